What follows belongs to an exercise in optimizing a design on an open flow for small area; a production flow would make more cautious choices. At most, simulation tests tie the RTL to the original design; equivalence was not proved. Runs are listed by start time; runs that overlapped did not see each other's results, and the first one shown may already differ from the original design. The series may have gaps, and a smaller design here may also do less where the tests do not look. For runs 3 and 4, only the layout was checked, not whether the RTL still works. The clock cells of runs 5 to 10 come from the design's own scripts or RTL, not from TritonCTS. The clock input has no modelled driver; a real chip could not lean on it and would need a root buffer or a full tree.

--- flow/config.mk ---
export PLATFORM = sky130hd
export DESIGN_NAME = UART_Loopback_Top
export DESIGN_NICKNAME = UART_Loopback_Top
export VERILOG_FILES = /design/flow/design.v
export SDC_FILE = /design/flow/constraint.sdc
export NUM_CORES = 4
export LEC_CHECK = 0
export CAP_MARGIN = 20
export CORE_MARGIN = 2
export CORE_UTILIZATION = 40
export SLEW_MARGIN = 20
--- flow/constraint.sdc ---
create_clock -name core_clock -period 10.0 [get_ports {i_Clk}]
set_input_delay 2.0000 -clock core_clock [delete_from_list [all_inputs] [get_ports {i_Clk}]]
set_output_delay 2.0000 -clock core_clock [all_outputs]
set_load 0.01 [all_outputs]
--- flow/design.v ---
module uart_rx #(
    parameter BAUD_RATE = 115200,
    parameter CLK_HZ = 25000000
) (
    input i_serial,
    input i_Clk,
    input i_reset,
    output [7:0] o_rx_data,
    output o_rx_done
);
    parameter CLK_PER_BIT = CLK_HZ/BAUD_RATE;
    parameter CLK_MID = ((CLK_PER_BIT-1)/2);
    parameter IDLE = 2'b00;
    parameter START = 2'b01;
    parameter DATA = 2'b10;
    parameter STOP = 2'b11;
    reg [7:0] r_rx_data;
    reg r_rx_done;
    reg [1:0] state;
    reg [2:0] data_bit_counter;
    reg [31:0] clk_bit_counter;
    reg bit_data;
    wire is_fe;
    wire r_serial;
    falling_edge_det falling_edge_det_0(i_serial, i_Clk, i_reset, is_fe, r_serial);
    wire bit_end;
    assign bit_end = (clk_bit_counter == CLK_PER_BIT - 1);  
    always @(posedge i_Clk or posedge i_reset) begin
        if (i_reset) begin
            r_rx_done <= 0;
            r_rx_data <= 8'b00000000;
            data_bit_counter <= 3'b000;
            clk_bit_counter <= 0;
            bit_data <= 0;
            state <= IDLE;
        end
        else begin
            case (state)
                IDLE: begin
                    r_rx_done <= 0;
                    data_bit_counter <= 3'b000;
                    clk_bit_counter <= 0;
                    bit_data <= 0;
                    if (is_fe)
                        state <= START;
                end
                START: begin
                    clk_bit_counter <= clk_bit_counter + 1;
                    if (clk_bit_counter == CLK_MID) begin
                        bit_data <= r_serial;
                    end
                    else if (clk_bit_counter == CLK_PER_BIT - 1) begin
                        clk_bit_counter <= 0;
                        if (bit_data == 0) begin
                            state <= DATA;
                        end
                        else 
                            state <= IDLE;
                    end 
                end
                DATA: begin
                    clk_bit_counter <= clk_bit_counter + 1;
                    if (clk_bit_counter == CLK_MID) begin
                        bit_data <= r_serial;
                    end
                    else if (clk_bit_counter == CLK_PER_BIT - 1) begin
                        clk_bit_counter <= 0;
                        r_rx_data[data_bit_counter] <= bit_data;
                        data_bit_counter <= data_bit_counter + 1;
                        if (data_bit_counter == 7) begin
                            state <= STOP;
                            data_bit_counter <= 0;
                        end
                    end
                end
                STOP: begin
                    clk_bit_counter <= clk_bit_counter + 1;
                    if (clk_bit_counter == CLK_PER_BIT - 1) begin
                        clk_bit_counter <= 0;
                        state <= IDLE;
                        r_rx_done <= 1;
                    end
                end
                default: 
                    state <= IDLE;
            endcase
        end
    end
    assign o_rx_data = r_rx_data;
    assign o_rx_done = r_rx_done;
endmodule
module falling_edge_det (
    input i_sig,
    input i_Clk,
    input i_reset,
    output reg o_is_fe,
    output reg o_sig
);
    reg [1:0] r_in;
    always @(posedge i_Clk or posedge i_reset) begin
        if (i_reset) begin
            r_in <= 2'b0;
            o_is_fe <= 0;
            o_sig   <= 1'b0;
        end
        else begin
            o_sig <= r_in[1];
            r_in[1] <= r_in[0];
            r_in[0] <= i_sig;
            if (r_in[1] & ~r_in[0]) 
                o_is_fe <= 1;
            else
                o_is_fe <= 0;
        end
    end
endmodule
module uart_tx #(
    parameter BAUD_RATE = 115200,
    parameter CLK_HZ = 25000000
) (
    input [7:0] i_data,
    input i_Clk,
    input i_reset,
    input i_start,
    output o_tx_serial,
    output o_tx_done,
    output o_busy
);
    parameter CLK_PER_BIT = CLK_HZ/BAUD_RATE;
    parameter IDLE = 2'b00;
    parameter START = 2'b01;
    parameter DATA = 2'b10;
    parameter STOP = 2'b11;
    reg [1:0] state;
    reg r_tx_serial;
    reg r_tx_done;
    reg r_busy;
    reg [2:0] data_bit_counter;
    reg [31:0] clk_bit_counter;
    reg [7:0] r_data;
    wire bit_end;
    assign bit_end = (clk_bit_counter == CLK_PER_BIT - 1);  
    always @(posedge i_Clk or posedge i_reset) begin
        if (i_reset) begin
            state <= IDLE;
            r_tx_serial <= 1;
            r_tx_done <= 0;
            data_bit_counter <= 0;
            clk_bit_counter <= 0;
            r_data <= 0;
        end
        else begin
            case (state)
                IDLE: begin
                    r_tx_serial <= 1;
                    r_tx_done <= 0;
                    data_bit_counter <= 0;
                    clk_bit_counter <= 0;
                    if (i_start && ~o_busy) begin
                        r_data <= i_data;
                        state <= START;
                    end
                end 
                START: begin
                    r_tx_serial <= 0;
                    clk_bit_counter <= clk_bit_counter + 1;
                    if (clk_bit_counter == CLK_PER_BIT - 1) begin
                        clk_bit_counter <= 0;
                        state <= DATA;
                    end
                end
                DATA: begin
                    r_tx_serial <= r_data[data_bit_counter];
                    clk_bit_counter <= clk_bit_counter + 1;
                    if (clk_bit_counter == CLK_PER_BIT - 1) begin
                        clk_bit_counter <= 0;
                        data_bit_counter <= data_bit_counter + 1;
                        if (data_bit_counter == 7) begin
                            state <= STOP;
                            data_bit_counter <= 0;
                        end
                    end
                end
                STOP: begin
                    r_tx_serial <= 1;
                    clk_bit_counter <= clk_bit_counter + 1;
                    if (clk_bit_counter == CLK_PER_BIT - 1) begin
                        clk_bit_counter <= 0;
                        r_tx_done <= 1;
                        state <= IDLE;
                    end
                end
                default: 
                    state <= IDLE;
            endcase
        end
    end
    assign o_tx_serial = r_tx_serial;
    assign o_tx_done = r_tx_done;
    assign o_busy = (state != IDLE);
endmodule
module LED_Display_two_hex (
    input [7:0] i_data,
    output a1,
    output b1,
    output c1,
    output d1,
    output e1,
    output f1,
    output g1,
    output a2,
    output b2,
    output c2,
    output d2,
    output e2,
    output f2,
    output g2
);
    wire [3:0] r_data_upper;
    wire [3:0] r_data_lower;
    assign r_data_upper = i_data[7:4];
    assign r_data_lower = i_data[3:0];
    wire [6:0] led_digit_data_upper;
    wire [6:0] led_digit_data_lower;
    num_2_led num_2_led_0(r_data_upper, led_digit_data_upper);
    num_2_led num_2_led_1(r_data_lower, led_digit_data_lower);
    assign a1 = led_digit_data_upper[0];
    assign b1 = led_digit_data_upper[1];
    assign c1 = led_digit_data_upper[2];
    assign d1 = led_digit_data_upper[3];
    assign e1 = led_digit_data_upper[4];
    assign f1 = led_digit_data_upper[5];
    assign g1 = led_digit_data_upper[6];
    assign a2 = led_digit_data_lower[0];
    assign b2 = led_digit_data_lower[1];
    assign c2 = led_digit_data_lower[2];
    assign d2 = led_digit_data_lower[3];
    assign e2 = led_digit_data_lower[4];
    assign f2 = led_digit_data_lower[5];
    assign g2 = led_digit_data_lower[6];
endmodule
module num_2_led (
    input [3:0] i_num,
    output reg [6:0] led_digit
);
always @(*) begin
    case (i_num)
        4'h0: led_digit = 7'b1000000;
        4'h1: led_digit = 7'b1111001;
        4'h2: led_digit = 7'b0100100;
        4'h3: led_digit = 7'b0110000;
        4'h4: led_digit = 7'b0011001;
        4'h5: led_digit = 7'b0010010;
        4'h6: led_digit = 7'b0000010;
        4'h7: led_digit = 7'b1111000;
        4'h8: led_digit = 7'b0000000;
        4'h9: led_digit = 7'b0010000;
        4'hA: led_digit = 7'b0001000;
        4'hB: led_digit = 7'b0000011;
        4'hC: led_digit = 7'b1000110;
        4'hD: led_digit = 7'b0100001;
        4'hE: led_digit = 7'b0000110;
        4'hF: led_digit = 7'b0001110;
        default: led_digit = 7'b1111111;
    endcase
end
endmodule
module UART_Loopback_Top (
    input i_UART_RX,
    input i_Clk,
    input i_Switch_1,  
    output o_UART_TX,
    output o_Segment1_A,
    output o_Segment1_B,
    output o_Segment1_C,
    output o_Segment1_D,
    output o_Segment1_E,
    output o_Segment1_F,
    output o_Segment1_G,
    output o_Segment2_A,
    output o_Segment2_B,
    output o_Segment2_C,
    output o_Segment2_D,
    output o_Segment2_E,
    output o_Segment2_F,
    output o_Segment2_G
);
    reg [7:0] r_rx_data;
    wire rx_done;
    uart_rx #(
        .BAUD_RATE(115200), 
        .CLK_HZ(25000000)
    ) uart_rx_0 (
        .i_serial(i_UART_RX),
        .i_Clk(i_Clk),
        .i_reset(i_Switch_1),
        .o_rx_data(r_rx_data),
        .o_rx_done(rx_done)
    );
    reg [7:0] data;
    reg start;
    wire busy;
    wire o_tx_serial;
    assign o_UART_TX = busy ? o_tx_serial : 1;
    uart_tx #(
        .BAUD_RATE(115200), 
        .CLK_HZ(25000000)
    ) uart_tx_0 (
        .i_data(data),
        .i_Clk(i_Clk),
        .i_reset(i_Switch_1),
        .i_start(start),
        .o_tx_serial(o_tx_serial),
        .o_tx_done(),
        .o_busy(busy)
    );
    LED_Display_two_hex LED_Display_two_hex_0(
        .i_data(data), 
        .a1(o_Segment1_A),
        .b1(o_Segment1_B),
        .c1(o_Segment1_C),
        .d1(o_Segment1_D),
        .e1(o_Segment1_E),
        .f1(o_Segment1_F),
        .g1(o_Segment1_G),
        .a2(o_Segment2_A),
        .b2(o_Segment2_B),
        .c2(o_Segment2_C),
        .d2(o_Segment2_D),
        .e2(o_Segment2_E),
        .f2(o_Segment2_F),
        .g2(o_Segment2_G)
    );
    always @(posedge i_Clk or posedge i_Switch_1) begin
        if (i_Switch_1) begin
            data <= 0;
            start <= 0;
        end
        else begin
            if (rx_done) begin
                data <= r_rx_data;
                start <= 1;
            end
            else begin
                data <= data;
                start <= 0;
            end
        end        
    end
endmodule 
--- flow/run.sh ---
#!/bin/bash
# synth_recipe.tcl (not shown) runs the flow's synth.tcl, then flattens the netlist and writes it again
# the make line also repeats each setting of config.mk as NAME=value (left out here)
make -C /OpenROAD-flow-scripts/flow DESIGN_CONFIG=/design/flow/config.mk WORK_HOME=/design/flow/orfs CLKGATE_MAP_FILE= SYNTH_SCRIPT=/design/flow/synth_recipe.tcl finish
==> results.txt, run 1 <==
- Dividing the detail-routed wire length by the instance count gives 14.4 microns.
- The placed instances occupy a cell area of 6330 sq um.
- Data arrives at the worst endpoint at 2.37 ns.
- Post-CTS repair changed the size of 0 cells.
- 0 antenna diodes ended up in the layout.
- The CTS tree is built.
- The ratio of final minimum period to clock period is 43.7%.
- The path class of the tightest hold or removal check is flop to flop.
- In the final layout, flip-flops and latches occupy 2650 sq um.
- CTS placed an instance of sky130_fd_sc_hd__clkbuf_16 at the clock tree root.
- The most common cell after layout, fill and taps aside is sky130_fd_sc_hd__dfrtp_1.
- The initial antenna violation count was 0.
- The fraction of final layout cells with drive strength greater than 1 is 9.94%.
- The global placement routability congestion is ~0.8.
- The full die area is 16000 sq um.
- After synthesis, the share of flip-flops with an asynchronous set or reset is 100%.
- The count of fill cells added during filler insertion is about 1300.
- The total area inside the core boundary comes to 14600 sq um.
- Dividing the detail-routed via count by the number of cells gives 5.39.
- Once routing completed, OpenROAD measured the worst setup slack at 5.63 ns.
- The die is about 130 microns wide.
- The number of I/O pins is 18.
- The count of input and output buffers is 17.
- After the last flow step, the layout net total stands at 655.
- The detailed router finished its first iteration with 221 violations.
- The number of vias after detailed routing is 4356.
- The largest net degree at the start of global routing is 67.
- Among all stages on the critical path, the largest delay is contributed by sky130_fd_sc_hd__clkdlybuf4s50_1.
- The largest single stage delay on the critical path is 0.55 ns.
- The detailed-route wire length is 11700 microns.
- The number of buffers inserted for hold repair after clock tree synthesis is 0.
- In this run the vertical extent of the chip is 127 microns.
- The startpoint identified for the worst register-to-register timing path is uart_rx_0.clk_bit_counter[0]$_DFF_PP0_.
- STA puts the critical path data required time at around 8.0 ns.
- The worst-case register-to-register setup slack is 7.44 ns.
- The family of cells with the greatest summed delay on the critical path is buffers and inverters.
- The worst hold path startpoint is uart_rx_0.falling_edge_det_0.r_in[1]$_DFF_PP0_.
- The maximum fanout encountered on the critical timing path is 6.
- The total congestion overflow is 0.
- The via count of the first global-routing pass is 4331.
- The setup skew after layout is 0.00721 ns.
- The count of cell types in the netlist is 64.
- The worst setup path is captured at an output pin.
- The number of remaining DRC errors is 0.
- The sequential area share after synthesis is 44.2%.
- Counting along the longest clock path gives a buffer depth of 2.
- The flow ran to the end and the layout has no timing, DRC or antenna violations.
- The number of setup buffers added after CTS is 0.
- The worst hold path was traced through 0 stages.
- The final hold violation count is 0.
- The post-synthesis cell count is 609.
- Once the floorplan was initialized, standard cells occupied between 40% and 50% of the core.
- The final count of pins violating max slew was 0.
- Counting I/O delays and the setup requirement, the final critical path takes between 4 and 5 ns.
- In the layout the commonest cells are 105 x sky130_fd_sc_hd__dfrtp_1, 87 x sky130_fd_sc_hd__nor2_1, 43 x sky130_fd_sc_hd__nand2_1.
- The primary flip-flop cell chosen by synthesis mapping is sky130_fd_sc_hd__dfrtp_1.
- The hold path endpoint is uart_rx_0.falling_edge_det_0.o_sig$_DFF_PP0_.
- Across the run, the number of max-cap violations was 0.
- The net count after synthesis is 645.
- Counting cells, the worst reg-to-reg path comes to 7.
- In this run, synthesis inferred 0 flip-flops with an integrated enable.
- Setup violations remaining at the end of the flow were counted as 0.
- The TritonCTS buffer count is 9.
- The area added between synthesis and finish is 10.4%.
- The first global-routing pass estimated 20500 microns of wire.
- After clock tree synthesis, the clock-pin slew on the worst setup and hold paths is ~0.060 ns.
- In this run, synthesis produced a sequential element count of 106.
- For this run, the number of Yosys warnings is 5.
- The half-perimeter wire length of the detailed placement result is 8160 microns.
- The worst setup path is launched from a flop.
- In the global route stage, overall resource usage came out at 15.6%.
- In this run the critical register-to-register path is captured at uart_rx_0.clk_bit_counter[27]$_DFF_PP0_.
- Traced cell by cell, the critical path runs through inv_1 > ha_1 > nor2b_1 > or3b_2 > o21ai_0 > clkdlybuf4s50_1.
- The level count of the clock H-tree is 3.
- The total area of multi-input combinational cells is 3160 sq um.
- The count of clock tree sinks is 106.
- The setup path with the least slack is of type flop to output pin.
- The total negative slack is 0 ns.
- The number of buffer and inverter instances along the worst setup path is 2.
- At the pin with the least slew margin, the transition time is 0.846 ns.
- After synthesis, the mean cell area works out to 9.87 sq um.
- Prior to clock tree synthesis, the placed netlist has a worst setup slack of 6.00 ns.
- After routing the design area is about 6600 sq um.
- The first-pass detailed-route iteration total is 6.
- The site row count is 44.
- The highest achievable clock rate is 0.229 GHz.
- The number of routed nets with antenna violations is 0.
- The clock reaches the later pin of the worst-skew pair after 0.35 ns.
- Setup repair after global routing left no endpoint under its margin.
- The relative slew slack is 43.2%.
- The netlist area before placement is 6010 sq um.
==> synth_stat cells (6+ instances only) <==
master	count	share of area (%)
sky130_fd_sc_hd__xnor2_1	20	2.9
sky130_fd_sc_hd__dfrtp_1	105	44
sky130_fd_sc_hd__a22o_1	6	0.87
sky130_fd_sc_hd__nand3_1	26	2.2
sky130_fd_sc_hd__o21ai_0	23	1.9
sky130_fd_sc_hd__a21oi_1	15	1.2
sky130_fd_sc_hd__inv_1	28	1.7
sky130_fd_sc_hd__nand2_1	43	2.7
sky130_fd_sc_hd__or3_1	6	0.62
sky130_fd_sc_hd__mux2_2	10	1.9
sky130_fd_sc_hd__ha_1	33	6.9
sky130_fd_sc_hd__mux2i_1	10	1.7
sky130_fd_sc_hd__clkbuf_1	10	0.62
sky130_fd_sc_hd__nor4_1	11	1.1
sky130_fd_sc_hd__nor3_1	10	0.83
sky130_fd_sc_hd__xor2_1	33	4.8
sky130_fd_sc_hd__nor2_1	87	5.4
sky130_fd_sc_hd__nand4_1	29	3.0
sky130_fd_sc_hd__nor2b_1	6	0.62
sky130_fd_sc_hd__and3_1	7	0.73
sky130_fd_sc_hd__and2_1	6	0.62
==> kinds of logic after synthesis <==
group,Yosys count,synth area share (%)
adder cells (fa/ha/maj),33,6.87
flip-flops,106,44.2
buffers and inverters,48,3.41
AND/OR/NAND/NOR,273,24.5
XOR/XNOR,53,7.72
AO/OA/AOI/OAI,68,7.47
multiplexers,28,5.85
==> worst reg2reg max path, cell delays in order (launching register included) <==
cell and delay, ns:
sky130_fd_sc_hd__dfrtp_1 0.42, sky130_fd_sc_hd__inv_1 0.08, sky130_fd_sc_hd__ha_1 0.13, sky130_fd_sc_hd__nor4b_2 0.23
sky130_fd_sc_hd__nand4_2 0.21, sky130_fd_sc_hd__nor3_2 0.59, sky130_fd_sc_hd__nand2b_2 0.64, sky130_fd_sc_hd__nor2_1 0.12
==> worst max path at each step <==
stage                   startpoint            to  slack [ns]  cells past startpoint
2_1_floorplan           i_Switch_1     async pin        5.21                      1
3_3_place_gp   data[5]$_DFFE_PP0P_  o_Segment1_A        6.05                      6
3_5_place_dp   data[5]$_DFFE_PP0P_  o_Segment1_A        6.00                      6
4_1_cts        data[5]$_DFFE_PP0P_  o_Segment1_A        5.61                      6
5_1_grt        data[5]$_DFFE_PP0P_  o_Segment1_A        5.52                      6
6_report       data[5]$_DFFE_PP0P_  o_Segment1_A        5.63                      6
==> flip-flops by register name, indices dropped and copies added, names as in the netlist, 2 cells and up, named ones only <==
name and count:
uart_rx_0.clk_bit_counter 32, uart_tx_0.clk_bit_counter 32, data 8, uart_rx_0.r_rx_data 8, uart_tx_0.data_bit_counter 3, uart_rx_0.falling_edge_det_0.r_in 2
uart_rx_0.data_bit_counter 3, uart_tx_0.state 2, uart_tx_0.r_data 8
==> metrics by stage <==
stage / hold WS, ns / instances / utilization, %
2_1_floorplan: 0.347 / 609 / -
3_3_place_gp: 0.358 / 792 / 43.4
3_5_place_dp: 0.362 / 792 / 43.4
4_1_cts: 0.379 / 808 / 45.4
5_1_grt: 0.390 / 808 / 45.5
6_report: 0.377 / 808 / 45.5
==> metal layers <==
metal  part of all wire, %  up-vias  global-route usage [%]
met5                     0        -                       0
met4                   1.1        0                    5.49
met3                   3.2        9                    2.78
met2                    45       73                    24.6
met1                    50     2102                    21.6
li1                      -     2172                       -
==> layout make-up <==
| cell class | instances | share of cell area (%) |
|---|---|---|
| Multi-Input combinational cell | 455 | 47.6 |
| Sequential cell | 106 | 40.0 |
| Clock inverter | 1 | 0.0754 |
| Inverter | 29 | 1.68 |
| Timing Repair Buffer | 18 | 2.68 |
| Tap cell | 184 | 3.47 |
| Clock buffer | 15 | 4.49 |
Power of run 1 is not shown: the default activity estimate is doubtful for this run.
==> run 2, diff against run 1 <==
==> flow/design.v (replaced) <==
module uart_rx (
    input        i_serial,
    input        i_Clk,
    input        i_reset,
    output [7:0] o_rx_data,
    output       o_rx_done
);
    localparam [3:0] IDLE = 4'd0, DONE = 4'd1, START = 4'd2, BAD = 4'd3,
                     STOP = 4'd4;
    reg [2:0] r_in;
    reg [3:0] state;
    reg [7:0] cnt;
    reg [7:0] sr;
    wire is_fe = r_in[2] & ~r_in[1];
    wire r_serial = r_in[2];
    wire mid, last;
    bit_timer t0 (.cnt(cnt), .mid(mid), .last(last));
    wire idle = (state == IDLE) | (state == DONE);
    always @(posedge i_Clk or posedge i_reset)
        if (i_reset)
            r_in <= 3'b000;
        else
            r_in <= {r_in[1:0], i_serial};
    always @(posedge i_Clk)
        cnt <= (idle | last) ? 8'd0 : bit_timer_next(cnt);
    always @(posedge i_Clk)
        if (state[3] & mid)
            sr <= {r_serial, sr[7:1]};
    always @(posedge i_Clk or posedge i_reset) begin
        if (i_reset)
            state <= IDLE;
        else if (idle)
            state <= is_fe ? START : IDLE;
        else if (state == START) begin
            if (mid & r_serial) state <= BAD;
            else if (last)      state <= 4'd8;
        end
        else if (last) begin
            if (state == BAD)       state <= IDLE;
            else if (state == STOP) state <= DONE;
            else if (state == 4'd15) state <= STOP;
            else                    state <= state + 4'd1;
        end
    end
    assign o_rx_data = sr;
    assign o_rx_done = (state == DONE);
    function [7:0] bit_timer_next(input [7:0] c);
        bit_timer_next = c + 8'd1;
    endfunction
endmodule
module bit_timer (
    input  [7:0] cnt,
    output       mid,
    output       last
);
    assign mid  = (cnt == 8'd108);
    assign last = (cnt == 8'd216);
endmodule
module uart_tx (
    input  [7:0] i_data,
    input        i_Clk,
    input        i_reset,
    input        i_start,
    output       o_tx_serial
);
    reg [3:0] state;
    reg [7:0] cnt;
    wire mid, last;
    bit_timer t0 (.cnt(cnt), .mid(mid), .last(last));
    wire run = state[3] | (state == 4'd7);
    always @(posedge i_Clk)
        cnt <= (~run | last) ? 8'd0 : cnt + 8'd1;
    always @(posedge i_Clk or posedge i_reset) begin
        if (i_reset)
            state <= 4'd0;
        else if (state == 4'd0)
            state <= i_start ? 4'd5 : 4'd0;
        else if (~run | last)
            state <= state + 4'd1;
    end
    assign o_tx_serial = state[3] ? i_data[state[2:0]] : (state != 4'd7);
endmodule
module LED_Display_two_hex (
    input [7:0] i_data,
    output a1,
    output b1,
    output c1,
    output d1,
    output e1,
    output f1,
    output g1,
    output a2,
    output b2,
    output c2,
    output d2,
    output e2,
    output f2,
    output g2
);
    wire [3:0] r_data_upper;
    wire [3:0] r_data_lower;
    assign r_data_upper = i_data[7:4];
    assign r_data_lower = i_data[3:0];
    wire [6:0] led_digit_data_upper;
    wire [6:0] led_digit_data_lower;
    num_2_led num_2_led_0(r_data_upper, led_digit_data_upper);
    num_2_led num_2_led_1(r_data_lower, led_digit_data_lower);
    assign a1 = led_digit_data_upper[0];
    assign b1 = led_digit_data_upper[1];
    assign c1 = led_digit_data_upper[2];
    assign d1 = led_digit_data_upper[3];
    assign e1 = led_digit_data_upper[4];
    assign f1 = led_digit_data_upper[5];
    assign g1 = led_digit_data_upper[6];
    assign a2 = led_digit_data_lower[0];
    assign b2 = led_digit_data_lower[1];
    assign c2 = led_digit_data_lower[2];
    assign d2 = led_digit_data_lower[3];
    assign e2 = led_digit_data_lower[4];
    assign f2 = led_digit_data_lower[5];
    assign g2 = led_digit_data_lower[6];
endmodule
module num_2_led (
    input [3:0] i_num,
    output reg [6:0] led_digit
);
always @(*) begin
    case (i_num)
        4'h0: led_digit = 7'b1000000;
        4'h1: led_digit = 7'b1111001;
        4'h2: led_digit = 7'b0100100;
        4'h3: led_digit = 7'b0110000;
        4'h4: led_digit = 7'b0011001;
        4'h5: led_digit = 7'b0010010;
        4'h6: led_digit = 7'b0000010;
        4'h7: led_digit = 7'b1111000;
        4'h8: led_digit = 7'b0000000;
        4'h9: led_digit = 7'b0010000;
        4'hA: led_digit = 7'b0001000;
        4'hB: led_digit = 7'b0000011;
        4'hC: led_digit = 7'b1000110;
        4'hD: led_digit = 7'b0100001;
        4'hE: led_digit = 7'b0000110;
        4'hF: led_digit = 7'b0001110;
        default: led_digit = 7'b1111111;
    endcase
end
endmodule
module UART_Loopback_Top (
    input i_UART_RX,
    input i_Clk,
    input i_Switch_1,  
    output o_UART_TX,
    output o_Segment1_A,
    output o_Segment1_B,
    output o_Segment1_C,
    output o_Segment1_D,
    output o_Segment1_E,
    output o_Segment1_F,
    output o_Segment1_G,
    output o_Segment2_A,
    output o_Segment2_B,
    output o_Segment2_C,
    output o_Segment2_D,
    output o_Segment2_E,
    output o_Segment2_F,
    output o_Segment2_G
);
    wire [7:0] rx_byte;
    wire rx_done;
    reg [7:0] data;
    uart_rx uart_rx_0 (
        .i_serial(i_UART_RX),
        .i_Clk(i_Clk),
        .i_reset(i_Switch_1),
        .o_rx_data(rx_byte),
        .o_rx_done(rx_done)
    );
    uart_tx uart_tx_0 (
        .i_data(data),
        .i_Clk(i_Clk),
        .i_reset(i_Switch_1),
        .i_start(rx_done),
        .o_tx_serial(o_UART_TX)
    );
    LED_Display_two_hex LED_Display_two_hex_0(
        .i_data(data),
        .a1(o_Segment1_A),
        .b1(o_Segment1_B),
        .c1(o_Segment1_C),
        .d1(o_Segment1_D),
        .e1(o_Segment1_E),
        .f1(o_Segment1_F),
        .g1(o_Segment1_G),
        .a2(o_Segment2_A),
        .b2(o_Segment2_B),
        .c2(o_Segment2_C),
        .d2(o_Segment2_D),
        .e2(o_Segment2_E),
        .f2(o_Segment2_F),
        .g2(o_Segment2_G)
    );
    always @(posedge i_Clk or posedge i_Switch_1) begin
        if (i_Switch_1)
            data <= 8'd0;
        else if (rx_done)
            data <= rx_byte;
    end
endmodule
==> run 2 against run 1 <==
- clock-buffer cell count fell by 7
- via count shrank 60%
- routed wire length shrank 64%
- synthesized area shrank 60%
- sequential share of layout area is 2.3 points lower
- utilization rose by 1.5 points
==> results.txt, run 2 <==
- The number of instances on the worst hold path was 0 (unchanged).
- The worst register-to-register path begins at uart_rx_0.state[1]$_DFFE_PP0P_.
- The count of input and output buffers is 17 (unchanged).
- The die height was 81.6 microns (-36%).
- The ratio of final minimum period to clock period is 41.5% (-2.3 points).
- The area added between synthesis and finish is 14.1%.
- The horizontal die dimension is 81.6 microns (-36%).
- TritonCTS built the clock tree.
- The top-area cell type share of the netlist area is 19.8% (-24 points).
- The total congestion overflow came to 0 (unchanged).
- The count of antenna diodes in the layout is 0 (unchanged).
- The synthesis warning total is 4 (-1).
- The setup skew after layout is 0.00766 ns (+0.000454 ns).
- The cell with the most instances after synthesis is sky130_fd_sc_hd__nor2_1.
- The final hold violation count is 0 (unchanged).
- The clock slew at the register clock pins of the worst setup and hold paths is 0.08 ns (+0.02 ns).
- The global placement routability congestion is 0.783 (-1.9%).
- The most common cell after layout, fill and taps aside is sky130_fd_sc_hd__nor2_1.
- The clock tree buffer depth is 2 (unchanged).
- The highest achievable clock rate is 0.241 GHz (+5.5%).
- The fraction of final layout cells with drive strength greater than 1 was 6.34% (-3.6 points).
- The site row count came to 28 (-36%).
- The mean area per synthesized cell is 9.63 sq um (-2.4%).
- The vias per cell was 5.09 (-5.5%).
- The number of routed nets with antenna violations is 0 (unchanged).
- The detailed-route wire length is 4190 microns (-64%).
- The maximum fanout encountered on the critical timing path is 7 (+1).
- The number of vias after detailed routing was 1747 (-60%).
- The first-pass detailed-route iteration total was 4 (-2).
- The TritonCTS buffer count came to 5 (-4).
- Among all flip-flop cells after synthesis, the most frequent one is sky130_fd_sc_hd__dfrtp_1.
- The critical path is of the flop to output pin type.
- By area the synthesized netlist is led by sky130_fd_sc_hd__dfrtp_1 20%, sky130_fd_sc_hd__dfxtp_1 13%, sky130_fd_sc_hd__ha_1 11%, sky130_fd_sc_hd__edfxtp_1 10%, sky130_fd_sc_hd__o21ai_0 4.6%.
- Setup repair after global routing left no endpoint under its margin.
- The count of max-cap constraint violations is 0 (unchanged).
- The initial antenna violation count is 0 (unchanged).
- The violation count after the first detailed-routing iteration is 43 (-81%).
- The count of clock tree sinks is 43 (-59%).
- The fraction of synthesis flops using an asynchronous set or reset pin is 44.2% (-56 points).
- The netlist area before placement is 2410 sq um (-60%).
- The full die area is 6650 sq um (-58%).
- The number of buffers inserted for hold repair after clock tree synthesis is 0 (unchanged).
- The min-delay analysis places its worst path in the category flop to flop.
- The count of cell types in the netlist is 46 (-28%).
- The largest net degree at the start of global routing was 20 (-70%).
- The type of origin of the critical path is a flop.
- The count of flip-flops with a built-in enable after synthesis is 8 (+8).
- The wire length per cell after detailed routing is 12.2 microns (-15%).
- The final count of pins violating max slew came to 0 (unchanged).
- The slew at the pin closest to its max-slew limit is 0.877 ns (+0.0311 ns).
- The setup violation total in the final timing report is 0 (unchanged).
- The critical path endpoint category is an output pin.
- The data required time of the worst path is 8.00 ns (about the same).
- The via count of the first global-routing pass came to 1566 (-64%).
- The post-synthesis cell count is 250 (-59%).
- The area of the core is 5850 sq um (-60%).
- The endpoint arrival time on the critical path came to 2.15 ns (-0.22 ns).
- The sequential area share after synthesis is 43.0% (-1.1 points).
- The final net count came to 292 (-55%).
- The worst hold path startpoint is uart_rx_0.r_in[0]$_DFF_PP0_.
- The clock latency at the later pin of the worst-skew pair is 0.30 ns (-0.05 ns).
- The worst hold-check slack was 0.356 ns (-0.0202 ns).
- The critical register-to-register path endpoint is data[6]$_DFFE_PP0P_.
- The cell chosen for the clock root is sky130_fd_sc_hd__clkbuf_8.
- The post-cts sizing count is 0 (unchanged).
- The run finished with no timing, DRC or antenna violations.
- The net count after synthesis was 275 (-57%).
- In the layout the commonest cells are 25 x sky130_fd_sc_hd__nor2_1, 22 x sky130_fd_sc_hd__nand2_1, 22 x sky130_fd_sc_hd__o21ai_0, 22 x sky130_fd_sc_hd__ha_1, 19 x sky130_fd_sc_hd__dfrtp_1.
- The number of remaining DRC errors is 0 (unchanged).
- The relative slew slack is 41.3% (-1.9 points).
- The total routing usage reported by global routing came to 14.2% (-1.4 points).
- The worst-case register-to-register setup slack is 8.03 ns (+0.59 ns).
- The path depth of the worst reg2reg path came to 4 (-3).
- The half-perimeter wire length of the detailed placement result is 2950 microns (-64%).
- The initial cell density of the core is 41.1% (-0.054 points).
- The clock period minus final worst setup slack is 4.15 ns (-0.228 ns).
- The number of I/O pins is 18 (unchanged).
- The post-CTS setup buffer count is 0 (unchanged).
- The wire length of the first global-routing pass is 7260 microns (-65%).
- For hold timing, the worst endpoint is uart_rx_0.r_in[1]$_DFF_PP0_.
- The commonest cells after synthesis are 25 x sky130_fd_sc_hd__nor2_1, 22 x sky130_fd_sc_hd__ha_1, 22 x sky130_fd_sc_hd__nand2_1, 22 x sky130_fd_sc_hd__o21ai_0, 19 x sky130_fd_sc_hd__dfrtp_1.
- The level count of the clock H-tree was 2 (-1).
- Of all cell types, the one taking the most synthesized area is sky130_fd_sc_hd__dfrtp_1.
- The post-synthesis register bit count came to 43 (-59%).
- The total negative slack was 0 ns (unchanged).
==> run 2: cell type report <==
class                   count  area (sq um)
fillers                   587          3100
inverters                  18          67.6
flip-flops and latches     43          1040
repair buffers             18           178
well taps                  75          93.8
multi-input cells         181          1270
clock buffers               8           101
==> run 2: stage by stage <==
stage | util, % | cell area, sq um | std cells | setup WS [ns]
6_report | 47.0 | 2750 | 343 | 5.85
5_1_grt | 47.0 | 2750 | 343 | 5.73
4_1_cts | 47.0 | 2750 | 343 | 5.85
3_5_place_dp | 45.2 | 2650 | 335 | 6.17
3_3_place_gp | 45.2 | 2650 | 335 | 6.20
2_1_floorplan | - | 2410 | 250 | 6.70
==> run 2: worst max-delay path by stage <==
stage / cells past startpoint / slack [ns] / startpoint / to
global placement: 4 / 6.20 / data[3]$_DFFE_PP0P_ / o_UART_TX
floorplan: 4 / 6.70 / data[0]$_DFFE_PP0P_ / o_Segment2_D
CTS: 5 / 5.85 / data[0]$_DFFE_PP0P_ / o_Segment2_D
finish: 5 / 5.85 / data[0]$_DFFE_PP0P_ / o_Segment2_D
detailed placement: 5 / 6.17 / data[0]$_DFFE_PP0P_ / o_Segment2_D
global route: 5 / 5.73 / data[0]$_DFFE_PP0P_ / o_Segment2_D
==> run 2: layer usage <==
metal	track usage [%]	routed length [microns]	part of all wire (%)
met3	4.62	148	3.5
met4	4.50	54	1.3
met5	0	0	0
met1	19.0	2210	53
met2	21.8	1780	43
==> run 2: cell families (layout without fill, tap and decap cells) <==
kind of cell             after synthesis  after routing  share of synthesized area [%]
AND/OR/NAND/NOR                       89             89                           19.0
AO/OA/AOI/OAI                         47             47                           11.7
flip-flops                            43             43                           43.0
buffers and inverters                 26             44                           4.16
adder cells (fa/ha/maj)               22             22                           11.4
XOR/XNOR                              13             13                           4.73
multiplexers                          10             10                           5.92
==> run 2: critical path: stages, from the launching register on <==
cell and delay [ns]:
sky130_fd_sc_hd__dfrtp_1 0.42, sky130_fd_sc_hd__inv_1 0.15, sky130_fd_sc_hd__ha_1 0.33, sky130_fd_sc_hd__inv_1 0.04
sky130_fd_sc_hd__mux4_2 0.43, sky130_fd_sc_hd__clkdlybuf4s50_1 0.48
Power of run 2 is not shown: the default activity estimate is doubtful for this run.
==> run 3, diff against run 2 <==
--- a/flow/design.v
+++ b/flow/design.v
@@ -22,6 +22,9 @@
         else
             r_in <= {r_in[1:0], i_serial};
-    always @(posedge i_Clk)
-        cnt <= (idle | last) ? 8'd0 : bit_timer_next(cnt);
+    always @(posedge i_Clk or posedge i_reset)
+        if (i_reset)
+            cnt <= 8'd0;
+        else
+            cnt <= {cnt[6:0], ~idle & ~(cnt[7] ^ cnt[2])};
     always @(posedge i_Clk)
         if (state[3] & mid)
@@ -45,7 +48,4 @@
     assign o_rx_data = sr;
     assign o_rx_done = (state == DONE);
-    function [7:0] bit_timer_next(input [7:0] c);
-        bit_timer_next = c + 8'd1;
-    endfunction
 endmodule
 module bit_timer (
@@ -54,6 +54,6 @@
     output       last
 );
-    assign mid  = (cnt == 8'd108);
-    assign last = (cnt == 8'd216);
+    assign mid  = ~cnt[7] & ~cnt[5] & cnt[4] & cnt[3] & cnt[2] & cnt[1] & ~cnt[0];
+    assign last = cnt[7] & ~cnt[6] & ~cnt[5] & ~cnt[4] & ~cnt[3] & ~cnt[2] & ~cnt[0];
 endmodule
 module uart_tx (
@@ -70,5 +70,5 @@
     wire run = state[3] | (state == 4'd7);
     always @(posedge i_Clk)
-        cnt <= (~run | last) ? 8'd0 : cnt + 8'd1;
+        cnt <= {cnt[6:0], run & ~(cnt[7] ^ cnt[2])};
     always @(posedge i_Clk or posedge i_reset) begin
         if (i_reset)
--- a/flow/config.mk
+++ b/flow/config.mk
@@ -6,6 +6,9 @@
 export NUM_CORES = 4
 export LEC_CHECK = 0
+export ABC_AREA = 1
 export CAP_MARGIN = 20
 export CORE_MARGIN = 2
 export CORE_UTILIZATION = 40
+export CTS_BUF_LIST = sky130_fd_sc_hd__clkbuf_2 sky130_fd_sc_hd__clkbuf_4
+export CTS_CLUSTER_SIZE = 30
 export SLEW_MARGIN = 20
==> run 3 against run 2 <==
- maximum frequency down 0.83%
- die area down 7.4%
- sequential share of layout area up 4.9 points
- clock skew up 0.0016 ns
- flip-flop and latch count unchanged
- routed wire length down 9.7%
- still clean on timing, DRC and antenna
- critical path depth down 1
- hold slack worse by 0.018 ns
- non-clock buffer count down 1
- synthesized area down 7.8%
- worst setup slack worse by 0.035 ns
- register-to-register slack better by 0.20 ns
==> results.txt, run 3 <==
- The worst setup path is launched from a flop.
- The ratio of final minimum period to clock period is 41.8% (+0.35 points).
- The data required time of the worst path is 8.00 ns (about the same).
- The horizontal die dimension came to 78.5 microns (-3.8%).
- The site row count came to 27 (-3.6%).
- The first-pass detailed-route iteration total is 4 (unchanged).
- The post-synthesis cell count is 253 (+1.2%).
- The relative slew slack was 33.5% (-7.8 points).
- The sequential area share after synthesis came to 48.5% (+5.4 points).
- The total negative slack came to 0 ns (unchanged).
- The number of remaining DRC errors is 0 (unchanged).
- The delay contributed by the slowest stage of the critical path is 0.60 ns (+0.12 ns).
- The cell sitting at the root of the clock tree is a sky130_fd_sc_hd__clkbuf_4.
- The setup violation total in the final timing report is 0 (unchanged).
- The CTS tree is built.
- The level count of the clock H-tree is 2 (unchanged).
- From synthesis to final layout, the design area changed by 13.9%.
- The fraction of synthesis flops using an asynchronous set or reset pin is 62.8% (+19 points).
- The top-area cell type share of the netlist area is 30.4% (+11 points).
- The critical path endpoint category is an output pin.
- The post-route standard cell area excluding fillers is 2530 sq um (-8.0%).
- The violation count after the first detailed-routing iteration is 83 (+93%).
- The wire length per cell after detailed routing is 11.0 microns (-10%).
- The initial cell density of the core is 40.8% (-0.34 points).
- The count of input and output buffers is 17 (unchanged).
- The setup skew after layout is 0.00927 ns (+0.00161 ns).
- The maximum fanout encountered on the critical timing path is 6 (-1).
- The wire length of the first global-routing pass is 6640 microns (-8.5%).
- The number of vias after detailed routing came to 1699 (-2.7%).
- The cell accounting for the most synthesized area is sky130_fd_sc_hd__dfrtp_1.
- The total routing usage reported by global routing was 13.3% (-0.90 points).
- The detailed-route wire length is 3780 microns (-9.7%).
- By count the netlist is led by 53 x sky130_fd_sc_hd__nand2_1, 30 x sky130_fd_sc_hd__inv_1, 27 x sky130_fd_sc_hd__dfrtp_1, 27 x sky130_fd_sc_hd__o21ai_0, 24 x sky130_fd_sc_hd__nand3_1.
- The number of I/O pins is 18 (unchanged).
- The area of the core is 5440 sq um (-7.0%).
- The number of buffers inserted for hold repair after clock tree synthesis came to 0 (unchanged).
- Setup repair after global routing left no endpoint under its margin.
- The cell area reported after detailed placement came to 2450 sq um (-7.4%).
- The initial antenna violation count is 0 (unchanged).
- The endpoint arrival time on the critical path is 2.18 ns (+0.03 ns).
- The most common cell after layout, fill and taps aside is sky130_fd_sc_hd__nand2_1.
- The synthesis warning total is 4 (unchanged).
- The clock slew at the register clock pins of the worst setup and hold paths is 0.12 ns (+0.04 ns).
- The count of antenna diodes in the layout is 0 (unchanged).
- The via count of the first global-routing pass is 1496 (-4.5%).
- The final hold violation count came to 0 (unchanged).
- The post-cts sizing count is 0 (unchanged).
- Leaving out fill and tap cells, the most frequent cells in the layout are 53 x sky130_fd_sc_hd__nand2_1, 29 x sky130_fd_sc_hd__inv_1, 27 x sky130_fd_sc_hd__o21ai_0, 27 x sky130_fd_sc_hd__dfrtp_1, 24 x sky130_fd_sc_hd__nand3_1.
- The net count after synthesis is 274 (-0.36%).
- The startpoint of the lowest-slack register-to-register path is uart_rx_0.state[3]$_DFFE_PP0P_.
- The number of buffer and inverter instances along the worst setup path is 2 (-1).
- The slew at the pin closest to its max-slew limit is 0.990 ns (+0.114 ns).
- The post-CTS setup buffer count is 0 (unchanged).
- The worst hold path class is flop to flop.
- The fraction of final layout cells with drive strength greater than 1 came to 6.96% (+0.62 points).
- The cell with the most instances after synthesis is sky130_fd_sc_hd__nand2_1.
- The final net count is 293 (+0.34%).
- The most critical setup path has its startpoint at data[1]$_DFFE_PP0P_.
- The count of flip-flops with a built-in enable after synthesis is 8 (unchanged).
- The mean area per synthesized cell was 8.77 sq um (-8.9%).
- The signal on the critical path passes through inv_1 > ha_1 > o311ai_0 > clkdlybuf4s50_1.
- The worst setup path is of the flop to output pin kind.
- The die height came to 78.5 microns (-3.8%).
- The full die area came to 6160 sq um (-7.4%).
- The largest net degree at the start of global routing is 28 (+40%).
- The post-synthesis register bit count was 43 (unchanged).
- The most used flip-flop cell after synthesis is sky130_fd_sc_hd__dfrtp_1.
- The total congestion overflow is 0 (unchanged).
- The netlist area before placement was 2220 sq um (-7.8%).
- The worst hold path startpoint is uart_tx_0.cnt[1]$_DFF_P_.
- The clock period minus final worst setup slack is 4.18 ns (+0.0347 ns).
- The count of clock tree sinks is 43 (unchanged).
- The run finished with no timing, DRC or antenna violations.
- The final count of pins violating max slew is 0 (unchanged).
- The TritonCTS buffer count is 5 (unchanged).
- By area the synthesized netlist is led by sky130_fd_sc_hd__dfrtp_1 30%, sky130_fd_sc_hd__edfxtp_1 11%, sky130_fd_sc_hd__ha_1 10%, sky130_fd_sc_hd__nand2_1 9.0%, sky130_fd_sc_hd__dfxtp_1 7.2%.
- The global placement routability congestion is 0.786 (+0.42%).
- The slowest stage of the critical path belongs to the cell sky130_fd_sc_hd__clkdlybuf4s50_1.
- The number of routed nets with antenna violations is 0 (unchanged).
- The count of cell types in the netlist is 33 (-28%).
- The vias per cell is 4.92 (-3.3%).
- The highest achievable clock rate was 0.239 GHz (-0.83%).
- The count of max-cap constraint violations is 0 (unchanged).
- The clock latency at the later pin of the worst-skew pair is 0.34 ns (+0.04 ns).
- The family of cells with the greatest summed delay on the critical path is buffers and inverters.
- The clock tree buffer depth was 2 (unchanged).
- The half-perimeter wire length of the detailed placement result is 2790 microns (-5.6%).
run 3: cell count changes in the layout (fill, tap and decap cells not counted), sizes merged, moves of 6 or more:
cell,before,now
o21ai,23,31
nor2,25,14
nand3,9,24
dfrtp,19,27
inv,18,32
nand2,23,55
dfxtp,16,8
nand2b,6,0
xor2,9,2
run 3: kinds of logic (layout without fill, tap and decap cells):
group / count (synthesis) / in the layout / share of synthesized area [%]
compound gates: 48 / 48 / 11.8
xor+xnor: 2 / 2 / 0.789
fa+ha+maj: 18 / 18 / 10.1
buf+inv: 37 / 57 / 6.71
flops: 43 / 43 / 48.5
simple gates: 105 / 105 / 22.0
run 3: final timing paths:
path                                             endpoint  slack (ns)  cells past startpoint
max                                          o_Segment2_D        5.82                      4
min                              uart_tx_0.cnt[2]$_DFF_P_        0.34                      0
max reg2reg                     uart_rx_0.sr[2]$_DFFE_PP_        8.23                      2
min reg2reg                      uart_tx_0.cnt[2]$_DFF_P_        0.34                      0
max in group asynchronous      uart_rx_0.cnt[6]$_DFF_PP0_        7.60                      2
min in group asynchronous  uart_tx_0.state[3]$_DFFE_PP0P_        2.02                      2
run 3: per-layer routing:
layer  vias to the layer above  global-route usage [%]  part of all wire [%]
li1                        885                       -                     -
met2                        32                    22.4                    46
met4                         0                    3.68                   1.3
met1                       776                    17.1                    49
met5                         -                       0                     0
met3                         6                    3.10                   3.6
run 3: area by class of cell:
class / instances / area, sq um
Clock buffer: 5 / 37.5
Inverter: 32 / 120
Timing Repair Buffer: 17 / 170
Fill cell: 533 / 2910
Sequential cell: 43 / 1080
Multi-Input combinational cell: 173 / 995
Tap cell: 72 / 90.1
Clock inverter: 3 / 38.8
run 3: metrics by stage:
| stage | instances | setup WS (ns) | utilization, % | hold slack [ns] |
|---|---|---|---|---|
| 3_3_place_gp | 337 | 6.26 | 45.1 | 0.314 |
| 5_1_grt | 345 | 5.67 | 46.5 | 0.359 |
| 3_5_place_dp | 337 | 6.21 | 45.1 | 0.315 |
| 6_report | 345 | 5.82 | 46.5 | 0.338 |
| 2_1_floorplan | 253 | 6.66 | - | 0.310 |
| 4_1_cts | 345 | 5.81 | 46.5 | 0.343 |
Power of run 3 is not shown: the default activity estimate is doubtful for this run.
==> run 4, diff against run 3 <==
--- a/flow/design.v
+++ b/flow/design.v
@@ -4,22 +4,21 @@
     input        i_reset,
     output [7:0] o_rx_data,
-    output       o_rx_done
-);
-    localparam [3:0] IDLE = 4'd0, DONE = 4'd1, START = 4'd2, BAD = 4'd3,
-                     STOP = 4'd4;
-    reg [2:0] r_in;
+    output       o_rx_end       
+);
+    localparam [3:0] IDLE = 4'd0, START = 4'd2, BAD = 4'd3, STOP = 4'd4;
+    reg [1:0] r_in;
     reg [3:0] state;
     reg [7:0] cnt;
     reg [7:0] sr;
-    wire is_fe = r_in[2] & ~r_in[1];
-    wire r_serial = r_in[2];
+    wire is_fe = r_in[1] & ~r_in[0];
+    wire r_serial = r_in[1];
     wire mid, last;
     bit_timer t0 (.cnt(cnt), .mid(mid), .last(last));
-    wire idle = (state == IDLE) | (state == DONE);
+    wire idle = (state == IDLE);
     always @(posedge i_Clk or posedge i_reset)
         if (i_reset)
-            r_in <= 3'b000;
+            r_in <= 2'b00;
         else
-            r_in <= {r_in[1:0], i_serial};
+            r_in <= {r_in[0], i_serial};
     always @(posedge i_Clk or posedge i_reset)
         if (i_reset)
@@ -40,12 +39,12 @@
         end
         else if (last) begin
-            if (state == BAD)       state <= IDLE;
-            else if (state == STOP) state <= DONE;
+            if (state == BAD)        state <= IDLE;
+            else if (state == STOP)  state <= IDLE;
             else if (state == 4'd15) state <= STOP;
-            else                    state <= state + 4'd1;
+            else                     state <= state + 4'd1;
         end
     end
     assign o_rx_data = sr;
-    assign o_rx_done = (state == DONE);
+    assign o_rx_end = (state == STOP) & last;
 endmodule
 module bit_timer (
@@ -62,4 +61,5 @@
     input        i_reset,
     input        i_start,
+    output       o_load,
     output       o_tx_serial
 );
@@ -75,8 +75,9 @@
             state <= 4'd0;
         else if (state == 4'd0)
-            state <= i_start ? 4'd5 : 4'd0;
+            state <= i_start ? 4'd3 : 4'd0;
         else if (~run | last)
             state <= state + 4'd1;
     end
+    assign o_load = (state == 4'd4);
     assign o_tx_serial = state[3] ? i_data[state[2:0]] : (state != 4'd7);
 endmodule
@@ -168,5 +169,6 @@
 );
     wire [7:0] rx_byte;
-    wire rx_done;
+    wire rx_end;
+    wire load;
     reg [7:0] data;
     uart_rx uart_rx_0 (
@@ -175,5 +177,5 @@
         .i_reset(i_Switch_1),
         .o_rx_data(rx_byte),
-        .o_rx_done(rx_done)
+        .o_rx_end(rx_end)
     );
     uart_tx uart_tx_0 (
@@ -181,5 +183,6 @@
         .i_Clk(i_Clk),
         .i_reset(i_Switch_1),
-        .i_start(rx_done),
+        .i_start(rx_end),
+        .o_load(load),
         .o_tx_serial(o_UART_TX)
     );
@@ -204,5 +207,5 @@
         if (i_Switch_1)
             data <= 8'd0;
-        else if (rx_done)
+        else if (load)
             data <= rx_byte;
     end
==> flow/flow/run.sh (new file) <==
#!/bin/bash
# The standard layout (standard.sh), with these changes:
#  - synthesis maps the logic with an area-oriented ABC script (area.abc);
#    everything else in the synthesis script is the standard flow's own;
#  - no adder cells (ADDER_MAP_FILE empty), so Yosys's adder extraction
#    leaves that logic to ABC;
#  - the port buffers are sky130_fd_sc_hd__buf_1;
#  - clock tree synthesis uses the arguments in cts_args (no dummy loads).
# Each tool's output goes to flow.log in this folder (and ORFS's own logs
# under orfs/logs).
set -euo pipefail
here=$(pwd)
sed "s#^source \$::env(SCRIPTS_DIR)/synth_preamble.tcl#&\nset abc_args [lreplace \$abc_args 1 1 $here/flow/area.abc]#" \
    "$FLOW_HOME/scripts/synth.tcl" > my_synth_core.tcl
sed "s#source \$::env(SCRIPTS_DIR)/synth.tcl#source $here/my_synth_core.tcl#" synth_recipe.tcl > my_synth.tcl
sed -e "s#SYNTH_SCRIPT=[^ ]*#SYNTH_SCRIPT=$here/my_synth.tcl ADDER_MAP_FILE=#" standard.sh > my_standard.sh
export BUFFER_PORTS_ARGS="-buffer_cell sky130_fd_sc_hd__buf_1"
export CTS_ARGS="$(cat flow/cts_args)"
bash my_standard.sh > flow.log 2>&1
==> flow/flow/area.abc (new file) <==
strash
dch
amap
topo
==> flow/flow/cts_args (new file) <==
-sink_clustering_enable -repair_clock_nets -dont_use_dummy_load -buf_list sky130_fd_sc_hd__clkbuf_4 sky130_fd_sc_hd__clkbuf_8
==> flow/standard.sh (new file) <==
#!/bin/bash
# synth_recipe.tcl (not shown) runs the flow's synth.tcl, then flattens the netlist and writes it again
# the make line also repeats each setting of config.mk as NAME=value (left out here)
make -C /OpenROAD-flow-scripts/flow DESIGN_CONFIG=/design/flow/config.mk WORK_HOME=/design/flow/orfs CLKGATE_MAP_FILE= SYNTH_SCRIPT=/design/flow/synth_recipe.tcl "${@:-finish}"
--- a/flow/config.mk
+++ b/flow/config.mk
@@ -6,9 +6,6 @@
 export NUM_CORES = 4
 export LEC_CHECK = 0
-export ABC_AREA = 1
 export CAP_MARGIN = 20
 export CORE_MARGIN = 2
 export CORE_UTILIZATION = 40
-export CTS_BUF_LIST = sky130_fd_sc_hd__clkbuf_2 sky130_fd_sc_hd__clkbuf_4
-export CTS_CLUSTER_SIZE = 30
 export SLEW_MARGIN = 20
removed: flow/run.sh
==> run 4 against run 3 <==
- the run now fails in clock tree synthesis (4_1_cts)
- synthesized cell count decreased by 29%
- synthesized area decreased by 20%
==> results.txt, run 4 <==
- In the synthesized netlist the dominant register cell turns out to be sky130_fd_sc_hd__dfrtp_1.
- The count of cell types in the netlist was 34 (+3.0%).
- The fraction of synthesis flops using an asynchronous set or reset pin is 61.9% (-0.89 points).
- The last stage reached is clock tree synthesis (4_1_cts).
- The number of I/O pins came to 18 (unchanged).
- The global placement routability congestion was 0.904 (+15%).
- The half-perimeter wire length of the detailed placement result is 2520 microns (-9.7%).
- The count of input and output buffers is 17 (unchanged).
- The die height is 70.6 microns (-10%).
- In the post-synthesis netlist, the biggest area contributors are sky130_fd_sc_hd__dfrtp_1 37%, sky130_fd_sc_hd__edfxtp_1 14%, sky130_fd_sc_hd__dfxtp_1 9.0%, sky130_fd_sc_hd__nor2_1 7.6%, sky130_fd_sc_hd__clkinv_1 5.1%.
- The site row count came to 24 (-11%).
- The run stopped with a tool error.
- The post-synthesis cell count is 180 (-29%).
- The sequential area share after synthesis came to 59.3% (+11 points).
- The cell accounting for the most synthesized area is sky130_fd_sc_hd__dfrtp_1.
- The cell with the most instances after synthesis is sky130_fd_sc_hd__nor2_1.
- The netlist area before placement is 1770 sq um (-20%).
- The net count after synthesis is 183 (-33%).
- The synthesis warning total is 4 (unchanged).
- The post-synthesis register bit count came to 42 (-2.3%).
- The first error in the log reads "[ERROR STA-0564] clock_tree_synthesis positional arguments not supported".
- The horizontal die dimension is 70.6 microns (-10%).
- The mean area per synthesized cell is 9.85 sq um (+12%).
- The initial cell density of the core was 41.0% (+0.19 points).
- Ranked by instance count, the synthesized netlist is headed by 36 x sky130_fd_sc_hd__nor2_1, 26 x sky130_fd_sc_hd__dfrtp_1, 24 x sky130_fd_sc_hd__clkinv_1.
- The top-area cell type share of the netlist area was 36.7% (+6.3 points).
- The count of flip-flops with a built-in enable after synthesis is 8 (unchanged).
run 4: cells by family after synthesis:
family                 after synthesis  synth area share (%)
and+or+nand+nor                     64                  15.9
AOI/OAI and AO/OA                   50                  19.7
DFF                                 42                  59.3
buffers and inverters               24                  5.08
run 4: worst min path at each step:
stage                     slack (ns)                        to  cells past startpoint
after global placement          0.31  uart_tx_0.cnt[2]$_DFF_P_                      0
after detailed placement        0.31  uart_tx_0.cnt[2]$_DFF_P_                      0
after floorplan                 0.31  uart_tx_0.cnt[2]$_DFF_P_                      0
run 4: stage by stage:
step | area, sq um | util, % | std cells | setup WS, ns | hold slack [ns]
2_1_floorplan | 1770 | - | 180 | 6.69 | 0.310
3_3_place_gp | 1900 | 44.0 | 249 | 6.54 | 0.314
3_5_place_dp | 1900 | 44.0 | 249 | 6.47 | 0.312
==> run 5, diff against run 4 <==
--- a/flow/design.v
+++ b/flow/design.v
@@ -7,10 +7,10 @@
 );
     localparam [3:0] IDLE = 4'd0, START = 4'd2, BAD = 4'd3, STOP = 4'd4;
-    reg [1:0] r_in;
+    reg r_in;
     reg [3:0] state;
     reg [7:0] cnt;
     reg [7:0] sr;
-    wire is_fe = r_in[1] & ~r_in[0];
-    wire r_serial = r_in[1];
+    wire is_fe = r_in & ~i_serial;
+    wire r_serial = r_in;
     wire mid, last;
     bit_timer t0 (.cnt(cnt), .mid(mid), .last(last));
@@ -18,7 +18,7 @@
     always @(posedge i_Clk or posedge i_reset)
         if (i_reset)
-            r_in <= 2'b00;
+            r_in <= 1'b0;
         else
-            r_in <= {r_in[0], i_serial};
+            r_in <= i_serial;
     always @(posedge i_Clk or posedge i_reset)
         if (i_reset)
@@ -75,5 +75,5 @@
             state <= 4'd0;
         else if (state == 4'd0)
-            state <= i_start ? 4'd3 : 4'd0;
+            state <= i_start ? 4'd2 : 4'd0;
         else if (~run | last)
             state <= state + 4'd1;
--- a/flow/flow/run.sh
+++ b/flow/flow/run.sh
@@ -6,5 +6,6 @@
 #    leaves that logic to ABC;
 #  - the port buffers are sky130_fd_sc_hd__buf_1;
-#  - clock tree synthesis uses the arguments in cts_args (no dummy loads).
+#  - the clock tree is one level of buffers, each driving a group of
+#    registers (cts.tcl).
 # Each tool's output goes to flow.log in this folder (and ORFS's own logs
 # under orfs/logs).
@@ -16,4 +17,7 @@
 sed -e "s#SYNTH_SCRIPT=[^ ]*#SYNTH_SCRIPT=$here/my_synth.tcl ADDER_MAP_FILE=#" standard.sh > my_standard.sh
 export BUFFER_PORTS_ARGS="-buffer_cell sky130_fd_sc_hd__buf_1"
-export CTS_ARGS="$(cat flow/cts_args)"
+export PRE_CTS_TCL=$here/flow/cts.tcl
+export CTS_CLOCK_PORT=i_Clk
+export CTS_LEAF_CELL=sky130_fd_sc_hd__clkbuf_4
+export CTS_LEAVES=4
 bash my_standard.sh > flow.log 2>&1
==> flow/flow/area.abc (replaced) <==
strash
&get -n
&deepsyn -T 60
&put
dch -f
amap
topo
==> flow/flow/cts.tcl (new file) <==
# Sourced by ORFS's cts.tcl before it builds the clock tree (PRE_CTS_TCL).
# The design has few registers, so the clock tree is one level: the
# registers are split by placement into CTS_LEAVES groups (1, 2 or 4:
# halves by x, then by y), and the clock port drives one CTS_LEAF_CELL per
# group, placed at the group's centre, which drives that group's clock pins.
rename clock_tree_synthesis orfs_clock_tree_synthesis

proc cts_split { items axis } {
  set sorted [lsort -real -index $axis $items]
  set half [expr {[llength $sorted] / 2}]
  return [list [lrange $sorted 0 [expr {$half - 1}]] [lrange $sorted $half end]]
}

proc clock_tree_synthesis { args } {
  set db [ord::get_db]
  set block [ord::get_db_block]
  set clk_net [$block findNet $::env(CTS_CLOCK_PORT)]
  set master [$db findMaster $::env(CTS_LEAF_CELL)]
  set sinks {}
  foreach it [$clk_net getITerms] {
    lassign [[$it getInst] getLocation] x y
    lappend sinks [list $x $y $it]
  }
  set groups [list $sinks]
  if { $::env(CTS_LEAVES) >= 2 } { set groups [cts_split $sinks 0] }
  if { $::env(CTS_LEAVES) >= 4 } {
    set groups [concat [cts_split [lindex $groups 0] 1] [cts_split [lindex $groups 1] 1]]
  }
  set i 0
  foreach g $groups {
    set buf [odb::dbInst_create $block $master clkbuf_leaf_$i]
    set net [odb::dbNet_create $block clknet_leaf_$i]
    $net setSigType CLOCK
    set sx 0
    set sy 0
    foreach s $g {
      lassign $s x y it
      set sx [expr {$sx + $x}]
      set sy [expr {$sy + $y}]
      $it disconnect
      $it connect $net
    }
    [$buf findITerm A] connect $clk_net
    [$buf findITerm X] connect $net
    $buf setLocation [expr {$sx / [llength $g]}] [expr {$sy / [llength $g]}]
    $buf setPlacementStatus PLACED
    puts "clock tree: $::env(CTS_LEAF_CELL) clkbuf_leaf_$i drives [llength $g] clock pins"
    incr i
  }
  set_propagated_clock [all_clocks]
}
--- a/flow/config.mk
+++ b/flow/config.mk
@@ -7,5 +7,5 @@
 export LEC_CHECK = 0
 export CAP_MARGIN = 20
-export CORE_MARGIN = 2
-export CORE_UTILIZATION = 40
+export CORE_AREA = 2 2 64 64
+export DIE_AREA = 0 0 66 66
 export SLEW_MARGIN = 20
removed: flow/flow/cts_args
==> run 5 against run 4 <==
- the run now finishes clean
- synthesized area is 3.7% lower
- synthesized cell count stayed put
==> results.txt, run 5 <==
- The fraction of synthesis flops using an asynchronous set or reset pin is 61.0% (-0.93 points).
- Entering global routing, the biggest net connects 26 pins.
- In the global route stage, overall resource usage came out at 16.3%.
- The horizontal die dimension is 66 microns (-6.5%).
- The area added between synthesis and finish is 9.01%.
- The routed design has 3270 microns of wire.
- The total congestion overflow is 0.
- The number of routed nets with antenna violations is 0.
- The run finished with no timing, DRC or antenna violations.
- The count of max-cap constraint violations is 0.
- The clock reaches the later pin of the worst-skew pair after about 0.18 ns.
- The number of antenna diodes in the final layout is 0.
- The area share of xor/xnor cells in the synthesized design was 0% (unchanged).
- The die covers roughly 4400 sq um.
- The commonest cells after synthesis are 40 x sky130_fd_sc_hd__nor2_1, 25 x sky130_fd_sc_hd__dfrtp_1, 22 x sky130_fd_sc_hd__clkinv_1.
- In the final design database the tool counted 206 nets.
- The worst hold path class is flop to flop.
- The critical path endpoint category is an output pin.
- The initial antenna violation count came to 0.
- The count of cell types in the netlist came to 29 (-15%).
- The number of vias after detailed routing is 1321.
- After routing, the total negative slack on setup checks comes to 0 ns.
- After synthesis, the cell types taking the most area are sky130_fd_sc_hd__dfrtp_1 37%, sky130_fd_sc_hd__edfxtp_1 14%, sky130_fd_sc_hd__dfxtp_1 9.4%, sky130_fd_sc_hd__nor2_1 8.8%, sky130_fd_sc_hd__clkinv_1 4.8%.
- The clock period minus final worst setup slack is about 3.8 ns.
- The total instance count after detailed placement is 245 (-1.6%).
- The fraction of the mapped netlist area in simple logic gates was 17.9% (+1.9 points).
- The count of flip-flops with a built-in enable after synthesis came to 8 (unchanged).
- Clock-pin slew was measured on the worst setup and hold paths at 0.12 ns.
- The data required time of the worst path is about 8.0 ns.
- The sequential area share after synthesis is 60.1% (+0.79 points).
- The post-cts sizing count is 0.
- The via count of the first global-routing pass came to 1295.
- The highest achievable clock rate is approximately 0.26 GHz.
- The share of the synthesized area in compound gates (AO/OA/AOI/OAI) came to 17.2% (-2.5 points).
- The netlist area before placement is 1710 sq um (-3.7%).
- The synthesis warning total is 4 (unchanged).
- The adder-cell share of the synthesized area is 0% (unchanged).
- The wire length of the first global-routing pass is 5790 microns.
- The number of I/O pins is 18 (unchanged).
- The signal on the critical path passes through clkinv_1 > nor2_1 > clkinv_1 > nor2_1 > nor2_1 > or3_1 > buf_1.
- The count of fill cells added during filler insertion is 354.
- The cell with the most instances after synthesis is sky130_fd_sc_hd__nor2_1.
- The most common cell after layout, fill and taps aside is sky130_fd_sc_hd__nor2_1.
- The setup skew after layout is between 0.02 and 0.025 ns.
- The final count of pins violating max slew came to 0.
- The type of origin of the critical path is a flop.
- In the synthesized netlist the dominant register cell turns out to be sky130_fd_sc_hd__dfrtp_1.
- The count of input and output buffers came to 17 (unchanged).
- The post-synthesis mux area share is 0% (unchanged).
- The mean area per synthesized cell is 9.49 sq um (-3.7%).
- For the worst setup path, the data arrival time is approximately 1.8 ns.
- Leaving out fill and tap cells, the most frequent cells in the layout are 40 x sky130_fd_sc_hd__nor2_1, 25 x sky130_fd_sc_hd__dfrtp_1, 22 x sky130_fd_sc_hd__clkinv_1.
- Setup repair after global routing left no endpoint under its margin.
- The half-perimeter wire length of the detailed placement result came to 2450 microns (-3.0%).
- The violation count after the first detailed-routing iteration is 76.
- The final non-filler cell total is 249.
- The site row count is 22 (-8.3%).
- For this run, the slowest stage of the critical path takes between 0.4 and 0.5 ns.
- After layout, the worst path uses 38.4% of the clock period.
- The relative slew slack is between 40 and 50%.
- The type of the worst setup path is flop to output pin.
- The top-area cell type share of the netlist area is 36.6% (-0.067 points).
- The cell area reported after detailed placement is 1830 sq um (-3.7%).
- By area, the combinational part of the netlist is dominated by simple AND/OR/NAND/NOR gates.
- The core region is 3690 sq um.
- Of the cells placed in the final design, the portion with a size suffix greater than 1 is 1.99%.
- The global placement routability congestion is 0.952 (+5.4%).
- The initial cell density of the core is 46.3% (+5.3 points).
- The final hold violation count is 0.
- The first detailed-routing pass ran for 4 iterations.
- The post-synthesis register bit count is 41 (-2.4%).
- Summed over all instances, the cell type with the most area after synthesis is sky130_fd_sc_hd__dfrtp_1.
- The net count after synthesis was 183 (unchanged).
- In the routed design, unresolved DRC markers number 0.
- The slowest library cell on the worst path is sky130_fd_sc_hd__dfrtp_1.
- The die height is 66 microns (-6.5%).
- The post-CTS setup buffer count is 0.
- Dividing the detail-routed wire length by the instance count gives approximately 13 microns.
- In the routed layout, each cell is associated on average with a via count of 5.31.
- Setup violations remaining at the end of the flow were counted as 0.
- The critical path's most frequent cell is sky130_fd_sc_hd__nor2_1.
- The post-synthesis cell count is 180 (unchanged).
- In this run the worst path has a maximum fanout of 7.
- For the pin with the worst max-slew slack, the measured transition is around 0.86 ns.
- The finished cells cover 1860 sq um.
- Hold repair after CTS inserted 0 buffers.
-- run 5: cell type report --
class	count	area, sq um	share of cell area, %
Timing Repair Buffer	17	63.8	3.43
Buffer	4	30.0	1.61
Multi-Input combinational cell	117	599	32.2
Tap cell	48	60.1	3.23
Inverter	22	82.6	4.44
Sequential cell	41	1030	55.1
-- run 5: final timing paths --
path / startpoint / endpoint / depth (start not counted) / slack (ns)
worst max-delay path: uart_tx_0.state[1]$_DFFE_PP0P_ / o_UART_TX / 7 / 6.16
worst min-delay path: uart_tx_0.cnt[5]$_DFF_P_ / uart_tx_0.cnt[6]$_DFF_P_ / 0 / 0.34
worst max register to register: uart_rx_0.cnt[2]$_DFF_PP0_ / uart_tx_0.state[1]$_DFFE_PP0P_ / 7 / 7.94
worst min register to register: uart_tx_0.cnt[5]$_DFF_P_ / uart_tx_0.cnt[6]$_DFF_P_ / 0 / 0.34
max in group asynchronous: i_Switch_1 / uart_rx_0.cnt[3]$_DFF_PP0_ / 2 / 7.73
min in group asynchronous: i_Switch_1 / uart_tx_0.state[1]$_DFFE_PP0P_ / 2 / 1.85
-- run 5: kinds of logic after synthesis --
group	Yosys count
flip-flops	41
AO/OA/AOI/OAI	47
AND/OR/NAND/NOR	70
buffers and inverters	22
-- run 5: stage by stage --
stage | utilization (%) | setup WS [ns] | hold WS (ns)
2_1_floorplan | - | 6.63 | 0.310
5_1_grt | 50.5 | 5.99 | 0.351
3_5_place_dp | 49.7 | 6.40 | 0.312
3_3_place_gp | 49.7 | 6.47 | 0.313
4_1_cts | 50.5 | 6.17 | 0.332
6_report | 50.5 | 6.16 | 0.335
-- run 5: routing by layer --
metal	GRT usage (%)	vias to the layer above	routed length (microns)
li1	-	667	-
met1	22.8	625	1550
met2	28.2	22	1520
met3	1.87	7	154
met4	1.79	0	51
met5	0	-	0
-- run 5: critical path: cells and delay by family (launching register included) --
kind / cells / cell delay [ns]
simple gates: 4 / 0.80
buf+inv: 3 / 0.44
flops: 1 / 0.43
Power of run 5 is not shown: the default activity estimate is doubtful for this run.
==> run 6, diff against run 5 <==
--- a/flow/config.mk
+++ b/flow/config.mk
@@ -9,3 +9,4 @@
 export CORE_AREA = 2 2 64 64
 export DIE_AREA = 0 0 66 66
+export PLACE_DENSITY = 0.9
 export SLEW_MARGIN = 20
==> run 6 against run 5 <==
- synthesized cell count stayed put
- cell count stayed put
- synthesized area stayed put
- via count is 0.68% lower
- largest cell class unchanged
- register-to-register slack better by 0.09 ns
- sequential share of layout area stayed put
==> results.txt, run 6 <==
- The flow ran to the end and the layout has no timing, DRC or antenna violations.
- The count of input and output buffers was 17 (unchanged).
- The sequential area share after synthesis is 60.1% (unchanged).
- The initial cell density of the core is 46.3% (unchanged).
- The primary flip-flop cell chosen by synthesis mapping is sky130_fd_sc_hd__dfrtp_1.
- The post-cts sizing count came to 0 (unchanged).
- The total negative slack is 0 ns (unchanged).
- The global placement routability congestion is 0.862 (-9.5%).
- The post-synthesis cell count came to 180 (unchanged).
- The wire length of the first global-routing pass is 5030 microns (-13%).
- The slew at the pin closest to its max-slew limit is 0.894 ns (+0.0360 ns).
- The final hold violation count is 0 (unchanged).
- The number of remaining DRC errors is 0 (unchanged).
- The endpoint arrival time on the critical path is 1.83 ns (about the same).
- The initial antenna violation count is 0 (unchanged).
- The total congestion overflow was 0 (unchanged).
- The most common cell after layout, fill and taps aside is sky130_fd_sc_hd__nor2_1.
- The horizontal die dimension is 66 microns (unchanged).
- The fraction of synthesis flops using an asynchronous set or reset pin is 61.0% (unchanged).
- The full die area is 4360 sq um (unchanged).
- The data required time of the worst path came to 8.00 ns (about the same).
- The wire length on met1 is 1380 microns (-11%).
- The mean area per synthesized cell is 9.49 sq um (unchanged).
- The clock latency at the later pin of the worst-skew pair is 0.17 ns (about the same).
- The synthesis warning total was 4 (unchanged).
- The area added between synthesis and finish is 9.01% (unchanged).
- The post-synthesis register bit count was 41 (unchanged).
- By count the netlist is led by 40 x sky130_fd_sc_hd__nor2_1, 25 x sky130_fd_sc_hd__dfrtp_1, 22 x sky130_fd_sc_hd__clkinv_1.
- The cell with the most instances after synthesis is sky130_fd_sc_hd__nor2_1.
- The first-pass detailed-route iteration total is 4 (unchanged).
- The number of vias after detailed routing is 1312 (-0.68%).
- The path depth of the worst reg2reg path is 7 (unchanged).
- The number of routed nets with antenna violations is 0 (unchanged).
- The highest achievable clock rate was 0.261 GHz (+0.27%).
- Ranked by total cell area, the synthesized netlist is headed by sky130_fd_sc_hd__dfrtp_1 37%, sky130_fd_sc_hd__edfxtp_1 14%, sky130_fd_sc_hd__dfxtp_1 9.4%, sky130_fd_sc_hd__nor2_1 8.8%, sky130_fd_sc_hd__clkinv_1 4.8%.
- The worst-case register-to-register setup slack is 8.03 ns (+0.09 ns).
- Summed over all instances, the cell type with the most area after synthesis is sky130_fd_sc_hd__dfrtp_1.
- The fraction of final layout cells with drive strength greater than 1 is 1.99% (unchanged).
- The via count of the first global-routing pass is 1206 (-6.9%).
- Leaving out fill and tap cells, the most frequent cells in the layout are 40 x sky130_fd_sc_hd__nor2_1, 25 x sky130_fd_sc_hd__dfrtp_1, 22 x sky130_fd_sc_hd__clkinv_1.
- The critical path endpoint category is an output pin.
- The die height was 66 microns (unchanged).
- The count of antenna diodes in the layout is 0 (unchanged).
- The highest metal layer carrying signal wires in the routed design is met4.
- The netlist area before placement is 1710 sq um (unchanged).
- The final count of pins violating max slew is 0 (unchanged).
- STA classifies the critical path startpoint as a flop.
- The relative slew slack is 40.0% (-2.4 points).
- The critical register-to-register path endpoint is uart_tx_0.state[1]$_DFFE_PP0P_.
- The largest net degree at the start of global routing is 26 (unchanged).
- The ratio of final minimum period to clock period is 38.3% (-0.10 points).
- In this run the worst setup path terminates at o_UART_TX.
- The wire length per cell after detailed routing is 11.7 microns (-11%).
- The worst setup path is of the flop to output pin kind.
- The violation count after the first detailed-routing iteration is 71 (-6.6%).
- The vias per cell is 5.27 (-0.68%).
- The met2 routed wirelength came to 1400 microns (-7.5%).
- The setup skew after layout is 0.0196 ns (-0.00148 ns).
- The worst hold path belongs to the class flop to flop.
- The length of routed met3 wiring was 108 microns (-30%).
- The setup violation total in the final timing report is 0 (unchanged).
- The number of I/O pins is 18 (unchanged).
- The number of buffers inserted for hold repair after clock tree synthesis is 0 (unchanged).
- The total routing usage reported by global routing is 13.9% (-2.3 points).
- The count of cell types in the netlist came to 29 (unchanged).
- The count of flip-flops with a built-in enable after synthesis is 8 (unchanged).
- Setup repair after global routing left no endpoint under its margin.
- Tracing the worst setup path back leads to its startpoint at uart_tx_0.state[1]$_DFFE_PP0P_.
- The maximum fanout encountered on the critical timing path is 7 (unchanged).
- The detailed-route wire length is 2920 microns (-11%).
- The post-CTS setup buffer count is 0 (unchanged).
- The area of the core was 3690 sq um (unchanged).
- The net count after synthesis is 183 (unchanged).
- The site row count is 22 (unchanged).
- The startpoint of the lowest-slack register-to-register path is uart_rx_0.cnt[2]$_DFF_PP0_.
- The clock slew at the register clock pins of the worst setup and hold paths is 0.11 ns (about the same).
- The half-perimeter wire length of the detailed placement result is 2240 microns (-8.4%).
- The final net count is 206 (unchanged).
- The clock period minus final worst setup slack came to 3.83 ns (-0.0102 ns).
- The top-area cell type share of the netlist area is 36.6% (unchanged).
- The count of max-cap constraint violations is 0 (unchanged).
run 6: cell counts in the layout (fill, tap and decap cells not counted):
No cell type changed its count.
run 6: how the worst min path moves through the flow:
stage / from / endpoint / slack, ns / cells after the start
after floorplan: uart_tx_0.cnt[1]$_DFF_P_ / uart_tx_0.cnt[2]$_DFF_P_ / 0.31 / 0
after global routing: uart_tx_0.cnt[1]$_DFF_P_ / uart_tx_0.cnt[2]$_DFF_P_ / 0.35 / 0
after detailed placement: uart_tx_0.cnt[1]$_DFF_P_ / uart_tx_0.cnt[2]$_DFF_P_ / 0.31 / 0
final: uart_tx_0.cnt[5]$_DFF_P_ / uart_tx_0.cnt[6]$_DFF_P_ / 0.34 / 0
after global placement: uart_tx_0.cnt[1]$_DFF_P_ / uart_tx_0.cnt[2]$_DFF_P_ / 0.31 / 0
after CTS: uart_tx_0.cnt[1]$_DFF_P_ / uart_tx_0.cnt[2]$_DFF_P_ / 0.35 / 0
run 6: per-stage QoR:
step	cell area [sq um]	setup WS (ns)	utilization, %	hold WS [ns]	cells
2_1_floorplan	1710	6.63	-	0.310	180
3_3_place_gp	1830	6.45	49.7	0.312	245
3_5_place_dp	1830	6.38	49.7	0.314	245
4_1_cts	1860	6.17	50.5	0.348	249
5_1_grt	1860	5.99	50.5	0.350	249
6_report	1860	6.17	50.5	0.338	249
run 6: metal layers:
layer	GRT usage (%)	up-vias
met5	0	-
met4	1.28	0
met3	1.70	3
met2	25.4	25
met1	18.5	607
li1	-	677
run 6: cell type report:
type                    count  area, sq um
flip-flops and latches     41         1030
well taps                  48         60.1
repair buffers             17         63.8
multi-input cells         117          599
fillers                   355         1830
inverters                  22         82.6
plain buffers               4         30.0
run 6: cell families (layout without fill, tap and decap cells):
kind of cell / Yosys count / after routing / share of synthesized area [%]
and+or+nand+nor: 70 / 70 / 17.9
AOI/OAI and AO/OA: 47 / 47 / 17.2
DFF: 41 / 41 / 60.1
buffers and inverters: 22 / 43 / 4.84
run 6: worst max-delay path, cell delays in order, from the launching register on:
cell                       delay [ns]
sky130_fd_sc_hd__dfrtp_1         0.42
sky130_fd_sc_hd__clkinv_1        0.21
sky130_fd_sc_hd__nor2_1          0.21
sky130_fd_sc_hd__clkinv_1        0.10
sky130_fd_sc_hd__nor2_1          0.12
sky130_fd_sc_hd__nor2_1          0.08
sky130_fd_sc_hd__or3_1           0.38
sky130_fd_sc_hd__buf_1           0.13
Power of run 6 is not shown: the default activity estimate is doubtful for this run.
==> run 7, diff against run 6 <==
--- a/flow/flow/run.sh
+++ b/flow/flow/run.sh
@@ -19,5 +19,5 @@
 export PRE_CTS_TCL=$here/flow/cts.tcl
 export CTS_CLOCK_PORT=i_Clk
-export CTS_LEAF_CELL=sky130_fd_sc_hd__clkbuf_4
+export CTS_LEAF_CELL=sky130_fd_sc_hd__clkbuf_8
 export CTS_LEAVES=4
 bash my_standard.sh > flow.log 2>&1
--- a/flow/config.mk
+++ b/flow/config.mk
@@ -9,4 +9,3 @@
 export CORE_AREA = 2 2 64 64
 export DIE_AREA = 0 0 66 66
-export PLACE_DENSITY = 0.9
 export SLEW_MARGIN = 20
==> run 7 against run 6 <==
- still clean on timing, DRC and antenna
- worst setup slack better by 0.056 ns
- via count is 0.30% higher
- critical path depth did not move
- critical endpoint unchanged
==> results.txt, run 7 <==
- The flow ran to the end and the layout has no timing, DRC or antenna violations.
- The number of instances on the worst hold path is 0 (unchanged).
- The mean area per synthesized cell is 9.49 sq um (unchanged).
- The die height came to 66 microns (unchanged).
- STA classifies the critical path startpoint as a flop.
- The number of buffer and inverter instances along the worst setup path is 3 (unchanged).
- The final count of pins violating max slew came to 0 (unchanged).
- The fraction of final layout cells with drive strength greater than 1 is 1.99% (unchanged).
- The post-synthesis cell count came to 180 (unchanged).
- The count of max-cap constraint violations is 0 (unchanged).
- The setup violation total in the final timing report is 0 (unchanged).
- The slew at the pin closest to its max-slew limit was 0.856 ns (-0.0373 ns).
- The violation count after the first detailed-routing iteration was 83 (+17%).
- The synthesis warning total came to 4 (unchanged).
- The first-pass detailed-route iteration total is 4 (unchanged).
- Compared with the post-synthesis result, the final layout area differs by 10.5%.
- The full die area came to 4360 sq um (unchanged).
- The post-CTS setup buffer count is 0 (unchanged).
- The final hold violation count is 0 (unchanged).
- The number of remaining DRC errors is 0 (unchanged).
- The highest achievable clock rate is 0.265 GHz (+1.5%).
- The worst-case register-to-register setup slack is 7.93 ns (-0.10 ns).
- The top-area cell type share of the netlist area came to 36.6% (unchanged).
- In this run the most critical hold path is launched from uart_tx_0.cnt[1]$_DFF_P_.
- The vias per cell is 5.29 (+0.30%).
- The clock slew at the register clock pins of the worst setup and hold paths is 0.08 ns (-0.03 ns).
- The total congestion overflow was 0 (unchanged).
- The initial antenna violation count is 0 (unchanged).
- The cell with the most instances after synthesis is sky130_fd_sc_hd__nor2_1.
- The data required time of the worst path is 8.00 ns (about the same).
- The path depth of the worst reg2reg path is 7 (unchanged).
- For this design, the slowest cell found on the critical path is sky130_fd_sc_hd__dfrtp_1.
- The relative slew slack came to 42.5% (+2.5 points).
- The count of fill cells added during filler insertion came to 350 (-1.4%).
- The post-synthesis register bit count was 41 (unchanged).
- Summed over all instances, the cell type with the most area after synthesis is sky130_fd_sc_hd__dfrtp_1.
- The setup skew after layout is 0.0144 ns (-0.00520 ns).
- The post-cts sizing count is 0 (unchanged).
- The sequential area share after synthesis is 60.1% (unchanged).
- The initial cell density of the core came to 46.3% (unchanged).
- The wire length per cell after detailed routing was 13.1 microns (+12%).
- The cell family contributing the most delay on the critical path is simple AND/OR/NAND/NOR gates.
- The endpoint arrival time on the critical path is 1.78 ns (-0.05 ns).
- Setup repair after global routing left no endpoint under its margin.
- The clock latency at the later pin of the worst-skew pair is 0.14 ns (-0.03 ns).
- The number of I/O pins is 18 (unchanged).
- The clock period minus final worst setup slack was 3.78 ns (-0.0556 ns).
- The largest net degree at the start of global routing was 26 (unchanged).
- The count of antenna diodes in the layout is 0 (unchanged).
- The maximum fanout encountered on the critical timing path is 7 (unchanged).
- In the synthesized netlist the dominant register cell turns out to be sky130_fd_sc_hd__dfrtp_1.
- The fraction of synthesis flops using an asynchronous set or reset pin was 61.0% (unchanged).
- The path with the worst hold slack has its endpoint at uart_tx_0.cnt[2]$_DFF_P_.
- Leaving out fill and tap cells, the most frequent cells in the layout are 40 x sky130_fd_sc_hd__nor2_1, 25 x sky130_fd_sc_hd__dfrtp_1, 22 x sky130_fd_sc_hd__clkinv_1.
- By startpoint and endpoint, the worst setup path is classified as flop to output pin.
- The wire length of the first global-routing pass is 5790 microns (+15%).
- The netlist area before placement was 1710 sq um (unchanged).
- The ratio of final minimum period to clock period is 37.8% (-0.56 points).
- The horizontal die dimension is 66 microns (unchanged).
- The net count after synthesis is 183 (unchanged).
- The count of flip-flops with a built-in enable after synthesis is 8 (unchanged).
- The critical register-to-register path endpoint is uart_tx_0.state[1]$_DFFE_PP0P_.
- The site row count is 22 (unchanged).
- The half-perimeter wire length of the detailed placement result is 2450 microns (+9.2%).
- The library cell used most frequently in the layout, excluding fill and tap cells, is sky130_fd_sc_hd__nor2_1.
- STA classifies the critical path endpoint as an output pin.
- The startpoint of the lowest-slack register-to-register path is uart_rx_0.cnt[2]$_DFF_PP0_.
- By count the netlist is led by 40 x sky130_fd_sc_hd__nor2_1, 25 x sky130_fd_sc_hd__dfrtp_1, 22 x sky130_fd_sc_hd__clkinv_1.
- The area of the core was 3690 sq um (unchanged).
- Among the stages of the critical path, the cell type that occurs most often is sky130_fd_sc_hd__nor2_1.
- The number of buffers inserted for hold repair after clock tree synthesis is 0 (unchanged).
- The global placement routability congestion is 0.952 (+11%).
- The via count of the first global-routing pass came to 1295 (+7.4%).
- By area the synthesized netlist is led by sky130_fd_sc_hd__dfrtp_1 37%, sky130_fd_sc_hd__edfxtp_1 14%, sky130_fd_sc_hd__dfxtp_1 9.4%, sky130_fd_sc_hd__nor2_1 8.8%, sky130_fd_sc_hd__clkinv_1 4.8%.
- The total negative slack was 0 ns (unchanged).
- The total routing usage reported by global routing is 16.3% (+2.3 points).
- The number of routed nets with antenna violations was 0 (unchanged).
- The number of vias after detailed routing is 1316 (+0.30%).
- The count of input and output buffers is 17 (unchanged).
- The detailed-route wire length is 3270 microns (+12%).
- The worst hold path class is flop to flop.
- The critical path goes through clkinv_1 > nor2_1 > clkinv_1 > nor2_1 > nor2_1 > or3_1 > buf_1.
- The final net count is 206 (unchanged).
- The count of cell types in the netlist came to 29 (unchanged).
- The delay contributed by the slowest stage of the critical path is 0.42 ns (about the same).
## run 7: cell counts after synthesis
Identical to the previous run, type by type.
## run 7: worst max path at each step
stage / startpoint / to / cells after the start
floorplan: uart_tx_0.state[1]$_DFFE_PP0P_ / o_UART_TX / 6
global placement: uart_tx_0.state[1]$_DFFE_PP0P_ / o_UART_TX / 7
detailed placement: uart_tx_0.state[1]$_DFFE_PP0P_ / o_UART_TX / 7
CTS: uart_tx_0.state[1]$_DFFE_PP0P_ / o_UART_TX / 7
global route: data[6]$_DFFE_PP0N_ / o_Segment1_B / 7
finish: uart_tx_0.state[1]$_DFFE_PP0P_ / o_UART_TX / 7
## run 7: per-layer routing
layer	share of wire (%)	track usage, %	vias to the layer above
li1	-	-	668
met1	47	22.6	620
met4	2.2	2.81	0
met3	3.9	1.19	6
met2	47	28.4	22
met5	0	0	-
## run 7: final cells by class
| class | count | area, sq um | share of cell area [%] |
|---|---|---|---|
| repair buffers | 17 | 63.8 | 3.38 |
| plain buffers | 4 | 55.1 | 2.92 |
| flip-flops and latches | 41 | 1030 | 54.4 |
| inverters | 22 | 82.6 | 4.38 |
| multi-input cells | 117 | 599 | 31.8 |
| well taps | 48 | 60.1 | 3.18 |
## run 7: stage by stage
| stage | setup slack [ns] | hold slack, ns | cell area (sq um) | cells | utilization (%) |
|---|---|---|---|---|---|
| after CTS | 6.23 | 0.327 | 1890 | 249 | 51.2 |
| after floorplan | 6.63 | 0.310 | 1710 | 180 | - |
| after global placement | 6.47 | 0.313 | 1830 | 245 | 49.7 |
| final | 6.22 | 0.328 | 1890 | 249 | 51.2 |
| after global routing | 6.04 | 0.349 | 1890 | 249 | 51.2 |
| after detailed placement | 6.40 | 0.312 | 1830 | 245 | 49.7 |
## run 7: worst reg2reg max path: stages, from the launching register on
cell	delay, ns
sky130_fd_sc_hd__dfrtp_1	0.38
sky130_fd_sc_hd__clkinv_1	0.06
sky130_fd_sc_hd__nand2_1	0.06
sky130_fd_sc_hd__or3_1	0.31
sky130_fd_sc_hd__nor3_1	0.44
sky130_fd_sc_hd__nand2_1	0.16
sky130_fd_sc_hd__or4_1	0.42
sky130_fd_sc_hd__a31oi_1	0.18
## run 7: logic make-up (layout without fill, tap and decap cells)
| logic type | after synthesis | after routing | share of synthesized area [%] |
|---|---|---|---|
| simple gates | 70 | 70 | 17.9 |
| compound gates | 47 | 47 | 17.2 |
| flops | 41 | 41 | 60.1 |
| buf+inv | 22 | 43 | 4.84 |
Power of run 7 is not shown: the default activity estimate is doubtful for this run.
==> run 8, diff against run 7 <==
--- a/flow/design.v
+++ b/flow/design.v
@@ -6,5 +6,5 @@
     output       o_rx_end       
 );
-    localparam [3:0] IDLE = 4'd0, START = 4'd2, BAD = 4'd3, STOP = 4'd4;
+    localparam [3:0] IDLE = 4'd1, START = 4'd7, BAD = 4'd6, STOP = 4'd0;
     reg r_in;
     reg [3:0] state;
@@ -32,16 +32,11 @@
         if (i_reset)
             state <= IDLE;
-        else if (idle)
-            state <= is_fe ? START : IDLE;
-        else if (state == START) begin
-            if (mid & r_serial) state <= BAD;
-            else if (last)      state <= 4'd8;
+        else if (idle) begin
+            if (is_fe) state <= START;
         end
-        else if (last) begin
-            if (state == BAD)        state <= IDLE;
-            else if (state == STOP)  state <= IDLE;
-            else if (state == 4'd15) state <= STOP;
-            else                     state <= state + 4'd1;
-        end
+        else if (state == START && mid && r_serial)
+            state <= BAD;
+        else if (last)
+            state <= (state == BAD) ? IDLE : state + 4'd1;
     end
     assign o_rx_data = sr;
@@ -74,7 +69,5 @@
         if (i_reset)
             state <= 4'd0;
-        else if (state == 4'd0)
-            state <= i_start ? 4'd2 : 4'd0;
-        else if (~run | last)
+        else if (run ? last : (state != 4'd1) | i_start)
             state <= state + 4'd1;
     end
--- a/flow/flow/run.sh
+++ b/flow/flow/run.sh
@@ -19,5 +19,5 @@
 export PRE_CTS_TCL=$here/flow/cts.tcl
 export CTS_CLOCK_PORT=i_Clk
-export CTS_LEAF_CELL=sky130_fd_sc_hd__clkbuf_8
+export CTS_LEAF_CELL=sky130_fd_sc_hd__clkbuf_4
 export CTS_LEAVES=4
 bash my_standard.sh > flow.log 2>&1
--- a/flow/flow/cts.tcl
+++ b/flow/flow/cts.tcl
@@ -1,11 +1,10 @@
-# Sourced by ORFS's cts.tcl before it builds the clock tree (PRE_CTS_TCL).
-# The design has few registers, so the clock tree is one level: the
-# registers are split by placement into CTS_LEAVES groups (1, 2 or 4:
-# halves by x, then by y), and the clock port drives one CTS_LEAF_CELL per
-# group, placed at the group's centre, which drives that group's clock pins.
 rename clock_tree_synthesis orfs_clock_tree_synthesis
 
-proc cts_split { items axis } {
-  set sorted [lsort -real -index $axis $items]
+proc cts_split { items } {
+  set xs [lmap s $items { lindex $s 0 }]
+  set ys [lmap s $items { lindex $s 1 }]
+  set dx [expr {[tcl::mathfunc::max {*}$xs] - [tcl::mathfunc::min {*}$xs]}]
+  set dy [expr {[tcl::mathfunc::max {*}$ys] - [tcl::mathfunc::min {*}$ys]}]
+  set sorted [lsort -integer -index [expr {$dx >= $dy ? 0 : 1}] $items]
   set half [expr {[llength $sorted] / 2}]
   return [list [lrange $sorted 0 [expr {$half - 1}]] [lrange $sorted $half end]]
@@ -23,7 +22,7 @@
   }
   set groups [list $sinks]
-  if { $::env(CTS_LEAVES) >= 2 } { set groups [cts_split $sinks 0] }
-  if { $::env(CTS_LEAVES) >= 4 } {
-    set groups [concat [cts_split [lindex $groups 0] 1] [cts_split [lindex $groups 1] 1]]
+  while { [llength $groups] < $::env(CTS_LEAVES) } {
+    set sorted [lsort -decreasing -command { apply {{a b} { expr {[llength $a] - [llength $b]}} } } $groups]
+    set groups [concat [lrange $sorted 1 end] [cts_split [lindex $sorted 0]]]
   }
   set i 0
--- a/flow/config.mk
+++ b/flow/config.mk
@@ -9,3 +9,4 @@
 export CORE_AREA = 2 2 64 64
 export DIE_AREA = 0 0 66 66
+export PLACE_DENSITY = 0.9
 export SLEW_MARGIN = 20
==> run 8 against run 7 <==
- critical path type unchanged
- design area shrank 2.2%
- critical endpoint is now o_Segment1_F
- hold slack gained 0.0082 ns
- utilization down 1.1 points
- worst setup slack improved by 0.0073 ns
- still clean on timing, DRC and antenna
- first-iteration DRC count shrank 17%
- clock skew shrank 0.0019 ns
- routed wire length shrank 5.2%
- sequential share of layout area grew 1.3 points
- synthesized cell count is 1.1% higher
==> results.txt, run 8 <==
- The final count of pins violating max slew is 0 (unchanged).
- The critical path's most frequent cell is sky130_fd_sc_hd__o21ai_0.
- The highest achievable clock rate came to 0.265 GHz (+0.19%).
- The fraction of the mapped netlist area in simple logic gates is 18.0% (+0.17 points).
- The worst hold path startpoint is uart_tx_0.cnt[1]$_DFF_P_.
- The routing usage on met1 is 19.0% (-3.6 points).
- The ratio of final minimum period to clock period is 37.7% (-0.073 points).
- The maximum fanout encountered on the critical timing path came to 4 (-3).
- The fraction of final layout cells with drive strength greater than 1 is 2.46% (+0.47 points).
- The count of fill cells added during filler insertion is 361 (+3.1%).
- The count of input and output buffers was 17 (unchanged).
- The total routing usage reported by global routing is 14.8% (-1.5 points).
- The wire length of the first global-routing pass is 5240 microns (-9.5%).
- The area share of xor/xnor cells in the synthesized design is 0% (unchanged).
- The initial cell density of the core is 45.9% (-0.44 points).
- The count of antenna diodes in the layout is 0 (unchanged).
- The met3 usage was 1.87% (+0.68 points).
- The count of max-cap constraint violations is 0 (unchanged).
- The initial antenna violation count is 0 (unchanged).
- The utilization after layout was 50.0% (-1.1 points).
- The met2 usage is 26.3% (-2.1 points).
- The largest individual stage delay along the critical path comes from the cell sky130_fd_sc_hd__dfrtp_1.
- The delay contributed by the slowest stage of the critical path is 0.40 ns (-0.02 ns).
- The number of vias after detailed routing came to 1330 (+1.1%).
- Among all flip-flop cells after synthesis, the most frequent one is sky130_fd_sc_hd__dfrtp_1.
- Ranked by instance count, the synthesized netlist is headed by 45 x sky130_fd_sc_hd__nor2_1, 26 x sky130_fd_sc_hd__clkinv_1, 24 x sky130_fd_sc_hd__dfrtp_1.
- The vias per cell is 5.30 (+0.26%).
- The post-synthesis register bit count is 41 (unchanged).
- The number of I/O pins is 18 (unchanged).
- The relative slew slack is 42.2% (-0.40 points).
- The half-perimeter wire length of the detailed placement result is 2330 microns (-4.9%).
- The site row count came to 22 (unchanged).
- The slew at the pin closest to its max-slew limit is 0.862 ns (+0.00590 ns).
- STA classifies the critical path startpoint as a flop.
- The full die area is 4360 sq um (unchanged).
- The mean area per synthesized cell is 9.29 sq um (-2.0%).
- The post-cts sizing count came to 0 (unchanged).
- The via count of the first global-routing pass is 1260 (-2.7%).
- The wire length per cell after detailed routing is 12.3 microns (-6.0%).
- The die height is 66 microns (unchanged).
- The synthesis warning total is 4 (unchanged).
- Sorting the synthesized cells by area gives the leading types as sky130_fd_sc_hd__dfrtp_1 36%, sky130_fd_sc_hd__edfxtp_1 14%, sky130_fd_sc_hd__nor2_1 10%, sky130_fd_sc_hd__dfxtp_1 9.5%, sky130_fd_sc_hd__clkinv_1 5.8%.
- The flow ran to the end and the layout has no timing, DRC or antenna violations.
- In this run the critical register-to-register path is launched from uart_rx_0.cnt[5]$_DFF_PP0_.
- Setup repair after global routing left no endpoint under its margin.
- The number of routed nets with antenna violations is 0 (unchanged).
- The post-CTS setup buffer count is 0 (unchanged).
- The top-area cell type share of the netlist area is 35.5% (-1.1 points).
- The final net count is 208 (+0.97%).
- The clock period minus final worst setup slack is 3.77 ns (-0.00728 ns).
- The post-synthesis cell count was 182 (+1.1%).
- The type of the worst setup path is flop to output pin.
- The endpoint arrival time on the critical path came to 1.77 ns (about the same).
- The net count after synthesis came to 185 (+1.1%).
- The sequential area share after synthesis is 60.7% (+0.65 points).
- The first-pass detailed-route iteration total came to 4 (unchanged).
- From synthesis to final layout, the design area changed by 9.10%.
- The largest net degree at the start of global routing is 26 (unchanged).
- The critical path endpoint category is an output pin.
- The number of buffers inserted for hold repair after clock tree synthesis is 0 (unchanged).
- The post-synthesis mux area share is 0% (unchanged).
- The netlist area before placement is 1690 sq um (-0.95%).
- The detailed-route wire length is 3100 microns (-5.2%).
- The clock slew at the register clock pins of the worst setup and hold paths was 0.11 ns (+0.03 ns).
- The global placement routability congestion is 0.893 (-6.2%).
- The launch point of the worst path is data[7]$_DFFE_PP0N_.
- The fraction of synthesis flops using an asynchronous set or reset pin was 61.0% (unchanged).
- The count of flip-flops with a built-in enable after synthesis is 8 (unchanged).
- The busiest layer in global routing is met2.
- The combinational family with the most area after synthesis is simple AND/OR/NAND/NOR gates.
- Of all cell types, the one taking the most synthesized area is sky130_fd_sc_hd__dfrtp_1.
- The total negative slack was 0 ns (unchanged).
- The share of the synthesized area in compound gates (AO/OA/AOI/OAI) was 15.5% (-1.8 points).
- The data required time of the worst path is 8.00 ns (about the same).
- The clock latency at the later pin of the worst-skew pair came to 0.17 ns (+0.03 ns).
- The setup violation total in the final timing report is 0 (unchanged).
- The adder-cell share of the synthesized area came to 0% (unchanged).
- Walking the worst path, the cells encountered are clkinv_1 > nor2_1 > nor2_1 > o21ai_0 > o21ai_0 > o21ai_0 > a21o_1 > buf_1.
- The count of cell types in the netlist was 28 (-3.4%).
- Leaving out fill and tap cells, the most frequent cell in the layout is sky130_fd_sc_hd__nor2_1.
- The area of the core is 3690 sq um (unchanged).
- The number of remaining DRC errors is 0 (unchanged).
- The setup skew after layout came to 0.0125 ns (-0.00189 ns).
- The violation count after the first detailed-routing iteration was 69 (-17%).
- In the layout the commonest cells are 45 x sky130_fd_sc_hd__nor2_1, 26 x sky130_fd_sc_hd__clkinv_1, 24 x sky130_fd_sc_hd__dfrtp_1.
- The cell with the most instances after synthesis is sky130_fd_sc_hd__nor2_1.
- The worst hold path class is flop to flop.
- The total congestion overflow is 0 (unchanged).
- The horizontal die dimension came to 66 microns (unchanged).
- The final hold violation count is 0 (unchanged).
[run 8: metal layers]
| metal | wire [microns] | share of wire (%) | vias to the layer above |
|---|---|---|---|
| met3 | 136 | 4.4 | 10 |
| met4 | 79 | 2.6 | 0 |
| li1 | - | - | 665 |
| met2 | 1470 | 47 | 35 |
| met1 | 1410 | 46 | 620 |
| met5 | 0 | 0 | - |
[run 8: kinds of logic (layout without fill, tap and decap cells)]
logic type             count (synthesis)  in the layout
AND/OR/NAND/NOR                       73             73
buffers and inverters                 26             47
flip-flops                            41             41
AO/OA/AOI/OAI                         42             42
[run 8: path summary, 6_finish.rpt]
kind,endpoint,slack (ns),depth (start not counted)
setup / recovery,o_Segment1_F,6.23,8
hold / removal,uart_tx_0.cnt[2]$_DFF_P_,0.34,0
setup reg to reg,uart_rx_0.sr[1]$_DFFE_PP_,8.26,4
hold reg to reg,uart_tx_0.cnt[2]$_DFF_P_,0.34,0
max in group asynchronous,uart_rx_0.cnt[4]$_DFF_PP0_,7.73,2
min in group asynchronous,uart_tx_0.state[0]$_DFFE_PP0P_,1.86,2
[run 8: final cells by class]
cell class / count / area, sq um / area share [%]
Sequential cell: 41 / 1030 / 55.7
Multi-Input combinational cell: 115 / 567 / 30.7
Inverter: 26 / 97.6 / 5.29
Timing Repair Buffer: 17 / 63.8 / 3.46
Tap cell: 48 / 60.1 / 3.25
Buffer: 4 / 30.0 / 1.63
[run 8: critical path, delay by kind of cell (launching register included)]
| kind | cells | cell delay [ns] |
|---|---|---|
| buf+inv | 2 | 0.29 |
| simple gates | 2 | 0.31 |
| flops | 1 | 0.40 |
| compound gates | 4 | 0.62 |
[run 8: stage by stage]
| step | setup WS, ns | area, sq um | instances | hold WS, ns |
|---|---|---|---|---|
| finish | 6.23 | 1850 | 251 | 0.336 |
| global route | 6.05 | 1850 | 251 | 0.344 |
| floorplan | 6.43 | 1690 | 182 | 0.310 |
| detailed placement | 6.44 | 1820 | 247 | 0.321 |
| global placement | 6.50 | 1820 | 247 | 0.312 |
| CTS | 6.23 | 1850 | 251 | 0.341 |
Power of run 8 is not shown: the default activity estimate is doubtful for this run.
==> run 9, diff against run 8 <==
==> flow/flow/area.abc (replaced) <==
strash
&get -n
&deepsyn -T 180
&put
dch -f
amap
topo
==> run 9 against run 8 <==
- critical path type unchanged
- clock skew about the same
- largest cell class unchanged
- worst setup slack got worse by 0.056 ns
- synthesized area decreased by 0.74%
- still clean
- die area unchanged
- critical path depth unchanged
==> results.txt, run 9 <==
- The slew at the pin closest to its max-slew limit was 0.882 ns (+0.0191 ns).
- The count of flip-flops with a built-in enable after synthesis is 8 (unchanged).
- The most used flip-flop cell after synthesis is sky130_fd_sc_hd__dfrtp_1.
- The endpoint arrival time on the critical path came to 1.83 ns (+0.06 ns).
- The final count of pins violating max slew is 0 (unchanged).
- The largest net degree at the start of global routing was 26 (unchanged).
- The utilization after layout is 49.7% (-0.34 points).
- The die height is 66 microns (unchanged).
- The final non-filler cell total is 247 (-1.6%).
- The total instance count after detailed placement is 243 (-1.6%).
- The hold path endpoint is uart_tx_0.cnt[2]$_DFF_P_.
- The netlist area before placement is 1680 sq um (-0.74%).
- The post-CTS setup buffer count was 0 (unchanged).
- The final net count is 204 (-1.9%).
- The full die area was 4360 sq um (unchanged).
- The cell area reported after detailed placement was 1800 sq um (-0.69%).
- sky130_fd_sc_hd__dfrtp_1 takes more of the synthesized area than any other cell.
- The synthesis warning total is 4 (unchanged).
- The worst hold path begins at uart_tx_0.cnt[1]$_DFF_P_.
- The count of input and output buffers is 17 (unchanged).
- The number of buffer and inverter instances along the worst setup path was 2 (unchanged).
- The post-synthesis cell count was 178 (-2.2%).
- The horizontal die dimension is 66 microns (unchanged).
- The number of routed nets with antenna violations is 0 (unchanged).
- The fraction of final layout cells with drive strength greater than 1 is 2.51% (+0.050 points).
- The kind of cell with the highest combined delay along the critical path is compound AO/OA/AOI/OAI gates.
- The storage element area is 1030 sq um (unchanged).
- The total area of multi-input combinational cells was 562 sq um (-0.88%).
- The critical path endpoint category is an output pin.
- Setup repair after global routing left no endpoint under its margin.
- The area added between synthesis and finish was 9.17% (about the same).
- The site row count was 22 (unchanged).
- Leaving out fill and tap cells, the most frequent cell in the layout is sky130_fd_sc_hd__nor2_1.
- The count of fill cells added during filler insertion is 357 (-1.1%).
- The clock latency at the later pin of the worst-skew pair is 0.16 ns (about the same).
- The vias per cell was 5.36 (+1.1%).
- The number of remaining DRC errors is 0 (unchanged).
- The commonest cells after synthesis are 42 x sky130_fd_sc_hd__nor2_1, 24 x sky130_fd_sc_hd__clkinv_1, 24 x sky130_fd_sc_hd__dfrtp_1.
- The net count after synthesis is 181 (-2.2%).
- The half-perimeter wire length of the detailed placement result is 2190 microns (-5.7%).
- The cell with the most instances after synthesis is sky130_fd_sc_hd__nor2_1.
- The number of vias after detailed routing is 1323 (-0.53%).
- The highest achievable clock rate is 0.261 GHz (-1.5%).
- The total congestion overflow was 0 (unchanged).
- The via count of the first global-routing pass came to 1203 (-4.5%).
- The ratio of final minimum period to clock period is 38.3% (+0.56 points).
- The area of the core came to 3690 sq um (unchanged).
- The flow ran to the end and the layout has no timing, DRC or antenna violations.
- The wire length of the first global-routing pass is 5090 microns (-2.9%).
- The initial cell density of the core is 45.5% (-0.34 points).
- The sequential area share after synthesis was 61.2% (+0.45 points).
- The global placement routability congestion is 0.812 (-9.0%).
- The signal on the critical path passes through clkinv_1 > nor2_1 > nor2_1 > o21ai_0 > o21ai_0 > o21ai_0 > a21o_1 > buf_1.
- The post-route standard cell area excluding fillers came to 1830 sq um (-0.68%).
- Among all stages on the critical path, the largest delay is contributed by sky130_fd_sc_hd__dfrtp_1.
- The initial antenna violation count is 0 (unchanged).
- The count of cell types in the netlist is 27 (-3.6%).
- The first-pass detailed-route iteration total is 4 (unchanged).
- The wire length per cell after detailed routing is 12.0 microns (-2.3%).
- The setup violation total in the final timing report is 0 (unchanged).
- The clock slew at the register clock pins of the worst setup and hold paths came to 0.10 ns (about the same).
- The total negative slack is 0 ns (unchanged).
- The count of max-cap constraint violations is 0 (unchanged).
- The path depth of the worst reg2reg path was 4 (unchanged).
- The count of antenna diodes in the layout is 0 (unchanged).
- The mean area per synthesized cell is 9.43 sq um (+1.5%).
- Among the stages of the critical path, the cell type that occurs most often is sky130_fd_sc_hd__o21ai_0.
- The startpoint identified for the worst register-to-register timing path is uart_rx_0.cnt[5]$_DFF_PP0_.
- In the layout the commonest cells are 42 x sky130_fd_sc_hd__nor2_1, 24 x sky130_fd_sc_hd__clkinv_1, 24 x sky130_fd_sc_hd__dfrtp_1.
- The number of I/O pins is 18 (unchanged).
- The number of buffers inserted for hold repair after clock tree synthesis is 0 (unchanged).
- The total routing usage reported by global routing was 14.3% (-0.52 points).
- The violation count after the first detailed-routing iteration came to 34 (-51%).
- The setup skew after layout came to 0.0122 ns (-0.000295 ns).
- By startpoint and endpoint, the worst setup path is classified as flop to output pin.
- The top-area cell type share of the netlist area is 35.8% (+0.26 points).
- The relative slew slack is 40.9% (-1.3 points).
- The detailed-route wire length was 2980 microns (-3.9%).
- The maximum fanout encountered on the critical timing path is 4 (unchanged).
- The number of instances on the worst hold path was 0 (unchanged).
- The delay contributed by the slowest stage of the critical path is 0.40 ns (about the same).
- The clock period minus final worst setup slack is 3.83 ns (+0.0562 ns).
- The data required time of the worst path is 8.00 ns (about the same).
- The fraction of synthesis flops using an asynchronous set or reset pin is 61.0% (unchanged).
- The critical register-to-register path endpoint is uart_rx_0.sr[1]$_DFFE_PP_.
- The post-synthesis register bit count is 41 (unchanged).
- The final hold violation count is 0 (unchanged).
- The tightest min-delay check is of the flop to flop type.
- Sorting the synthesized cells by area gives the leading types as sky130_fd_sc_hd__dfrtp_1 36%, sky130_fd_sc_hd__edfxtp_1 14%, sky130_fd_sc_hd__dfxtp_1 9.5%, sky130_fd_sc_hd__nor2_1 9.4%, sky130_fd_sc_hd__clkinv_1 5.4%.
- The worst setup path is launched from a flop.
- The post-cts sizing count is 0 (unchanged).
- The worst-case register-to-register setup slack came to 8.24 ns (-0.02 ns).
run 9: cell type report:
class | count | area share [%]
sequential | 41 | 56.0
multi-input combinational | 113 | 30.6
inverter | 24 | 4.91
timing repair buffer | 17 | 3.48
tap | 48 | 3.28
buffer | 4 | 1.64
run 9: kinds of logic (layout without fill, tap and decap cells):
group / count (synthesis) / count (layout) / synth area share (%)
DFF: 41 / 41 / 61.2
buffers and inverters: 24 / 45 / 5.37
AOI/OAI and AO/OA: 42 / 42 / 15.5
and+or+nand+nor: 71 / 71 / 18.0
run 9: through the flow:
stage / worst slack (ns) / hold slack, ns
finish: 6.17 / 0.337
global route: 5.99 / 0.344
CTS: 6.18 / 0.340
detailed placement: 6.40 / 0.321
global placement: 6.44 / 0.312
floorplan: 6.43 / 0.310
run 9: worst max path at each step:
stage	startpoint	end	cells past startpoint
2_1_floorplan	data[5]$_DFFE_PP0N_	o_Segment1_F	7
3_3_place_gp	data[7]$_DFFE_PP0N_	o_Segment1_F	8
3_5_place_dp	data[5]$_DFFE_PP0N_	o_Segment1_F	8
4_1_cts	data[5]$_DFFE_PP0N_	o_Segment1_F	8
5_1_grt	data[5]$_DFFE_PP0N_	o_Segment1_F	8
6_report	data[5]$_DFFE_PP0N_	o_Segment1_F	8
run 9: per-layer routing:
metal  GRT usage (%)  share of wire, %  vias up
li1                -                 -      668
met1            19.9                49      615
met2            24.7                45       34
met3            1.02               4.3        6
met4            2.81               1.9        0
met5               0                 0        -
run 9: worst register-to-register path, stage by stage, from the launching register on:
cell and delay [ns]:
sky130_fd_sc_hd__dfrtp_1 0.39, sky130_fd_sc_hd__or2_0 0.24, sky130_fd_sc_hd__nor3_1 0.13, sky130_fd_sc_hd__nand4_1 0.14, sky130_fd_sc_hd__nor2_1 0.50
Power of run 9 is not shown: the default activity estimate is doubtful for this run.
==> run 10, diff against run 9 <==
--- a/flow/design.v
+++ b/flow/design.v
@@ -13,6 +13,6 @@
     wire is_fe = r_in & ~i_serial;
     wire r_serial = r_in;
-    wire mid, last;
-    bit_timer t0 (.cnt(cnt), .mid(mid), .last(last));
+    wire mid  = ~cnt[7] & ~cnt[6] & ~cnt[5] & cnt[4] & ~cnt[3] & cnt[2] & ~cnt[0];
+    wire last = cnt[7] & cnt[6] & cnt[4] & cnt[3] & cnt[2] & cnt[1] & cnt[0];
     wire idle = (state == IDLE);
     always @(posedge i_Clk or posedge i_reset)
@@ -21,9 +21,6 @@
         else
             r_in <= i_serial;
-    always @(posedge i_Clk or posedge i_reset)
-        if (i_reset)
-            cnt <= 8'd0;
-        else
-            cnt <= {cnt[6:0], ~idle & ~(cnt[7] ^ cnt[2])};
+    always @(posedge i_Clk)
+        cnt <= idle ? 8'd0 : {~cnt[6:0], cnt[7] ^ cnt[2]};
     always @(posedge i_Clk)
         if (state[3] & mid)
@@ -43,12 +40,4 @@
     assign o_rx_end = (state == STOP) & last;
 endmodule
-module bit_timer (
-    input  [7:0] cnt,
-    output       mid,
-    output       last
-);
-    assign mid  = ~cnt[7] & ~cnt[5] & cnt[4] & cnt[3] & cnt[2] & cnt[1] & ~cnt[0];
-    assign last = cnt[7] & ~cnt[6] & ~cnt[5] & ~cnt[4] & ~cnt[3] & ~cnt[2] & ~cnt[0];
-endmodule
 module uart_tx (
     input  [7:0] i_data,
@@ -61,6 +50,6 @@
     reg [3:0] state;
     reg [7:0] cnt;
-    wire mid, last;
-    bit_timer t0 (.cnt(cnt), .mid(mid), .last(last));
+    wire last;
+    bit_timer t0 (.cnt(cnt), .last(last));
     wire run = state[3] | (state == 4'd7);
     always @(posedge i_Clk)
@@ -74,4 +63,10 @@
     assign o_load = (state == 4'd4);
     assign o_tx_serial = state[3] ? i_data[state[2:0]] : (state != 4'd7);
+endmodule
+module bit_timer (
+    input  [7:0] cnt,
+    output       last
+);
+    assign last = cnt[7] & ~cnt[6] & ~cnt[5] & ~cnt[4] & ~cnt[3] & ~cnt[2] & ~cnt[0];
 endmodule
 module LED_Display_two_hex (
==> run 10 against run 9 <==
- still clean
- highest routed layer unchanged
- clock skew decreased by 0.0053 ns
- synthesized area decreased by 0.52%
- critical endpoint is now o_Segment2_G
- synthesized cell count increased by 5.1%
- die area unchanged
- worst setup slack got worse by 0.37 ns
- hold slack got worse by 0.0036 ns
- routed wire length decreased by 0.20%
- critical path depth increased by 3
- first-iteration DRC count increased by 76%
- flip-flop and latch count unchanged
- utilization decreased by 0.24 points
- register-to-register slack improved by 0.07 ns
==> results.txt, run 10 <==
- The run finished with no timing, DRC or antenna violations.
- The detailed-route wire length came to 2970 microns (-0.20%).
- The post-synthesis register bit count is 41 (unchanged).
- The horizontal die dimension is 66 microns (unchanged).
- The startpoint of the lowest-slack register-to-register path is uart_tx_0.cnt[2]$_DFF_P_.
- The number of buffers inserted for hold repair after clock tree synthesis is 0 (unchanged).
- The met3 usage is 0.852% (-0.17 points).
- The netlist area before placement is 1670 sq um (-0.52%).
- The count of flip-flops with a built-in enable after synthesis came to 8 (unchanged).
- The number of instances on the worst hold path is 0 (unchanged).
- The count of cell types in the netlist is 24 (-11%).
- The fraction of final layout cells with drive strength greater than 1 is 2.40% (-0.11 points).
- The die height came to 66 microns (unchanged).
- The full die area is 4360 sq um (unchanged).
- The met2 usage is 25.9% (+1.1 points).
- The slew at the pin closest to its max-slew limit was 0.665 ns (-0.217 ns).
- The number of routed nets with antenna violations is 0 (unchanged).
- The post-cts sizing count came to 0 (unchanged).
- The half-perimeter wire length of the detailed placement result came to 2300 microns (+4.8%).
- The vias per cell was 5.26 (-1.8%).
- The primary flip-flop cell chosen by synthesis mapping is sky130_fd_sc_hd__dfxtp_1.
- The violation count after the first detailed-routing iteration is 60 (+76%).
- Summed over all instances, the cell type with the most area after synthesis is sky130_fd_sc_hd__dfrtp_1.
- The number of I/O pins was 18 (unchanged).
- The clock period minus final worst setup slack is 4.19 ns (+0.367 ns).
- The count of input and output buffers is 17 (unchanged).
- In the synthesized netlist, the cells that appear most often are 51 x sky130_fd_sc_hd__nor2_1, 21 x sky130_fd_sc_hd__clkinv_1, 16 x sky130_fd_sc_hd__dfrtp_1, 16 x sky130_fd_sc_hd__dfxtp_1, 13 x sky130_fd_sc_hd__a21oi_1.
- The global placement routability congestion was 0.839 (+3.3%).
- The routing usage on met1 was 18.3% (-1.6 points).
- The first-pass detailed-route iteration total came to 4 (unchanged).
- The total instance count after detailed placement is 252 (+3.7%).
- The net count after synthesis is 190 (+5.0%).
- The final net count is 213 (+4.4%).
- The busiest layer in global routing is met2.
- The sequential area share after synthesis is 59.1% (-2.1 points).
- The path with the worst hold slack has its endpoint at uart_tx_0.cnt[2]$_DFF_P_.
- The site row count is 22 (unchanged).
- The area of the core is 3690 sq um (unchanged).
- Sorting the synthesized cells by area gives the leading types as sky130_fd_sc_hd__dfrtp_1 24%, sky130_fd_sc_hd__dfxtp_1 19%, sky130_fd_sc_hd__edfxtp_1 14%, sky130_fd_sc_hd__nor2_1 11%, sky130_fd_sc_hd__clkinv_1 4.7%.
- The number of vias after detailed routing is 1347 (+1.8%).
- The wire length of the first global-routing pass is 5000 microns (-1.8%).
- The count of fill cells added during filler insertion is 358 (+0.28%).
- The worst hold path class is flop to flop.
- The top cell types in the final layout, fill and taps aside, are 51 x sky130_fd_sc_hd__nor2_1, 21 x sky130_fd_sc_hd__clkinv_1, 17 x sky130_fd_sc_hd__buf_1.
- The setup violation total in the final timing report was 0 (unchanged).
- The initial cell density of the core was 45.3% (-0.24 points).
- The worst register-to-register path ends at uart_tx_0.state[1]$_DFFE_PP0P_.
- The cell with the most instances after synthesis is sky130_fd_sc_hd__nor2_1.
- The type of the worst setup path is flop to output pin.
- The clock latency at the later pin of the worst-skew pair came to 0.16 ns (about the same).
- The final hold violation count is 0 (unchanged).
- The worst hold-check slack was 0.334 ns (-0.00362 ns).
- The endpoint arrival time on the critical path is 2.19 ns (+0.36 ns).
- The mean area per synthesized cell is 8.93 sq um (-5.3%).
- The maximum fanout encountered on the critical timing path is 6 (+2).
- The count of max-cap constraint violations is 0 (unchanged).
- The path depth of the worst reg2reg path is 8 (+4).
- The setup skew after layout was 0.00690 ns (-0.00527 ns).
- The initial antenna violation count was 0 (unchanged).
- The synthesis warning total was 4 (unchanged).
- The final count of pins violating max slew is 0 (unchanged).
- The fraction of synthesis flops using an asynchronous set or reset pin came to 41.5% (-20 points).
- The type of origin of the critical path is a flop.
- The via count of the first global-routing pass is 1187 (-1.3%).
- The count of antenna diodes in the layout is 0 (unchanged).
- The worst-case register-to-register setup slack is 8.31 ns (+0.07 ns).
- The wire length per cell after detailed routing was 11.6 microns (-3.7%).
- The post-CTS setup buffer count is 0 (unchanged).
- The area added between synthesis and finish is 9.21% (about the same).
- The number of remaining DRC errors is 0 (unchanged).
- The data required time of the worst path was 8.00 ns (about the same).
- The total negative slack is 0 ns (unchanged).
- The post-synthesis cell count is 187 (+5.1%).
- The library cell used most frequently in the layout, excluding fill and tap cells, is sky130_fd_sc_hd__nor2_1.
- In this run the most critical hold path is launched from uart_tx_0.cnt[1]$_DFF_P_.
- The clock slew at the register clock pins of the worst setup and hold paths is 0.10 ns (about the same).
- The largest net degree at the start of global routing is 18 (-31%).
- The total routing usage reported by global routing is 14.1% (-0.17 points).
- The total congestion overflow is 0 (unchanged).
- The top-area cell type share of the netlist area is 24.0% (-12 points).
- The critical path endpoint category is an output pin.
- The relative slew slack is 55.5% (+15 points).
- The final non-filler cell total was 256 (+3.6%).
- Setup repair after global routing left no endpoint under its margin.
- The highest achievable clock rate came to 0.238 GHz (-8.7%).
- The ratio of final minimum period to clock period is 41.9% (+3.7 points).
==> run 10: cell types whose count changed after synthesis, moves of 2 or more <==
cell,delta
sky130_fd_sc_hd__clkinv_1,-3
sky130_fd_sc_hd__dfrtp_1,-8
sky130_fd_sc_hd__dfxtp_1,+8
sky130_fd_sc_hd__nand3_1,+2
sky130_fd_sc_hd__nor2_1,+9
sky130_fd_sc_hd__nor3_1,+4
sky130_fd_sc_hd__o22a_1,+3
sky130_fd_sc_hd__o31ai_1,-2
sky130_fd_sc_hd__or3_1,-2
==> run 10: per-stage QoR <==
| stage | instance area (sq um) | utilization [%] | setup slack [ns] |
|---|---|---|---|
| after detailed placement | 1790 | 48.6 | 6.03 |
| after global placement | 1790 | 48.6 | 6.10 |
| after global routing | 1820 | 49.5 | 5.67 |
| after floorplan | 1670 | - | 6.20 |
| after CTS | 1820 | 49.5 | 5.82 |
| final | 1820 | 49.5 | 5.81 |
==> run 10: cell families (layout without fill, tap and decap cells) <==
group           count (synthesis)  in the layout  share of synthesized area, %
flops                          41             41                          59.1
simple gates                   85             85                          21.3
buf+inv                        21             42                          4.72
compound gates                 40             40                          14.8
==> run 10: worst max-delay path by stage <==
| stage | start | to | slack [ns] | depth (start not counted) |
|---|---|---|---|---|
| floorplan | data[7]$_DFFE_PP0N_ | o_Segment1_G | 6.20 | 10 |
| global placement | data[3]$_DFFE_PP0N_ | o_Segment2_G | 6.10 | 11 |
| detailed placement | data[3]$_DFFE_PP0N_ | o_Segment2_G | 6.03 | 11 |
| CTS | data[3]$_DFFE_PP0N_ | o_Segment2_G | 5.82 | 11 |
| global route | data[3]$_DFFE_PP0N_ | o_Segment2_G | 5.67 | 11 |
| finish | data[3]$_DFFE_PP0N_ | o_Segment2_G | 5.81 | 11 |
==> run 10: layout make-up <==
type                       instances  area (sq um)  area share [%]
sequential                        41           987            54.1
tap                               48          60.1            3.29
buffer                             4          30.0            1.65
inverter                          21          78.8            4.32
timing repair buffer              17          63.8            3.50
multi-input combinational        125           604            33.1
==> run 10: per-layer routing <==
| layer | wire length [microns] | vias to the layer above | share of wire [%] |
|---|---|---|---|
| met1 | 1360 | 627 | 46 |
| met2 | 1430 | 24 | 48 |
| met3 | 118 | 7 | 4.0 |
| li1 | - | 689 | - |
| met4 | 59 | 0 | 2.0 |
| met5 | 0 | - | 0 |
==> run 10: critical path: stages, from the launching register on <==
cell and delay (ns):
sky130_fd_sc_hd__dfrtp_1 0.45, sky130_fd_sc_hd__clkinv_1 0.17, sky130_fd_sc_hd__nand2_1 0.13, sky130_fd_sc_hd__nor2_1 0.07, sky130_fd_sc_hd__a21oi_1 0.24, sky130_fd_sc_hd__nor2_1 0.10
sky130_fd_sc_hd__a21o_1 0.20, sky130_fd_sc_hd__nor2_1 0.13, sky130_fd_sc_hd__nor2_1 0.07, sky130_fd_sc_hd__nor3_1 0.23, sky130_fd_sc_hd__o32ai_1 0.11, sky130_fd_sc_hd__buf_1 0.14
Power of run 10 is not shown: the default activity estimate is doubtful for this run.

## separate check: timing with driven ports
In the flow no input, the clock included, has a driving cell. The finished layouts below were timed again as built, in two steps. Step 1, drivers: a clkbuf_16 drives i_Clk and a buf_2 each remaining input, both assumed. Step 2 adds t to the input delays and takes it off the output delays; t is the mean of the earliest and latest rising clock arrival at the registers after step 1. Input paths then give back, and output paths get back, about the clock's delay inside the block. Three values: no drivers, after step 1, after step 2; two values: the first two.
run | t (ns) | setup slack, ns | worst setup path after step 2 | slew at the worst register clock pin (ns)
run 1 | 0.386 | 5.625 / 5.582 / 5.968 | register to output | 0.07 / 0.07
run 2 | 0.318 | 5.853 / 5.827 / 6.145 | register to output | 0.08 / 0.08
run 3 | 0.361 | 5.818 / 5.795 / 6.156 | register to output | 0.12 / 0.12
run 5 | 0.214 | 6.156 / 6.109 / 6.323 | register to output | 0.12 / 0.12
run 6 | 0.204 | 6.166 / 6.123 / 6.327 | register to output | 0.11 / 0.11
run 7 | 0.189 | 6.222 / 6.167 / 6.355 | register to output | 0.08 / 0.08
run 8 | 0.204 | 6.229 / 6.187 / 6.391 | register to output | 0.11 / 0.11
run 9 | 0.198 | 6.173 / 6.131 / 6.329 | register to output | 0.10 / 0.10
run 10 | 0.198 | 5.806 / 5.765 / 5.962 | register to output | 0.10 / 0.10
After both steps setup and hold are still met in every run listed.
